This is an optimization exercise on Yosys and OpenROAD, whose aim is small area, not a production implementation.
RTL that was checked went through simulation tests only; none was proved equivalent to the original.
Order is by start time. A run may have started before the one above it ended, and the first run may already hold edits.
Some runs may be left out. An edit can pass the tests and still lose a function that they never use.
Only the layout flow was run in runs 8 and 9; the RTL was not checked for function there.
The clock cells of runs 7 to 13 come from the design's own scripts or RTL, not from TritonCTS.
No driver is modelled on the clock port, so clock power and skew are understated where the tree is cut down; a real chip needs a root buffer or a tree.

--- run.sh ---
#!/bin/bash
# synth_recipe.tcl (not shown) runs the flow's synth.tcl, then flattens the netlist and writes it again
# the make line also repeats each setting of config.mk as NAME=value (left out here)
make -C /OpenROAD-flow-scripts/flow DESIGN_CONFIG=/design/flow/config.mk WORK_HOME=/design/flow/orfs CLKGATE_MAP_FILE= SYNTH_SCRIPT=/design/flow/synth_recipe.tcl finish
--- config.mk ---
export PLATFORM = sky130hd
export DESIGN_NAME = CRYPTO_PROCESSOR
export DESIGN_NICKNAME = CRYPTO_PROCESSOR
export VERILOG_FILES = /design/flow/design.v
export SDC_FILE = /design/flow/constraint.sdc
export NUM_CORES = 4
export LEC_CHECK = 0
export CAP_MARGIN = 20
export CORE_MARGIN = 2
export CORE_UTILIZATION = 40
export SLEW_MARGIN = 20
--- constraint.sdc ---
create_clock -name core_clock -period 4.0 [get_ports {clk}]
set_input_delay 0.8000 -clock core_clock [delete_from_list [all_inputs] [get_ports {clk}]]
set_output_delay 0.8000 -clock core_clock [all_outputs]
set_load 0.01 [all_outputs]
--- design.v ---
module debounce (
	input wire clk, rst, btn,
	output reg db_level, db_tick
);
localparam [1:0]
				zero = 2'b00,
				wait0 = 2'b01,
				one = 2'b10,
				wait1 = 2'b11;
localparam N = 12;   
reg [N-1:0] q_reg, q_next;
reg [1:0] state, next_state;
always @(posedge clk, negedge rst) begin
	if(!rst) begin
		state <= zero;
		q_reg <= 0;
	end else begin
		state <= next_state;
		q_reg <= q_next;
	end
end
always @* begin
	next_state = state;  
	q_next = q_reg;  
	db_tick = 1'b0;  
	db_level = 1'b0;
	case (state)
	zero : begin
		db_level = 1'b0;
		if (!btn) begin
			next_state = wait1;
			q_next = {N{1'b1}};  
		end
	end
	wait1 : begin
	db_level = 1'b0;
		if (!btn) begin
			q_next = q_reg - 1;
			if (q_next == 0) begin
				next_state = one;
				db_tick = 1'b1;
			end
		end else  
			next_state = zero;
	end
	one : begin
	db_level = 1'b1;
	if (btn) begin
		next_state = wait0;
		q_next = {N{1'b1}};  
		end
	end
	wait0 : begin   
	db_level = 1'b1;
	if (btn) begin
		q_next = q_reg - 1;
		if (q_next == 0)
		next_state = zero;
		end
	else  
		next_state = one;
	end
	default : next_state = zero;
	endcase
end
endmodule
`timescale 1ns / 1ps
module Tausworthe #(parameter N = 8)(
    input wire clk_in,
	 input wire reset_in,
    input wire en_in,
	 output wire send,
    output wire [N-1:0] urng_out
);
localparam IDLE = 1'b0, GENERATE = 1'b1;
reg [31:0] s0, s1, s2;
reg [31:0] next_s0, next_s1, next_s2;
reg [31:0] urng_out_r, next_urng_out;
reg state, next_state;
reg done, next_done;
reg [31:0] c0, c1, c2;
	always@(posedge clk_in or negedge reset_in) begin
		if(!reset_in) begin
			state <= 0;
			s0 <= 32'h00FFFFFF;
			s1 <= 32'h00CCCCCC;
			s2 <= 32'h00FF00FF;
			c0 <= 32'hFFFFFFFE;
			c1 <= 32'hFFFFFFF8;
			c2 <= 32'hFFFFFFF0;
			urng_out_r <= 0;
			done <= 0;
		end else begin
			state <= next_state;
			s0 <= next_s0;
			s1 <= next_s1;
			s2 <= next_s2;
			urng_out_r <= next_urng_out;
			done <= next_done;
		end
	end
	always @* begin
		next_state = state;
		next_urng_out = urng_out_r;
		next_done = 0;
		next_s0 = s0;
		next_s1 = s1;
		next_s2 = s2;
		case(state) 
			IDLE: begin
				if(!en_in) begin
					next_state = GENERATE;
				end 
			end
			GENERATE: begin
				next_s0 = ((s0 & c0) << 12) ^ (((s0 << 13) ^ s0) >> 19);
            next_s1 = ((s1 & c1) << 4) ^ (((s1 << 2) ^ s1) >> 25);
            next_s2 = ((s2 & c2) << 17) ^ (((s2 << 3) ^ s2) >> 11);
            next_urng_out = next_s0 ^ next_s1 ^ next_s2;
				next_done = 1'b1;
				next_state = IDLE;
			end
		endcase
	end
	assign urng_out = urng_out_r[N-1:0];
	assign send = done;
endmodule
module scrambler
#(parameter N = 8)(
	input wire clk, rst, en,
	input wire [N-1:0] seed, data_in,
	output wire send_to_uart,
	output wire [N-1:0] data_out,
	output wire [N-1:0] data_in_reg
);
localparam IDLE = 1'b0, SCRAM = 1'b1;
reg state, next_state;
reg send_to_uart_reg, next_send_to_uart_reg;
reg [N-1:0] seed_reg, next_seed_reg;
reg [N-1:0] data_scram, next_data_scram;
reg [3:0] counter, counter_reg;
reg [N-1:0] data_in_hold;
always @(posedge clk) begin
	if(state == IDLE)
		data_in_hold <= data_in;
end
assign data_in_reg = (state == IDLE) ? data_in : data_in_hold;
always @(posedge clk or negedge rst) begin
	if(!rst) begin
		state <= 0;
		send_to_uart_reg <= 0;
		seed_reg <= {N{1'b0}};
		data_scram <= {N{1'b0}};
		counter <= 0;
	end else begin
		state <= next_state;
		data_scram <= next_data_scram;
		seed_reg <= next_seed_reg;
		send_to_uart_reg <= next_send_to_uart_reg;
		counter <= counter_reg;
	end
end
always @* begin
	next_state = state;
	next_data_scram = data_scram;
	next_seed_reg = seed_reg;
	next_send_to_uart_reg = send_to_uart_reg;
	counter_reg = counter;
	case(state)
		IDLE: begin
			next_send_to_uart_reg = 0;
			counter_reg = 0;
			if(en) begin
				next_state = SCRAM;
				next_seed_reg = seed;
				next_data_scram = data_scram;
			end
		end
		SCRAM: begin
			if(counter == 4'b0111) begin
				next_state = IDLE;
				next_data_scram = next_seed_reg;
				next_send_to_uart_reg = 1'b1;
			end else begin
				counter_reg = counter_reg + 1;
				next_seed_reg = {seed_reg[N-2:0], seed_reg[N-1] ^ seed_reg[N-2] ^ seed_reg[2]};
			end
		end
	endcase
end
assign data_out = data_in ^ data_scram;
assign send_to_uart = send_to_uart_reg;
endmodule
module Crypto_Module #(parameter N = 8) (
	input wire clk, rst, en,
	input wire [N-1:0] plain_text,
	output wire [N-1:0] cipher_text,
	output wire [N-1:0] plain_text_reg,
	output wire send_to_uart
);
	wire [N-1:0] seed;
	wire send;
	scrambler #(.N(N)) scram(
		.clk(clk),
		.rst(rst),
		.en(send),
		.data_in(plain_text),
		.seed(seed),
		.data_out(cipher_text),
		.send_to_uart(send_to_uart),
		.data_in_reg(plain_text_reg)
	);
	Tausworthe #(.N(N)) taus(
		.clk_in(clk),
		.reset_in(rst),
		.en_in(en),
		.send(send),
		.urng_out(seed)
	);
endmodule
module uart_tx
	#(parameter DBIT = 8,		 
					SB_TICK = 16	 
	)
	(
	 input wire clk, reset, tx_start, s_tick,
	 input wire [7:0] din,
	 output reg tx_done_tick,
	 output wire tx
	);
	localparam [1:0]
		idle = 2'b00,
		start = 2'b01,
		data = 2'b10,
		stop = 2'b11;
	reg [1:0] state, next_state;
	reg [3:0] s_reg, s_next;
	reg [2:0] n_reg, n_next;
	reg [7:0] din_reg, din_next;
	reg tx_reg, tx_next;
	always @(posedge clk, negedge reset)
		if(!reset) begin
			state <= 0;
			s_reg <= 0;
			n_reg <= 0;
			din_reg <= 0;
			tx_reg <= 1'b1;
		end else begin
			state <= next_state;
			s_reg <= s_next;
			n_reg <= n_next;
			din_reg <= din_next;
			tx_reg <= tx_next;
		end
	always @*
	begin
		next_state = state;
		tx_done_tick = 1'b0;
		s_next = s_reg;
		n_next = n_reg;
		din_next = din_reg;
		tx_next = tx_reg;
		case(state)
			idle:
				begin
					tx_next = 1'b1;
					if(tx_start)
						begin
							next_state = start;
							s_next = 0;
							din_next = din;
						end
				end
			start:
				begin
					tx_next = 1'b0;
					if(s_tick)
						if(s_reg ==15)
							begin
								next_state = data;
								s_next = 0;
								n_next = 0;
							end
						else
							s_next = s_reg + 1'b1;
				end
			data:
				begin
					tx_next = din_reg[0];
					if(s_tick)
						if(s_reg==15)
							begin
								s_next = 0;
								din_next = din_reg >> 1;
								if(n_reg == (DBIT-1))
									next_state = stop;
								else
									n_next = n_reg + 1'b1;
							end
						else
							s_next = s_reg +1'b1;
				end
			stop:
				begin
					tx_next = 1'b1;
					if(s_tick)
						if(s_reg == (SB_TICK-1))
							begin
								next_state = idle;
								tx_done_tick = 1'b1;
							end
						else
							s_next = s_reg + 1'b1;
				end
		endcase
	end
	assign tx = tx_reg;
endmodule
module mux #(parameter N = 8)(
	input wire select,
	input wire [N-1:0] in_1, in_2,
	output wire [N-1:0] out
);
	assign out = (select ? in_2 : in_1);
endmodule
module mod_m_counter
	#(
		parameter N=9,  
					 M=325	 
	)
	(
		input wire clk, rst,
		output wire max_tick,
		output wire [N-1:0] q
	);
	reg [N-1:0] r_reg;
	wire [N-1:0] r_next;
	always @(posedge clk or negedge rst) begin
		if(~rst)
			r_reg <= 0;
		else
			r_reg <= r_next;
	end
	assign r_next = (r_reg == (M - 1)) ? 0 : r_reg + 1;
	assign q = r_reg;
	assign max_tick = (r_reg == (M - 1)) ? 1'b1 : 1'b0;
endmodule
module CRYPTO_PROCESSOR #(parameter DBITS = 8)(
	input wire clk, rst, en, select,
	input wire [DBITS-1:0] plain_text,
	output wire [DBITS-1:0] led_out,
	output wire tx
);
	wire [DBITS-1:0] cipher_text, plain_text_reg;
	wire send_to_uart, send_to_crypto;
	parameter N = 9, M = 325;
	wire tx_done_tick;
	wire s_tick;
	wire [N-1:0] q;
	debounce btn_debounce(
		.clk(clk),
		.rst(rst),
		.btn(en),
		.db_level(),
		.db_tick(send_to_crypto)
	);
	Crypto_Module #(.N(DBITS)) crypto_mod(
		.clk(clk),
		.rst(rst),
		.en(!send_to_crypto),
		.plain_text(plain_text),
		.send_to_uart(send_to_uart),
		.cipher_text(cipher_text),
		.plain_text_reg(plain_text_reg)
	);
	uart_tx uart_tx_mod(
		.clk(clk),
		.reset(rst),
		.tx_start(send_to_uart),
		.s_tick(s_tick),
		.din(cipher_text),
		.tx_done_tick(tx_done_tick),
		.tx(tx)
	);
	mux #(.N(DBITS)) mux1 (
		.select(select),
		.in_1(cipher_text),
		.in_2(plain_text_reg),
		.out(led_out)
	);
	mod_m_counter #(.N(N),.M(M)) counter(
		.clk(clk),
		.rst(rst),
		.max_tick(s_tick),
		.q(q)
	);
endmodule
==> reports/metrics.cfg, run 1 <==
[outcome]
status=finished clean

[yosys]
seq_area_frac_synth=0.5389
synth_edf_count=0
synth.avg_cell_area_um2=11.51
ys.flop_type=dfrtp_1
syn-num-nets=710
ys_seq_elements=169
netlist_instances=685
synth_top_area_frac=0.3619
synth_area_leaders=dfrtp_1 36%, dfstp_2 16%, mux2_2 12%
ys_types=52
asyncSetResetFlopFracSynth=0.9527
synth_area_leader_cell=dfrtp_1
synth_area_um2=7883
yosysWarnings=5

[layout]
areaGrowthSynthToFinish_pct=14.29
antenna_cells=0
nets=720
largest_register=crypto_mod.taus.s0
top_regs=crypto_mod.taus.s0 x31, crypto_mod.taus.s1 x29, crypto_mod.taus.s2 x28
drive_above_1_share=0.2458
instances_no_fill=973
largest_reg_flops=31

[sta]
slew_headroom=0.3590
fin_skew_ns=0.008289
fin_setup_tns_ns=0
rsz0062_at_grt=no
fin_crit_ns=3.391
hold_viol_final=0
fmax_ghz=0.2949
tightest_slew_ns=0.9615
setup_violations=0
drv_slew=0
fin_crit_sh=0.8478

[global_route]
gr-total-overflow=0
grt_pass1_vias=4897
antenna_found_initial=0
grtUsageTotal=0.1442
grt_max_degree=89
grt_pass1_wl_um=23730

[cts]
cts_tree=yes
cts_buffers=17
post-cts-setup-buffers=0
cts_resized=0
clkLatencyLatePin_ns=0.42
cts-root-buf=clkbuf_16
clock-sinks=169
cts_buffer_depth=2
cts_hold_buffers=0
clk_pin_slew_worst_paths_ns=0.07
htreeDepth=4

[setup_path]
cp.required_ns=3.20
cp-end-kind=primary output
criticalPathCategory=reg2out
arrival_ns=2.59
crit_fanout=23
worst_setup_path_start_kind=flop
reg2regPathDepth=3

[routing]
drtIter0Drc=220
drt_pass1_iterations=5
post-route-drc-count=0
vias=4869
wl_um=13900
wl_per_cell_um=14.28
ant_nets=0
vias_per_cell=5.004

[flow_run]
cap_viol_max_count=0

[placement]
placedCellCount=941
dp_hpwl_um=9319
globalplace.congestion=0.7524
numPortBuffers=20

[floorplan]
die-area_um2=20850
die_w_um=144.4
ioPinCount=21
initial_core_util=0.4063
fp.dieH_um=144.4
row_count=51
core_um2=19400

[hold_path]
hold_class=in2async

metal layers:
layer	routed length (um)	share of wire	vias to the layer above	GRT usage
li1	-	-	2399	-
met1	6381	0.46	2387	0.1791
met2	6933	0.50	63	0.2432
met3	356	0.026	20	0.03377
met4	227	0.016	0	0.05723
met5	0	0	-	0
kinds of logic after synthesis:
| kind of cell | share of synthesized area |
|---|---|
| xor gates and xnor gates | 0.08556 |
| buffers and inverters | 0.02603 |
| adders and majority gates | 0.02064 |
| AOI/OAI and AO/OA | 0.08555 |
| muxes | 0.1492 |
| DFF | 0.5389 |
| and+or+nand+nor | 0.09413 |
final timing paths:
path                                                           from                                  endpoint  slack, ns
setup reg to reg                   crypto_mod.scram.state$_DFF_PN0_  crypto_mod.scram.seed_reg[0]$_DFFE_PN0P_       1.53
hold reg to reg            crypto_mod.scram.data_in_hold[2]$_DFF_P_  crypto_mod.scram.data_in_hold[2]$_DFF_P_       0.47
max in group asynchronous                                       rst        crypto_mod.taus.s1[19]$_DFFE_PN1P_       2.65
setup / recovery                   crypto_mod.scram.state$_DFF_PN0_                                led_out[5]       0.61
min in group core_clock    crypto_mod.scram.data_in_hold[2]$_DFF_P_  crypto_mod.scram.data_in_hold[2]$_DFF_P_       0.47
hold / removal                                                  rst                counter.r_reg[3]$_DFF_PN0_       0.43
synth_stat cells, types with 3 or more instances:
cell type  count
dfrtp_1      114
mux2_2        84
xnor2_1       62
nor2_1        58
a21oi_1       55
dfstp_2       47
o21ai_0       32
nand2_1       30
clkbuf_1      28
mux2i_1       23
nand3_1       19
inv_1         18
xor2_1        15
ha_1          13
a211oi_1       9
dfxtp_1        8
and3_1         6
nor3_1         6
or3_1          5
a22o_1         4
nand2b_1       4
nor2b_1        4
buf_1          3
through the flow:
| stage | cell area, um^2 | hold WS [ns] | setup WS, ns | utilization |
|---|---|---|---|---|
| detailed placement | 8332 | 0.4612 | 0.7799 | 0.4295 |
| finish | 9009 | 0.4289 | 0.6087 | 0.4644 |
| floorplan | 7883 | 0.3519 | 1.684 | - |
| CTS | 9009 | 0.4616 | 0.5634 | 0.4644 |
| global placement | 8332 | 0.4523 | 0.7854 | 0.4295 |
| global route | 9009 | 0.4836 | 0.4912 | 0.4644 |
worst max-delay path, cell delays in order (launching register included):
cell             delay, ns
dfrtp_1               0.98
mux2_2                0.43
mux2_2                0.28
clkdlybuf4s50_1       0.48
layout make-up:
class	count	area, um^2
fill	1825	10390
sequential	169	4252
multi-input combinational	464	3430
clock buffer	20	456.7
tap	265	331.6
timing repair buffer	25	251.5
clock inverter	12	220.2
inverter	18	67.56
layout by cell type, fill, tap and decap left out, types with 6 or more instances in the layout:
cell and n:
clkbuf_16 17, xor2_1 15, mux2_2 84, o21ai_0 32, nor2_1 58, a211oi_1 9, nor3_1 6, and3_1 6
nand3_1 19, xnor2_1 62, nand2_1 30, mux2i_1 23, dfrtp_1 113, dfstp_2 47, dfxtp_1 8, ha_1 13
clkdlybuf4s50_1 19, bufinv_16 6, a21oi_1 55, inv_1 18
Power of run 1 is not shown: the default activity estimate is doubtful for this run.
==> run 2: changes to the inputs <==
==> design.v (replaced) <==
module debounce (
	input wire clk, rst, btn,
	output wire db_tick
);
reg level;        
reg waiting;      
reg [11:0] q;     
wire change = (~btn) ^ level;
wire last = waiting & (&q);
always @(posedge clk, negedge rst) begin
	if(!rst) begin
		level <= 1'b0;
		waiting <= 1'b0;
	end else begin
		level <= level ^ (change & last);
		waiting <= change & ~last;
	end
end
always @(posedge clk)
	q <= waiting ? {q[10:0], q[11] ^ q[10] ^ q[9] ^ q[3]} : 12'hFFE;
assign db_tick = change & last & ~level;
endmodule
module Tausworthe (
	input wire clk_in,
	input wire reset_in,
	input wire step,
	output wire [7:0] key
);
reg [31:1] s0;
reg [31:3] s1;
reg [31:4] s2;
wire [12:1] x0;
wire [6:3]  x1;
wire [20:4] x2;
genvar i;
generate
	for (i = 1; i <= 12; i = i + 1) begin : g0
		assign x0[i] = s0[i+6] ^ s0[i+19];
	end
	for (i = 3; i <= 6; i = i + 1) begin : g1
		assign x1[i] = s1[i+23] ^ s1[i+25];
	end
	for (i = 4; i <= 20; i = i + 1) begin : g2
		assign x2[i] = s2[i+8] ^ s2[i+11];
	end
endgenerate
always @(posedge clk_in or negedge reset_in) begin
	if(!reset_in) begin
		s0 <= 31'h007FFFFF;    
		s1 <= 29'h00199999;    
		s2 <= 28'h000FF00F;    
	end else if(step) begin
		s0 <= {s0[19:1], x0};
		s1 <= {s1[27:3], x1};
		s2 <= {s2[14:4], x2};
	end
end
wire [31:0] w0 = {s0, x0[12]};
wire [31:0] w1 = {s1, x1[6:4]};
wire [31:0] w2 = {s2, x2[20:17]};
wire [7:0] y = w0[7:0] ^ w1[7:0] ^ w2[7:0];
function [7:0] lfsr7(input [7:0] b);
	integer k;
	begin
		lfsr7 = b;
		for (k = 0; k < 7; k = k + 1)
			lfsr7 = {lfsr7[6:0], lfsr7[7] ^ lfsr7[6] ^ lfsr7[2]};
	end
endfunction
assign key = lfsr7(y);
endmodule
module scrambler (
	input wire clk, rst, press,
	input wire [7:0] data_in,
	output wire step,
	output wire hold,
	output wire send_to_uart,
	output wire [7:0] data_in_reg
);
reg [3:0] c;
wire rest = (c == 4'd1);
always @(posedge clk or negedge rst) begin
	if(!rst)
		c <= 4'd1;
	else if(!rest)
		c <= c + 4'd1;
	else if(press)
		c <= 4'd6;
end
assign hold = c[3];
assign step = (c == 4'd15);
assign send_to_uart = (c == 4'd0);
reg [7:0] data_in_hold;
assign data_in_reg = hold ? data_in_hold : data_in;
always @(posedge clk)
	data_in_hold <= data_in_reg;
endmodule
module Crypto_Module (
	input wire clk, rst, press,
	input wire [7:0] plain_text,
	output wire [7:0] cipher_text,
	output wire [7:0] plain_text_reg,
	output wire send_to_uart
);
	wire step, hold;
	wire [7:0] key;
	scrambler scram(
		.clk(clk),
		.rst(rst),
		.press(press),
		.data_in(plain_text),
		.step(step),
		.hold(hold),
		.send_to_uart(send_to_uart),
		.data_in_reg(plain_text_reg)
	);
	Tausworthe taus(
		.clk_in(clk),
		.reset_in(rst),
		.step(step),
		.key(key)
	);
	reg valid;
	always @(posedge clk or negedge rst)
		if(!rst) valid <= 1'b0;
		else if(step) valid <= 1'b1;
	assign cipher_text = plain_text ^ (key & {8{valid}});
endmodule
module uart_tx (
	input wire clk, reset, tx_start, s_tick,
	input wire [7:0] din,
	output wire tx
);
	reg [3:0] p;
	reg [3:0] s;
	reg [7:0] data;
	reg tx_reg;
	wire idle = (p == 4'b1001);
	wire bit_end = s_tick & (&s);
	always @(posedge clk, negedge reset)
		if(!reset) begin
			p <= 4'b1001;
			tx_reg <= 1'b1;
		end else begin
			if(idle) begin
				if(tx_start) p <= 4'b1111;
			end else if(bit_end)
				p <= p + 4'd1;
			tx_reg <= p[3] ? ~p[2] : data[p[2:0]];
		end
	always @(posedge clk) begin
		s <= idle ? 4'd0 : s + {3'd0, s_tick};
		if(idle) data <= din;
	end
	assign tx = tx_reg;
endmodule
module mux #(parameter N = 8)(
	input wire select,
	input wire [N-1:0] in_1, in_2,
	output wire [N-1:0] out
);
	assign out = (select ? in_2 : in_1);
endmodule
module mod_m_counter (
	input wire clk, rst,
	output wire max_tick
);
	reg [8:0] r;
	assign max_tick = ~r[8] & r[6] & ~r[4] & ~r[3] & r[2] & ~r[1] & ~r[0];
	always @(posedge clk or negedge rst) begin
		if(~rst)
			r <= 9'b011001001;
		else
			r <= {r[7:0], r[8] ^ r[4] ^ max_tick};
	end
endmodule
module CRYPTO_PROCESSOR #(parameter DBITS = 8)(
	input wire clk, rst, en, select,
	input wire [DBITS-1:0] plain_text,
	output wire [DBITS-1:0] led_out,
	output wire tx
);
	wire press;                  
	wire [7:0] cipher_text, plain_text_reg;
	wire send_to_uart, s_tick;
	debounce btn_debounce(
		.clk(clk),
		.rst(rst),
		.btn(en),
		.db_tick(press)
	);
	Crypto_Module crypto_mod(
		.clk(clk),
		.rst(rst),
		.press(press),
		.plain_text(plain_text),
		.send_to_uart(send_to_uart),
		.cipher_text(cipher_text),
		.plain_text_reg(plain_text_reg)
	);
	uart_tx uart_tx_mod(
		.clk(clk),
		.reset(rst),
		.tx_start(send_to_uart),
		.s_tick(s_tick),
		.din(cipher_text),
		.tx(tx)
	);
	mux #(.N(DBITS)) mux1 (
		.select(select),
		.in_1(cipher_text),
		.in_2(plain_text_reg),
		.out(led_out)
	);
	mod_m_counter counter(
		.clk(clk),
		.rst(rst),
		.max_tick(s_tick)
	);
endmodule
==> run 2 against run 1 <==
Still clean. Count of clock-buffer cells in the layout is 3 higher. Synthesized cell count is 32% lower. Global-route usage is 0.22 points lower. Critical endpoint is now led_out[0].
==> reports/metrics.cfg, run 2 <==
[sta]
fin_skew_ns=0.004873  ; was 0.008289 ns
setup_violations=0  ; unchanged
fmax_ghz=0.2559  ; was 0.2949 GHz
slew_headroom=0.4455  ; was 0.3590
hold_viol_final=0  ; unchanged
drv_slew=0  ; unchanged
rsz0062_at_grt=no  ; unchanged
fin_crit_ns=3.908  ; was 3.391 ns
fin_crit_sh=0.9769  ; was 0.8478
fin_setup_tns_ns=0  ; unchanged
fin_hold_ws_ns=0.3619  ; was 0.4289 ns
tightest_slew_ns=0.8318  ; was 0.9615 ns

[floorplan]
fp.dieH_um=126.8  ; was 144.4 um
initial_core_util=0.4120  ; was 0.4063
core_um2=14640  ; was 19400 um^2
row_count=44  ; was 51
die-area_um2=16080  ; was 20850 um^2
die_w_um=126.8  ; was 144.4 um
ioPinCount=21  ; unchanged

[routing]
ant_nets=0  ; unchanged
drtIter0Drc=135  ; was 220
drt_pass1_iterations=4  ; was 5
vias_per_cell=4.854  ; was 5.004
wl_per_cell_um=14.37  ; was 14.28 um
wl_um=9943  ; was 13900 um
post-route-drc-count=0  ; unchanged
drt-met1-wl_um=4656  ; was 6381 um
vias=3359  ; was 4869
met2_length_um=4810  ; was 6933 um
met3_length_um=275  ; was 356 um
maxUsedRoutingLayer=met4  ; unchanged

[setup_path]
r2r_setup_slack_ns=1.54  ; was 1.53 ns
cp-end-kind=primary output  ; unchanged
path_cells=xnor3_4, xnor2_2, xnor3_2, xnor3_1, or3_1, a31oi_1, clkdlybuf4s15_2  ; was mux2_2, mux2_2, clkdlybuf4s50_1
criticalPathCategory=reg2out  ; unchanged
cp.required_ns=3.20  ; about the same
crit_fanout=3  ; was 23
arrival_ns=3.11  ; was 2.59 ns
cp_slowest_cell=dfstp_2  ; was dfrtp_1
critPathMaxStageDelay_ns=0.54  ; was 0.98 ns
worst_setup_path_start_kind=flop  ; unchanged

[yosys]
synth_top_area_frac=0.2352  ; was 0.3619
synth_area_leaders=dfstp_2 24%, dfrtp_1 23%, mux2_2 13%  ; was dfrtp_1 36%, dfstp_2 16%, mux2_2 12%
synth_commonest_cells=67 x mux2_2, 56 x xnor2_1, 55 x dfrtp_1  ; was 114 x dfrtp_1, 84 x mux2_2, 62 x xnor2_1
seq_area_frac_synth=0.5827  ; was 0.5389
syn-num-nets=488  ; was 710
ys_seq_elements=141  ; was 169
yosysWarnings=6  ; was 5
synth_edf_count=8  ; was 0
synth_area_um2=6033  ; was 7883 um^2
post-synth-top-count-cell=mux2_2  ; was dfrtp_1
ys_types=34  ; was 52
asyncSetResetFlopFracSynth=0.7730  ; was 0.9527
synth.avg_cell_area_um2=12.92  ; was 11.51 um^2
netlist_instances=467  ; was 685
synth_area_leader_cell=dfstp_2  ; was dfrtp_1
ys.flop_type=dfrtp_1  ; unchanged

[layout]
final_common_cell=mux2_2  ; was dfrtp_1
fill_cells=1279  ; was 1825
drive_above_1_share=0.3366  ; was 0.2458
multi_input_area_um2=2440  ; was 3430 um^2
final_core_util=0.4857  ; was 0.4644
largest_register=crypto_mod.taus.s0  ; unchanged
top_regs=crypto_mod.taus.s0 x31, crypto_mod.taus.s1 x29, crypto_mod.taus.s2 x28  ; unchanged
regArea_um2=3516  ; was 4252 um^2
antenna_cells=0  ; unchanged
largest_reg_flops=31  ; unchanged
nets=516  ; was 720
areaGrowthSynthToFinish_pct=17.90  ; was 14.29%
layout_common_cells=67 x mux2_2, 55 x dfrtp_1, 54 x xnor2_1, 54 x dfstp_2, 50 x nand2_1  ; was 113 x dfrtp_1, 84 x mux2_2, 62 x xnor2_1

[global_route]
grt_pass1_vias=3546  ; was 4897
grt_max_degree=86  ; was 89
grt_pass1_wl_um=17560  ; was 23730 um
grtUsageTotal=0.1420  ; was 0.1442
gr-total-overflow=0  ; unchanged
antenna_found_initial=0  ; unchanged

[cts]
cts_buffer_depth=2  ; unchanged
clk_pin_slew_worst_paths_ns=0.06  ; was 0.07 ns
cts_buffers=17  ; unchanged
clkLatencyLatePin_ns=0.41  ; was 0.42 ns
clock-sinks=141  ; was 169
post-cts-setup-buffers=0  ; unchanged
cts_tree=yes  ; unchanged
cts_hold_buffers=0  ; unchanged
cts-root-buf=clkbuf_16  ; unchanged
htreeDepth=4  ; unchanged

[outcome]
status=finished clean  ; unchanged

[hold_path]
hold_class=reg2reg  ; was in2async

[placement]
numPortBuffers=20  ; unchanged
globalplace.congestion=0.7712  ; was 0.7524
dp_hpwl_um=6704  ; was 9319 um

[flow_run]
cap_viol_max_count=0  ; unchanged

[run 2: cell type report]
cell class,count,share of cell area
sequential,141,0.4943
tap,184,0.03237
timing repair buffer,26,0.03465
inverter,11,0.005805
clock buffer,23,0.07177
multi-input combinational,298,0.3430
clock inverter,9,0.01812
[run 2: timing repair]
action	in CTS	in global routing
pin swaps	0	3
setup endpoints to repair	1	4
resized for setup	4	2
[run 2: worst max-delay path: cells and delay by family (launching register included)]
family	cells	cell delay, ns
compound gates	1	0.20
xor+xnor	4	1.36
buf+inv	1	0.26
flops	1	0.54
simple gates	1	0.34
[run 2: through the flow]
stage          cells  instance area [um^2]  setup WS, ns
6_report         692                  7113       0.09232
5_1_grt          692                  7113      0.004924
4_1_cts          692                  7103       0.01522
3_5_place_dp     660                  6455        0.1087
3_3_place_gp     660                  6455        0.1506
2_1_floorplan    467                  6033        0.7063
[run 2: path summary, 6_finish.rpt]
kind	start	end	depth (start not counted)
max	crypto_mod.taus.s2[6]$_DFFE_PN1N_	led_out[0]	7
min	counter.r[5]$_DFF_PN0_	counter.r[6]$_DFF_PN1_	0
max reg2reg	crypto_mod.taus.s2[6]$_DFFE_PN1N_	uart_tx_mod.data[0]$_DFFE_PP_	6
min reg2reg	counter.r[5]$_DFF_PN0_	counter.r[6]$_DFF_PN1_	0
max in group asynchronous	rst	counter.r[7]$_DFF_PN1_	2
min in group asynchronous	rst	crypto_mod.taus.s1[12]$_DFFE_PN0N_	1
[run 2: logic make-up after synthesis]
| family | count (synthesis) | share of synthesized area |
|---|---|---|
| AO/OA/AOI/OAI | 47 | 0.04148 |
| multiplexers | 69 | 0.1325 |
| buffers and inverters | 28 | 0.01742 |
| AND/OR/NAND/NOR | 103 | 0.08005 |
| flip-flops | 141 | 0.5827 |
| adder cells (fa/ha/maj) | 9 | 0.01866 |
| XOR/XNOR | 70 | 0.1271 |
[run 2: routing by layer]
| layer | up-vias | global-route usage |
|---|---|---|
| li1 | 1640 | - |
| met1 | 1677 | 0.1840 |
| met2 | 26 | 0.2201 |
| met3 | 16 | 0.04175 |
| met4 | 0 | 0.06658 |
| met5 | - | 0 |
Power of run 2 is not shown: the default activity estimate is doubtful for this run.
==> run 3: changes to the inputs <==
--- a/config.mk
+++ b/config.mk
@@ -8,4 +8,5 @@
 export CAP_MARGIN = 20
 export CORE_MARGIN = 2
-export CORE_UTILIZATION = 40
+export CORE_UTILIZATION = 70
+export CTS_BUF_LIST = sky130_fd_sc_hd__clkbuf_8
 export SLEW_MARGIN = 20
==> run 3 against run 2 <==
Still clean. Worst hold slack hardly changed. Count of clock-buffer cells in the layout fell by 5. Via count increased by 1.3%. Area after synthesis unchanged. Utilization is 33 points higher. Sequential share of layout area rose by 2.5 points. Critical path depth is the same. Critical path type unchanged.
==> reports/metrics.cfg, run 3 <==
[outcome]
status=finished clean  ; unchanged

[yosys]
ys.flop_type=dfrtp_1  ; unchanged
synth_commonest_cells=67 x mux2_2, 56 x xnor2_1, 55 x dfrtp_1  ; unchanged
ys_types=34  ; unchanged
synth_top_area_frac=0.2352  ; unchanged
syn-num-nets=488  ; unchanged
seq_area_frac_synth=0.5827  ; unchanged
yosysWarnings=6  ; unchanged
synth_area_um2=6033  ; unchanged
post-synth-top-count-cell=mux2_2  ; unchanged
synth_edf_count=8  ; unchanged
ys_seq_elements=141  ; unchanged
synth_area_leaders=dfstp_2 24%, dfrtp_1 23%, mux2_2 13%  ; unchanged
netlist_instances=467  ; unchanged
synth_area_leader_cell=dfstp_2  ; unchanged
synth.avg_cell_area_um2=12.92  ; unchanged
asyncSetResetFlopFracSynth=0.7730  ; unchanged

[setup_path]
crit_fanout=3  ; unchanged
r2r_end=uart_tx_mod.data[0]$_DFFE_PP_  ; unchanged
cpMostUsedCell=xnor2_1
arrival_ns=3.11  ; about the same
cp-startpoint=crypto_mod.taus.s2[6]$_DFFE_PN1N_  ; unchanged
reg2regPathDepth=6  ; unchanged
criticalPathCategory=reg2out  ; unchanged
path_cells=xnor3_4, xnor2_1, xnor2_1, xnor2_1, a211o_1, nand3_1, clkdlybuf4s50_1  ; was xnor3_4, xnor2_2, xnor3_2, xnor3_1, or3_1, a31oi_1, clkdlybuf4s15_2
cp_slowest_cell=dfstp_2  ; unchanged
cp.required_ns=3.20  ; about the same
cp-end-kind=primary output  ; unchanged
cp_num_buf_inv=1  ; unchanged
worst_setup_path_start_kind=flop  ; unchanged
critPathMaxStageDelay_ns=0.55  ; was 0.54 ns
r2r_setup_slack_ns=1.43  ; was 1.54 ns
cp.depth=7  ; unchanged
crit_end=led_out[2]  ; was led_out[0]
worstReg2RegStart=crypto_mod.taus.s2[6]$_DFFE_PN1N_  ; unchanged
path_delay_family=XOR/XNOR gates  ; unchanged

[floorplan]
die-area_um2=9378  ; was 16080 um^2
core_um2=8299  ; was 14640 um^2
ioPinCount=21  ; unchanged
fp.dieH_um=96.84  ; was 126.8 um
row_count=33  ; was 44
die_w_um=96.84  ; was 126.8 um
initial_core_util=0.7270  ; was 0.4120

[global_route]
grt_use_met2=0.3622  ; was 0.2201
grtUsageTotal=0.2329  ; was 0.1420
grt_pass1_wl_um=17220  ; was 17560 um
grt_pass1_vias=3563  ; was 3546
grt_max_degree=85  ; was 86
antenna_found_initial=0  ; unchanged
gr-max-usage-layer=met2  ; unchanged
use_met3=0.05564  ; was 0.04175
gr-total-overflow=0  ; unchanged
use_met1=0.3248  ; was 0.1840

[cts]
clk_pin_slew_worst_paths_ns=0.08  ; was 0.06 ns
htreeDepth=4  ; unchanged
post-cts-setup-buffers=0  ; unchanged
cts_hold_buffers=0  ; unchanged
clock-sinks=141  ; unchanged
cts_tree=yes  ; unchanged
cts_buffers=17  ; unchanged
clkLatencyLatePin_ns=0.43  ; was 0.41 ns
cts_buffer_depth=2  ; unchanged
cts-root-buf=clkbuf_8  ; was clkbuf_16

[layout]
layout_common_cells=67 x mux2_2, 55 x dfrtp_1, 54 x dfstp_2  ; was 67 x mux2_2, 55 x dfrtp_1, 54 x xnor2_1, 54 x dfstp_2, 50 x nand2_1
antenna_cells=0  ; unchanged
top_regs=crypto_mod.taus.s0 x31, crypto_mod.taus.s1 x29, crypto_mod.taus.s2 x28  ; unchanged
largest_register=crypto_mod.taus.s0  ; unchanged
drive_above_1_share=0.3393  ; was 0.3366
instances_no_fill=612  ; was 692
largest_reg_flops=31  ; unchanged
areaGrowthSynthToFinish_pct=12.26  ; was 17.90%
nets=515  ; was 516
final_common_cell=mux2_2  ; unchanged

[placement]
placedCellCount=580  ; was 660
globalplace.congestion=0.8061  ; was 0.7712
dp_hpwl_um=6638  ; was 6704 um
numPortBuffers=20  ; unchanged

[routing]
wl_per_cell_um=16.43  ; was 14.37 um
drtIter0Drc=197  ; was 135
ant_nets=0  ; unchanged
drt_pass1_iterations=4  ; unchanged
vias=3401  ; was 3359
wl_um=10060  ; was 9943 um
post-route-drc-count=0  ; unchanged
vias_per_cell=5.557  ; was 4.854

[sta]
fin_skew_ns=0.01492  ; was 0.004873 ns
slew_headroom=0.3563  ; was 0.4455
hold_viol_final=0  ; unchanged
tightest_slew_ns=0.9655  ; was 0.8318 ns
fin_crit_ns=3.910  ; was 3.908 ns
fmax_ghz=0.2557  ; was 0.2559 GHz
setup_violations=0  ; unchanged
fin_crit_sh=0.9776  ; was 0.9769
drv_slew=0  ; unchanged

[hold_path]
hold_class=reg2reg  ; unchanged
hold_path_depth=0  ; unchanged

[flow_run]
cap_viol_max_count=0  ; unchanged

==> run 3: cell counts after synthesis <==
No cell type changed its count.
==> run 3: cell type report <==
| cell class | count | area (um^2) |
|---|---|---|
| Clock inverter | 14 | 145.1 |
| Clock buffer | 18 | 247.7 |
| Tap cell | 105 | 131.4 |
| Sequential cell | 141 | 3516 |
| Inverter | 11 | 41.29 |
| Fill cell | 472 | 1526 |
| Timing Repair Buffer | 25 | 232.7 |
| Multi-Input combinational cell | 298 | 2459 |
==> run 3: worst min path at each step <==
stage                           startpoint                      to  slack, ns
finish              counter.r[5]$_DFF_PN0_  counter.r[6]$_DFF_PN1_       0.36
global route        counter.r[5]$_DFF_PN0_  counter.r[6]$_DFF_PN1_       0.37
CTS                 counter.r[5]$_DFF_PN0_  counter.r[6]$_DFF_PN1_       0.36
detailed placement  counter.r[5]$_DFF_PN0_  counter.r[6]$_DFF_PN1_       0.34
global placement    counter.r[5]$_DFF_PN0_  counter.r[6]$_DFF_PN1_       0.34
floorplan           counter.r[5]$_DFF_PN0_  counter.r[6]$_DFF_PN1_       0.33
==> run 3: through the flow <==
step	util	TNS, ns	area (um^2)	hold WS, ns	setup WS, ns
3_3_place_gp	0.7650	0	6349	0.3399	0.1558
6_report	0.8161	0	6773	0.3618	0.08955
2_1_floorplan	-	0	6033	0.3330	0.7063
4_1_cts	0.8132	0	6749	0.3625	0.01079
3_5_place_dp	0.7650	0	6349	0.3392	0.1368
5_1_grt	0.8161	-0.03811	6773	0.3670	-0.03811
==> run 3: cell families after synthesis <==
family / after synthesis / synth area share
buffers and inverters: 28 / 0.01742
xor gates and xnor gates: 70 / 0.1271
muxes: 69 / 0.1325
and+or+nand+nor: 103 / 0.08005
adders and majority gates: 9 / 0.01866
AOI/OAI and AO/OA: 47 / 0.04148
DFF: 141 / 0.5827
==> run 3: timing repair <==
action                                  in CTS  in global routing
resized for setup                            3                  6
endpoints found under the setup margin       2                  4
hold endpoints to repair                     0                  0
pin swaps                                    0                  1
==> run 3: layer usage <==
metal | share of wire | routed length [um] | vias up
li1 | - | - | 1643
met1 | 0.47 | 4729 | 1706
met2 | 0.49 | 4925 | 34
met3 | 0.025 | 252 | 18
met4 | 0.015 | 149 | 0
met5 | 0 | 0 | -
Power of run 3 is not shown: the default activity estimate is doubtful for this run.
==> run 4: changes to the inputs <==
==> flow/run.sh (new file) <==
#!/bin/bash
export CTS_ARGS="-sink_clustering_enable -repair_clock_nets -buf_list sky130_fd_sc_hd__clkbuf_8 -dont_use_dummy_load"
export BUFFER_PORTS_ARGS="-buffer_cell sky130_fd_sc_hd__buf_1"
export RECOVER_POWER=100
bash standard.sh > standard.log 2>&1
==> standard.sh (new file) <==
#!/bin/bash
# synth_recipe.tcl (not shown) runs the flow's synth.tcl, then flattens the netlist and writes it again
# the make line also repeats each setting of config.mk as NAME=value (left out here)
make -C /OpenROAD-flow-scripts/flow DESIGN_CONFIG=/design/flow/config.mk WORK_HOME=/design/flow/orfs CLKGATE_MAP_FILE= SYNTH_SCRIPT=/design/flow/synth_recipe.tcl "${@:-finish}"
removed: run.sh
==> run 4 against run 3 <==
Sequential cell count did not move. Final area shrank 4.6%. Sequential share of layout area is 2.5 points higher. Critical path type unchanged. Area after synthesis unchanged. Setup slack better by 0.037 ns. Die area stayed put. First-iteration DRC count shrank 36%. Global-route usage shrank 1.3 points. Non-clock buffer count fell by 1. The layout now fails its checks (capacitance limit, slew limit). Final cell count is 2.6% lower. Critical endpoint is now led_out[0].
==> reports/metrics.cfg, run 4 <==
[global_route]
gr-total-overflow=0  ; unchanged
antenna_found_initial=0  ; unchanged
grt_pass1_vias=3478  ; was 3563
use_met3=0.05419  ; was 0.05564
use_met1=0.2953  ; was 0.3248
grtUsageTotal=0.2199  ; was 0.2329
grt_max_degree=121  ; was 85
grt_pass1_wl_um=16290  ; was 17220 um
gr-max-usage-layer=met2  ; unchanged
grt_use_met2=0.3488  ; was 0.3622

[sta]
fmax_ghz=0.2582  ; was 0.2557 GHz
fin_crit_sh=0.9684  ; was 0.9776
hold_viol_final=0  ; unchanged
fin_crit_ns=3.874  ; was 3.910 ns
fin_setup_tns_ns=0  ; unchanged
fin_hold_ws_ns=0.3591  ; was 0.3618 ns
fin_skew_ns=0.02003  ; was 0.01492 ns
tightest_slew_ns=2.731  ; was 0.9655 ns
rsz0062_at_grt=no
slew_headroom=-0.8204  ; was 0.3563
drv_slew=177  ; was 0
setup_violations=0  ; unchanged

[cts]
cts_tree=yes  ; unchanged
clk_pin_slew_worst_paths_ns=0.06  ; was 0.08 ns
cts_buffer_depth=2  ; unchanged
clock-sinks=141  ; unchanged
cts-root-buf=clkbuf_8  ; unchanged
clkLatencyLatePin_ns=0.41  ; was 0.43 ns
cts_buffers=17  ; unchanged
cts_hold_buffers=0  ; unchanged
post-cts-setup-buffers=0  ; unchanged
cts_resized=0  ; was 3
htreeDepth=4  ; unchanged

[placement]
numPortBuffers=20  ; unchanged
globalplace.congestion=0.8073  ; was 0.8061
dp_hpwl_um=6422  ; was 6638 um

[layout]
top_regs=crypto_mod.taus.s0 x31, crypto_mod.taus.s1 x29, crypto_mod.taus.s2 x28  ; unchanged
drive_above_1_share=0.3055  ; was 0.3393
nets=514  ; was 515
final_common_cell=mux2_2  ; unchanged
antenna_cells=0  ; unchanged
layout_common_cells=66 x mux2_2, 55 x xnor2_1, 55 x dfrtp_1  ; was 67 x mux2_2, 55 x dfrtp_1, 54 x dfstp_2
areaGrowthSynthToFinish_pct=7.072  ; was 12.26%
fill_cells=549  ; was 472
largest_register=crypto_mod.taus.s0  ; unchanged
largest_reg_flops=31  ; unchanged

[setup_path]
r2r_end=crypto_mod.taus.s0[25]$_DFFE_PN0N_  ; was uart_tx_mod.data[0]$_DFFE_PP_
worst_setup_path_start_kind=flop  ; unchanged
path_cells=xnor3_4, xnor2_4, xnor3_2, xnor3_1, or3_1, a31oi_1, buf_1  ; was xnor3_4, xnor2_1, xnor2_1, xnor2_1, a211o_1, nand3_1, clkdlybuf4s50_1
arrival_ns=3.07  ; was 3.11 ns
cp-end-kind=primary output  ; unchanged
crit_fanout=3  ; unchanged
critPathMaxStageDelay_ns=0.54  ; was 0.55 ns
r2r_setup_slack_ns=0.95  ; was 1.43 ns
cp_num_buf_inv=1  ; unchanged
path_delay_family=XOR/XNOR gates  ; unchanged
criticalPathCategory=reg2out  ; unchanged
worstReg2RegStart=crypto_mod.scram.c[1]$_DFFE_PN0P_  ; was crypto_mod.taus.s2[6]$_DFFE_PN1N_
cp_slowest_cell=dfstp_2  ; unchanged
cp.required_ns=3.20  ; about the same
reg2regPathDepth=4  ; was 6

[routing]
wl_per_cell_um=15.75  ; was 16.43 um
vias=3319  ; was 3401
drt_pass1_iterations=4  ; unchanged
post-route-drc-count=0  ; unchanged
ant_nets=0  ; unchanged
vias_per_cell=5.569  ; was 5.557
drtIter0Drc=126  ; was 197
wl_um=9388  ; was 10060 um

[yosys]
synth_area_um2=6033  ; unchanged
synth_edf_count=8  ; unchanged
asyncSetResetFlopFracSynth=0.7730  ; unchanged
synth_commonest_cells=67 x mux2_2, 56 x xnor2_1, 55 x dfrtp_1  ; unchanged
netlist_instances=467  ; unchanged
syn-num-nets=488  ; unchanged
ys.flop_type=dfrtp_1  ; unchanged
yosysWarnings=6  ; unchanged
synth_top_area_frac=0.2352  ; unchanged
synth_area_leader_cell=dfstp_2  ; unchanged
ys_seq_elements=141  ; unchanged
post-synth-top-count-cell=mux2_2  ; unchanged
ys_types=34  ; unchanged
synth_area_leaders=dfstp_2 24%, dfrtp_1 23%, mux2_2 13%  ; unchanged
synth.avg_cell_area_um2=12.92  ; unchanged
seq_area_frac_synth=0.5827  ; unchanged

[floorplan]
die_w_um=96.84  ; unchanged
die-area_um2=9378  ; unchanged
fp.dieH_um=96.84  ; unchanged
ioPinCount=21  ; unchanged
core_um2=8299  ; unchanged
initial_core_util=0.7270  ; unchanged
row_count=33  ; unchanged

[hold_path]
hold_path_depth=0  ; unchanged
hold_class=reg2reg  ; unchanged
worstHoldEndpoint=counter.r[6]$_DFF_PN1_  ; unchanged
min_from=counter.r[5]$_DFF_PN0_  ; unchanged

[outcome]
so.violations=capacitance limit, slew limit
status=failed layout checks  ; was finished clean

[flow_run]
cap_viol_max_count=2  ; was 0

==> run 4: cell counts after synthesis <==
No cell type changed its count.
==> run 4: cells by family after synthesis <==
| group | synth area share |
|---|---|
| and+or+nand+nor | 0.08005 |
| AOI/OAI and AO/OA | 0.04148 |
| adders and majority gates | 0.01866 |
| buffers and inverters | 0.01742 |
| xor gates and xnor gates | 0.1271 |
| DFF | 0.5827 |
| muxes | 0.1325 |
==> run 4: per-layer routing <==
layer  wire length [um]  share of wire
met1               4433           0.47
met2               4631           0.49
met4                114          0.012
met3                209          0.022
met5                  0              0
==> run 4: worst max path at each step <==
stage / start / end / slack (ns) / cells after the start
after CTS: crypto_mod.taus.s1[6]$_DFFE_PN1N_ / led_out[0] / 0.002 / 7
after global routing: crypto_mod.taus.s1[6]$_DFFE_PN1N_ / led_out[0] / 0.01 / 7
after floorplan: crypto_mod.taus.s1[6]$_DFFE_PN1N_ / led_out[0] / 0.71 / 6
after detailed placement: crypto_mod.taus.s1[6]$_DFFE_PN1N_ / led_out[0] / 0.46 / 7
final: crypto_mod.taus.s1[6]$_DFFE_PN1N_ / led_out[0] / 0.13 / 7
after global placement: crypto_mod.taus.s1[6]$_DFFE_PN1N_ / led_out[0] / 0.54 / 7
==> run 4: final cells by class <==
class / instances / area (um^2) / share of cell area
multi-input cells: 298 / 2444 / 0.3783
repair buffers: 24 / 93.84 / 0.01453
flip-flops and latches: 141 / 3516 / 0.5443
well taps: 105 / 131.4 / 0.02034
clock buffers: 17 / 234.0 / 0.03622
inverters: 11 / 41.29 / 0.006392
==> run 4: worst register-to-register path, cell delays in order (launching register included) <==
cell and delay [ns]:
dfrtp_1 0.41, ha_1 0.25, nand3_4 0.09, clkbuf_2 1.61, mux2_2 0.56
==> run 4: per-stage QoR <==
stage	instances	cell area, um^2	worst slack (ns)	util
global placement	579	6222	0.5353	0.7497
global route	596	6460	0.01426	0.7784
finish	596	6460	0.1263	0.7784
floorplan	467	6033	0.7063	-
detailed placement	579	6222	0.4647	0.7497
CTS	596	6456	0.001612	0.7779
Power of run 4 is not shown: the default activity estimate is doubtful for this run.
==> run 5: changes to the inputs <==
--- a/design.v
+++ b/design.v
@@ -27,7 +27,12 @@
 	output wire [7:0] key
 );
-reg [31:1] s0;
-reg [31:3] s1;
-reg [31:4] s2;
+localparam [31:0] SEED0 = 32'h00FFFFFF, SEED1 = 32'h00CCCCCC, SEED2 = 32'h00FF00FF;
+localparam [31:0] POL0 = 32'hFEFFEFFE, POL1 = 32'hCCCCCCC8, POL2 = 32'h00FF0070;
+reg [31:1] r0;
+reg [31:3] r1;
+reg [31:4] r2;
+wire [31:1] s0 = r0 ^ POL0[31:1];
+wire [31:3] s1 = r1 ^ POL1[31:3];
+wire [31:4] s2 = r2 ^ POL2[31:4];
 wire [12:1] x0;
 wire [6:3]  x1;
@@ -45,14 +50,14 @@
 	end
 endgenerate
-always @(posedge clk_in or negedge reset_in) begin
-	if(!reset_in) begin
-		s0 <= 31'h007FFFFF;    
-		s1 <= 29'h00199999;    
-		s2 <= 28'h000FF00F;    
-	end else if(step) begin
-		s0 <= {s0[19:1], x0};
-		s1 <= {s1[27:3], x1};
-		s2 <= {s2[14:4], x2};
-	end
+wire [31:1] n0 = {s0[19:1], x0} ^ POL0[31:1];
+wire [31:3] n1 = {s1[27:3], x1} ^ POL1[31:3];
+wire [31:4] n2 = {s2[14:4], x2} ^ POL2[31:4];
+wire st = step & reset_in;
+wire hd = ~step & reset_in;
+wire rs = ~reset_in;
+always @(posedge clk_in) begin
+	r0 <= (n0 & {31{st}}) | (r0 & {31{hd}}) | ((SEED0[31:1] ^ POL0[31:1]) & {31{rs}});
+	r1 <= (n1 & {29{st}}) | (r1 & {29{hd}}) | ((SEED1[31:3] ^ POL1[31:3]) & {29{rs}});
+	r2 <= (n2 & {28{st}}) | (r2 & {28{hd}}) | ((SEED2[31:4] ^ POL2[31:4]) & {28{rs}});
 end
 wire [31:0] w0 = {s0, x0[12]};
==> flow/run.sh (replaced) <==
#!/bin/bash
# The standard layout (standard.sh) with these changes:
#  - synthesis maps logic with ABC's area mapper (flow/abc_area.script,
#    used through a copy of the ORFS scripts folder); registers are mapped
#    before ABC runs, so they are the standard synthesis's registers;
#  - the clock tree gets no dummy loads;
#  - ports are buffered with sky130_fd_sc_hd__buf_2.
# Each tool's output goes to the ORFS logs; standard.sh's to standard.log.
set -euo pipefail
HERE=$(pwd)
rm -rf "$HERE/scripts_local"
cp -r "$FLOW_HOME/scripts" "$HERE/scripts_local"
cp "$HERE/flow/abc_area.script" "$HERE/scripts_local/abc_area.script"
export SCRIPTS_DIR="$HERE/scripts_local"
export CTS_ARGS="-sink_clustering_enable -repair_clock_nets -buf_list sky130_fd_sc_hd__clkbuf_8 -dont_use_dummy_load"
export BUFFER_PORTS_ARGS="-buffer_cell sky130_fd_sc_hd__buf_2"
bash standard.sh > standard.log 2>&1
==> flow/abc_area.script (new file) <==
strash
dch
amap
topo
stime -c
buffer -c
upsize -c
dnsize -c
--- a/config.mk
+++ b/config.mk
@@ -6,4 +6,5 @@
 export NUM_CORES = 4
 export LEC_CHECK = 0
+export ABC_AREA = 1
 export CAP_MARGIN = 20
 export CORE_MARGIN = 2
==> run 5 against run 4 <==
Clock skew grew 0.0091 ns. Worst hold slack lost 0.034 ns. Final cell count grew 15%. Count of clock-buffer cells in the layout is the same. Sequential cell count is the same. Synthesized cell count grew 22%. The run now finishes clean. Maximum frequency grew 7.0%. Highest routed layer unchanged. Global-route usage grew 4.3 points.
==> reports/metrics.cfg, run 5 <==
[outcome]
status=finished clean  ; was failed layout checks

[flow_run]
cap_viol_max_count=0  ; was 2

[cts]
post-cts-setup-buffers=0  ; unchanged
cts-root-buf=clkbuf_8  ; unchanged
htreeDepth=4  ; unchanged
clkLatencyLatePin_ns=0.43  ; was 0.41 ns
cts_buffer_depth=2  ; unchanged
cts_hold_buffers=0  ; unchanged
cts_tree=yes  ; unchanged
clock-sinks=141  ; unchanged
clk_pin_slew_worst_paths_ns=0.08  ; was 0.06 ns
cts_resized=0  ; unchanged
cts_buffers=17  ; unchanged

[floorplan]
ioPinCount=21  ; unchanged
die-area_um2=8332  ; was 9378 um^2
initial_core_util=0.7274  ; was 0.7270
core_um2=7331  ; was 8299 um^2
row_count=31  ; was 33
fp.dieH_um=91.28  ; was 96.84 um
die_w_um=91.28  ; was 96.84 um

[global_route]
antenna_found_initial=0  ; unchanged
gr-total-overflow=0  ; unchanged
grt_pass1_wl_um=17480  ; was 16290 um
grt_pass1_vias=3924  ; was 3478
grt_max_degree=89  ; was 121
grtUsageTotal=0.2632  ; was 0.2199

[setup_path]
worst_setup_path_start_kind=flop  ; unchanged
cp_slowest_cell=dfxtp_1  ; was dfstp_2
path_cells=nor2_1, a21oi_1, a21oi_1, o21ai_0, inv_1, o22ai_1, nor2_1, a211oi_2, nor2_1, a21oi_1, o22a_1, buf_2  ; was xnor3_4, xnor2_4, xnor3_2, xnor3_1, or3_1, a31oi_1, buf_1
critPathMaxStageDelay_ns=0.40  ; was 0.54 ns
arrival_ns=2.82  ; was 3.07 ns
cp-end-kind=primary output  ; unchanged
criticalPathCategory=reg2out  ; unchanged
crit_fanout=5  ; was 3
cp.required_ns=3.20  ; about the same

[yosys]
yosysWarnings=6  ; unchanged
seq_area_frac_synth=0.5659  ; was 0.5827
asyncSetResetFlopFracSynth=0.1489  ; was 0.7730
synth_area_leader_cell=dfxtp_1  ; was dfstp_2
synth_edf_count=8  ; unchanged
synth_area_um2=5333  ; was 6033 um^2
synth_commonest_cells=112 x dfxtp_1, 106 x o22ai_1, 104 x inv_1  ; was 67 x mux2_2, 56 x xnor2_1, 55 x dfrtp_1
ys_seq_elements=141  ; unchanged
post-synth-top-count-cell=dfxtp_1  ; was mux2_2
netlist_instances=568  ; was 467
synth_area_leaders=dfxtp_1 42%, o22ai_1 12%, inv_1 7.3%  ; was dfstp_2 24%, dfrtp_1 23%, mux2_2 13%
syn-num-nets=589  ; was 488
ys.flop_type=dfxtp_1  ; was dfrtp_1
ys_types=37  ; was 34
synth_top_area_frac=0.4205  ; was 0.2352
synth.avg_cell_area_um2=9.388  ; was 12.92 um^2

[layout]
multi_input_area_um2=1843  ; was 2444 um^2
largest_register=crypto_mod.taus.r0  ; was crypto_mod.taus.s0
top_regs=crypto_mod.taus.r0 x31, crypto_mod.taus.r1 x29, crypto_mod.taus.r2 x28  ; was crypto_mod.taus.s0 x31, crypto_mod.taus.s1 x29, crypto_mod.taus.s2 x28
layout_common_cells=112 x dfxtp_1, 106 x o22ai_1, 104 x inv_1  ; was 66 x mux2_2, 55 x xnor2_1, 55 x dfrtp_1
antenna_cells=0  ; unchanged
areaGrowthSynthToFinish_pct=7.790  ; was 7.072%
largest_reg_flops=31  ; unchanged
regArea_um2=3018  ; was 3516 um^2
nets=610  ; was 514
fill_cells=482  ; was 549
final_common_cell=dfxtp_1  ; was mux2_2
drive_above_1_share=0.1175  ; was 0.3055

[sta]
drv_slew=0  ; was 177
fmax_ghz=0.2761  ; was 0.2582 GHz
rsz0062_at_grt=no  ; unchanged
fin_setup_tns_ns=0  ; unchanged
tightest_slew_ns=0.8598  ; was 2.731 ns
slew_headroom=0.4268  ; was -0.8204
fin_skew_ns=0.02915  ; was 0.02003 ns
hold_viol_final=0  ; unchanged
fin_crit_sh=0.9053  ; was 0.9684
setup_violations=0  ; unchanged
fin_crit_ns=3.621  ; was 3.874 ns

[routing]
ant_nets=0  ; unchanged
drt_pass1_iterations=5  ; was 4
vias_per_cell=5.794  ; was 5.569
wl_um=10170  ; was 9388 um
vias=3975  ; was 3319
drtIter0Drc=248  ; was 126
wl_per_cell_um=14.83  ; was 15.75 um
post-route-drc-count=0  ; unchanged

[hold_path]
hold_class=in2async  ; was reg2reg

[placement]
numPortBuffers=20  ; unchanged
dp_hpwl_um=6929  ; was 6422 um
globalplace.congestion=0.9044  ; was 0.8073

==> run 5: cells by family (layout without fill, tap and decap cells) <==
group	count (synthesis)	after routing	share of synthesized area
buf+inv	127	146	0.08939
simple gates	90	90	0.07508
fa+ha+maj	9	9	0.02112
flops	141	141	0.5659
compound gates	201	201	0.2485
==> run 5: metal layers <==
| layer | track usage | share of wire | routed length [um] |
|---|---|---|---|
| met5 | 0 | 0 | 0 |
| met4 | 0.1136 | 0.022 | 220 |
| met2 | 0.4432 | 0.50 | 5036 |
| met3 | 0.06888 | 0.037 | 373 |
| met1 | 0.3188 | 0.45 | 4543 |
==> run 5: final cells by class <==
| class | count | area share |
|---|---|---|
| clock buffers | 17 | 0.04071 |
| inverters | 107 | 0.06987 |
| flip-flops and latches | 141 | 0.5250 |
| repair buffers | 22 | 0.02220 |
| well taps | 99 | 0.02155 |
| multi-input cells | 300 | 0.3206 |
==> run 5: worst max-delay path: cells and delay by family (launching register included) <==
family          cells  cell delay [ns]
compound gates      7             1.50
buf+inv             2             0.27
flops               1             0.40
simple gates        3             0.21
==> run 5: through the flow <==
stage	setup slack (ns)	instances	instance area (um^2)	utilization	hold slack, ns
floorplan	1.215	568	5333	-	0.3330
global route	0.05445	686	5748	0.7841	0.3391
detailed placement	0.8364	669	5514	0.7522	0.3418
finish	0.3786	686	5748	0.7841	0.3251
CTS	0.3612	686	5748	0.7841	0.3147
global placement	0.8708	669	5514	0.7522	0.3446
==> run 5: path summary, 6_finish.rpt <==
check	cells past startpoint	slack [ns]	startpoint	end
min in group core_clock	0	0.36	counter.r[5]$_DFF_PN0_	counter.r[6]$_DFF_PN1_
max in group asynchronous	1	3.29	rst	uart_tx_mod.p[3]$_DFFE_PN1P_
hold / removal	1	0.33	rst	counter.r[8]$_DFF_PN0_
hold reg to reg	0	0.36	counter.r[5]$_DFF_PN0_	counter.r[6]$_DFF_PN1_
setup / recovery	12	0.38	crypto_mod.taus.r1[28]$_DFF_P_	led_out[1]
setup reg to reg	6	1.26	crypto_mod.scram.c[3]$_DFFE_PN0P_	crypto_mod.taus.r0[5]$_DFF_P_
Power of run 5 is not shown: the default activity estimate is doubtful for this run.
==> run 6: changes to the inputs <==
--- a/design.v
+++ b/design.v
@@ -3,20 +3,16 @@
 	output wire db_tick
 );
+localparam [11:0] P = 12'hAAA;
 reg level;        
 reg waiting;      
-reg [11:0] q;     
+reg [11:0] v;     
+wire [11:0] q = v ^ P;
 wire change = (~btn) ^ level;
-wire last = waiting & (&q);
-always @(posedge clk, negedge rst) begin
-	if(!rst) begin
-		level <= 1'b0;
-		waiting <= 1'b0;
-	end else begin
-		level <= level ^ (change & last);
-		waiting <= change & ~last;
-	end
+wire last = waiting & (q == 12'h800);
+always @(posedge clk) begin
+	level <= rst & (level ^ (change & last));
+	waiting <= rst & change & ~last;
+	v <= ({q[10:0], ~(q[11] ^ q[10] ^ q[9] ^ q[3])} & {12{waiting}}) ^ P;
 end
-always @(posedge clk)
-	q <= waiting ? {q[10:0], q[11] ^ q[10] ^ q[9] ^ q[3]} : 12'hFFE;
 assign db_tick = change & last & ~level;
 endmodule
@@ -137,24 +133,20 @@
 	output wire tx
 );
-	reg [3:0] p;
+	reg [9:0] sr;
 	reg [3:0] s;
-	reg [7:0] data;
 	reg tx_reg;
-	wire idle = (p == 4'b1001);
+	wire idle = ~|sr;
 	wire bit_end = s_tick & (&s);
+	wire ld = idle & tx_start & reset;
+	wire sh = bit_end & reset;
+	wire hd = ~(idle & tx_start) & ~bit_end & reset;
 	always @(posedge clk, negedge reset)
-		if(!reset) begin
-			p <= 4'b1001;
+		if(!reset)
 			tx_reg <= 1'b1;
-		end else begin
-			if(idle) begin
-				if(tx_start) p <= 4'b1111;
-			end else if(bit_end)
-				p <= p + 4'd1;
-			tx_reg <= p[3] ? ~p[2] : data[p[2:0]];
-		end
+		else
+			tx_reg <= sr[0] | idle;
 	always @(posedge clk) begin
 		s <= idle ? 4'd0 : s + {3'd0, s_tick};
-		if(idle) data <= din;
+		sr <= ({1'b1, din, 1'b0} & {10{ld}}) | ({1'b0, sr[9:1]} & {10{sh}}) | (sr & {10{hd}});
 	end
 	assign tx = tx_reg;
==> flow/abc_area.script (replaced) <==
strash
dc2
&get -n
&dch -f
&nf -R 1000
&put
topo
dnsize -c
==> run 6 against run 5 <==
Critical path type unchanged. Register-to-register slack better by 0.54 ns. Area after synthesis is 5.8% lower. Final cell count fell by 14%. First-iteration DRC count decreased by 41%. Via count shrank 16%. Critical path depth fell by 2. Still clean. Routed wire length fell by 14%. Final area fell by 3.9%. Die area down 5.5%. Worst hold slack worse by 0.0055 ns.
==> reports/metrics.cfg, run 6 <==
[outcome]
status=finished clean  ; unchanged

[setup_path]
cpMostUsedCell=xnor2_1
r2r_setup_slack_ns=1.80  ; was 1.26 ns
worstReg2RegStart=crypto_mod.scram.c[0]$_DFFE_PN1P_  ; was crypto_mod.scram.c[3]$_DFFE_PN0P_
path_cells=xor2_1, xnor2_1, xnor2_1, xnor2_1, xnor2_1, xnor2_1, nand2_1, xor2_1, o21ai_0, buf_2  ; was nor2_1, a21oi_1, a21oi_1, o21ai_0, inv_1, o22ai_1, nor2_1, a211oi_2, nor2_1, a21oi_1, o22a_1, buf_2
arrival_ns=2.58  ; was 2.82 ns
criticalPathCategory=reg2out  ; unchanged
cp_slowest_cell=dfxtp_1  ; unchanged
reg2regPathDepth=5  ; was 6
crit_fanout=3  ; was 5
r2r_end=crypto_mod.taus.r1[13]$_DFF_P_  ; was crypto_mod.taus.r0[5]$_DFF_P_
crit_end=led_out[0]  ; was led_out[1]
worst_setup_path_start_kind=flop  ; unchanged
critPathMaxStageDelay_ns=0.37  ; was 0.40 ns
cp-end-kind=primary output  ; unchanged
cp.required_ns=3.20  ; about the same
cp-startpoint=crypto_mod.taus.r1[29]$_DFF_P_  ; was crypto_mod.taus.r1[28]$_DFF_P_

[yosys]
synth_area_um2=5025  ; was 5333 um^2
post-synth-top-count-cell=dfxtp_1  ; unchanged
syn-num-nets=473  ; was 589
ys_types=26  ; was 37
seq_area_frac_synth=0.5702  ; was 0.5659
synth.avg_cell_area_um2=11.07  ; was 9.388 um^2
asyncSetResetFlopFracSynth=0.1079  ; was 0.1489
synth_commonest_cells=124 x dfxtp_1, 57 x nand2_1, 47 x a22o_1, 47 x o21ai_0, 42 x xnor2_1  ; was 112 x dfxtp_1, 106 x o22ai_1, 104 x inv_1
synth_area_leader_cell=dfxtp_1  ; unchanged
ys_seq_elements=139  ; was 141
synth_area_leaders=dfxtp_1 49%, a22o_1 8.2%, xnor2_1 7.3%  ; was dfxtp_1 42%, o22ai_1 12%, inv_1 7.3%
synth_top_area_frac=0.4940  ; was 0.4205
ys.flop_type=dfxtp_1  ; unchanged
synth_edf_count=0  ; was 8
netlist_instances=454  ; was 568
yosysWarnings=6  ; unchanged

[cts]
htreeDepth=4  ; unchanged
cts_buffers=17  ; unchanged
clkLatencyLatePin_ns=0.43  ; about the same
cts-root-buf=clkbuf_8  ; unchanged
cts_buffer_depth=2  ; unchanged
post-cts-setup-buffers=0  ; unchanged
clk_pin_slew_worst_paths_ns=0.06  ; was 0.08 ns
cts_tree=yes  ; unchanged
cts_resized=0  ; unchanged
cts_hold_buffers=0  ; unchanged
clock-sinks=139  ; was 141

[floorplan]
fp.dieH_um=88.73  ; was 91.28 um
core_um2=6869  ; was 7331 um^2
initial_core_util=0.7315  ; was 0.7274
ioPinCount=21  ; unchanged
die_w_um=88.73  ; was 91.28 um
row_count=30  ; was 31
die-area_um2=7872  ; was 8332 um^2

[sta]
fin_skew_ns=0.02579  ; was 0.02915 ns
fmax_ghz=0.2963  ; was 0.2761 GHz
fin_crit_ns=3.375  ; was 3.621 ns
tightest_slew_ns=0.9226  ; was 0.8598 ns
hold_viol_final=0  ; unchanged
slew_headroom=0.3802  ; was 0.4268
rsz0062_at_grt=no  ; unchanged
fin_setup_tns_ns=0  ; unchanged
drv_slew=0  ; unchanged
setup_violations=0  ; unchanged
fin_crit_sh=0.8438  ; was 0.9053
fin_ws_ns=0.6247  ; was 0.3786 ns

[placement]
place_ws_ns=1.028  ; was 0.8364 ns
numPortBuffers=20  ; unchanged
dp_hpwl_um=5934  ; was 6929 um
placedCellCount=575  ; was 669
globalplace.congestion=0.8413  ; was 0.9044

[routing]
post-route-drc-count=0  ; unchanged
drtIter0Drc=147  ; was 248
wl_per_cell_um=14.86  ; was 14.83 um
ant_nets=0  ; unchanged
drt_pass1_iterations=4  ; was 5
wl_um=8798  ; was 10170 um
vias_per_cell=5.645  ; was 5.794
vias=3342  ; was 3975

[layout]
nets=517  ; was 610
areaGrowthSynthToFinish_pct=9.960  ; was 7.790%
largest_reg_flops=31  ; unchanged
largest_register=crypto_mod.taus.r0  ; unchanged
layout_common_cells=124 x dfxtp_1, 57 x nand2_1, 47 x o21ai_0, 47 x a22o_1, 42 x xnor2_1  ; was 112 x dfxtp_1, 106 x o22ai_1, 104 x inv_1
antenna_cells=0  ; unchanged
top_regs=crypto_mod.taus.r0 x31, crypto_mod.taus.r1 x29, crypto_mod.taus.r2 x28  ; unchanged
drive_above_1_share=0.1008  ; was 0.1175
final_common_cell=dfxtp_1  ; unchanged
fill_cells=441  ; was 482
instances_no_fill=592  ; was 686

[global_route]
grt_max_degree=44  ; was 89
grtUsageTotal=0.2437  ; was 0.2632
antenna_found_initial=0  ; unchanged
gr-total-overflow=0  ; unchanged
grt_pass1_vias=3124  ; was 3924
grt_pass1_wl_um=14520  ; was 17480 um

[flow_run]
cap_viol_max_count=0  ; unchanged

[hold_path]
hold_class=in2async  ; unchanged

## run 6: cell types whose count changed after synthesis, moves of 10 or more
| cell | previous run | this run |
|---|---|---|
| a22o_1 | 7 | 47 |
| clkbuf_1 | 17 | 0 |
| o21ai_0 | 20 | 47 |
| o22ai_1 | 106 | 0 |
| a21oi_1 | 23 | 5 |
| dfxtp_1 | 112 | 124 |
| o22a_1 | 22 | 12 |
| xnor2_1 | 0 | 42 |
| nand2_1 | 28 | 57 |
| inv_1 | 104 | 0 |
| nor2_1 | 34 | 10 |
| xor2_1 | 0 | 35 |
## run 6: worst min path at each step
stage                                                    to  cells after the start                    from  slack (ns)
after floorplan                      counter.r[6]$_DFF_PN1_                      0  counter.r[5]$_DFF_PN0_        0.33
after global placement               counter.r[6]$_DFF_PN1_                      0  counter.r[5]$_DFF_PN0_        0.34
after detailed placement             counter.r[6]$_DFF_PN1_                      0  counter.r[5]$_DFF_PN0_        0.35
after CTS                            counter.r[8]$_DFF_PN0_                      1                     rst        0.31
after global routing      crypto_mod.scram.c[3]$_DFFE_PN0P_                      1                     rst        0.32
final                                counter.r[8]$_DFF_PN0_                      1                     rst        0.32
## run 6: cell families after synthesis
logic type               after synthesis  synth area share
adder cells (fa/ha/maj)                7           0.01743
XOR/XNOR                              77            0.1342
buffers and inverters                  7          0.005230
multiplexers                           9           0.02017
flip-flops                           139            0.5702
AO/OA/AOI/OAI                        120            0.1683
AND/OR/NAND/NOR                       95           0.08442
## run 6: final cells by class
class | instances | area [um^2] | area share
Multi-Input combinational cell | 308 | 2142 | 0.3877
Clock buffer | 17 | 234.0 | 0.04235
Timing Repair Buffer | 25 | 137.6 | 0.02491
Tap cell | 96 | 120.1 | 0.02174
Sequential cell | 139 | 2865 | 0.5186
Inverter | 7 | 26.28 | 0.004755
## run 6: critical path, delay by kind of cell (launching register included)
kind	cells	cell delay, ns
xor gates and xnor gates	7	1.46
buffers and inverters	1	0.15
AOI/OAI and AO/OA	1	0.13
DFF	1	0.37
and+or+nand+nor	1	0.08
## run 6: through the flow
stage	util	cell area (um^2)	hold slack (ns)
after detailed placement	0.7703	5291	0.3463
after CTS	0.8044	5525	0.3142
after floorplan	-	5025	0.3330
after global routing	0.8044	5525	0.3249
final	0.8044	5525	0.3196
after global placement	0.7703	5291	0.3366
## run 6: per-layer routing
metal,track usage,wire (um),share of wire,vias up
li1,-,-,-,1689
met1,0.3103,4144,0.47,1597
met2,0.3942,4259,0.48,41
met3,0.05784,251,0.029,15
met4,0.1116,143,0.016,0
met5,0,0,0,-
Power of run 6 is not shown: the default activity estimate is doubtful for this run.
==> run 7: changes to the inputs <==
==> flow/run.sh (replaced) <==
#!/bin/bash
# The standard layout (standard.sh) with these changes:
#  - synthesis maps logic with an area-oriented ABC script
#    (flow/abc_area.script, used through a copy of the ORFS scripts folder);
#    registers are mapped before ABC runs, so they are the standard
#    synthesis's registers;
#  - the clock tree is built by flow/manual_cts.tcl instead of TritonCTS:
#    the clock port drives one root buffer, which drives MCTS_N leaf buffers,
#    each at the centre of a balanced k-means cluster of flip-flops;
#  - ports are buffered with sky130_fd_sc_hd__buf_2.
# Each tool's output goes to the ORFS logs; standard.sh's to standard.log.
set -euo pipefail
HERE=$(pwd)
rm -rf "$HERE/scripts_local"
cp -r "$FLOW_HOME/scripts" "$HERE/scripts_local"
cp "$HERE/flow/abc_area.script" "$HERE/scripts_local/abc_area.script"
python3 - "$HERE" <<'PY'
import sys
here = sys.argv[1]
p = here + "/scripts_local/cts.tcl"
s = open(p).read()
old = "log_cmd clock_tree_synthesis {*}$cts_args"
assert old in s
s = s.replace(old, "source " + here + "/flow/manual_cts.tcl\n"
              "mcts_build 8 sky130_fd_sc_hd__clkbuf_8 sky130_fd_sc_hd__clkbuf_8\n"
              "set_propagated_clock [all_clocks]")
open(p, "w").write(s)
PY
export SCRIPTS_DIR="$HERE/scripts_local"
export BUFFER_PORTS_ARGS="-buffer_cell sky130_fd_sc_hd__buf_2"
bash standard.sh > standard.log 2>&1
==> flow/manual_cts.tcl (new file) <==
# Manual clock tree: the clock port drives NBUF leaf buffers (a balanced
# one-level tree), each placed at the centre of a k-means cluster of the
# flip-flops it drives.
proc mcts_build {nbuf bufcell {rootcell ""}} {
  set block [ord::get_db_block]
  set db [ord::get_db]
  set clk_net [$block findNet clk]
  set sinks {}
  foreach it [$clk_net getITerms] {
    if {[$it isInputSignal]} { lappend sinks $it }
  }
  set n [llength $sinks]
  set xs {}; set ys {}
  foreach it $sinks {
    set loc [[$it getInst] getLocation]
    lappend xs [lindex $loc 0]; lappend ys [lindex $loc 1]
  }
  # initial centres: spread along sorted x then y
  set cx {}; set cy {}
  set idx [lsort -integer -indices $xs]
  for {set k 0} {$k < $nbuf} {incr k} {
    set i [lindex $idx [expr {int(($k + 0.5) * $n / $nbuf)}]]
    lappend cx [lindex $xs $i]; lappend cy [lindex $ys $i]
  }
  # balanced k-means: assign by distance with a capacity limit
  set cap [expr {int(ceil(double($n) / $nbuf))}]
  for {set iter 0} {$iter < 30} {incr iter} {
    set pairs {}
    for {set i 0} {$i < $n} {incr i} {
      for {set k 0} {$k < $nbuf} {incr k} {
        set d [expr {abs([lindex $xs $i]-[lindex $cx $k]) + abs([lindex $ys $i]-[lindex $cy $k])}]
        lappend pairs [list $d $i $k]
      }
    }
    set pairs [lsort -integer -index 0 $pairs]
    set assign [lrepeat $n -1]
    set cnt [lrepeat $nbuf 0]
    foreach p $pairs {
      lassign $p d i k
      if {[lindex $assign $i] >= 0} continue
      if {[lindex $cnt $k] >= $cap} continue
      lset assign $i $k
      lset cnt $k [expr {[lindex $cnt $k] + 1}]
    }
    set sx [lrepeat $nbuf 0]; set sy [lrepeat $nbuf 0]
    for {set i 0} {$i < $n} {incr i} {
      set k [lindex $assign $i]
      lset sx $k [expr {[lindex $sx $k] + [lindex $xs $i]}]
      lset sy $k [expr {[lindex $sy $k] + [lindex $ys $i]}]
    }
    for {set k 0} {$k < $nbuf} {incr k} {
      set c [lindex $cnt $k]
      if {$c > 0} {
        lset cx $k [expr {[lindex $sx $k] / $c}]
        lset cy $k [expr {[lindex $sy $k] / $c}]
      }
    }
  }
  set master [$db findMaster $bufcell]
  set drv_net $clk_net
  if {$rootcell ne ""} {
    set rinst [odb::dbInst_create $block [$db findMaster $rootcell] "mcts_root"]
    set rnet [odb::dbNet_create $block "mcts_clk_root"]
    $rnet setSigType CLOCK
    [$rinst findITerm A] connect $clk_net
    [$rinst findITerm X] connect $rnet
    set mx 0; set my 0
    for {set k 0} {$k < $nbuf} {incr k} { set mx [expr {$mx + [lindex $cx $k]}]; set my [expr {$my + [lindex $cy $k]}] }
    $rinst setLocation [expr {int($mx / $nbuf)}] [expr {int($my / $nbuf)}]
    $rinst setPlacementStatus PLACED
    set drv_net $rnet
  }
  for {set k 0} {$k < $nbuf} {incr k} {
    set inst [odb::dbInst_create $block $master "mcts_buf_$k"]
    set net [odb::dbNet_create $block "mcts_clk_$k"]
    $net setSigType CLOCK
    [$inst findITerm A] connect $drv_net
    [$inst findITerm X] connect $net
    $inst setLocation [expr {int([lindex $cx $k])}] [expr {int([lindex $cy $k])}]
    $inst setPlacementStatus PLACED
    set b($k) $net
  }
  for {set i 0} {$i < $n} {incr i} {
    set it [lindex $sinks $i]
    $it disconnect
    $it connect $b([lindex $assign $i])
  }
  puts "mcts: $n sinks, $nbuf x $bufcell, cluster sizes $cnt"
}
==> run 7 against run 6 <==
Area after synthesis did not move. Final area fell by 2.0%. Die area did not move. First-iteration DRC count fell by 8.8%. Via count fell by 1.9%. Critical path depth did not move. Worst hold slack improved by 0.022 ns. Routed wire length fell by 1.8%. Maximum frequency rose by 0.21%. Global-route usage fell by 2.2 points. Largest cell class unchanged.
==> reports/metrics.cfg, run 7 <==
[outcome]
status=finished clean  ; unchanged

[layout]
largest_register=crypto_mod.taus.r0  ; unchanged
layout_common_cells=124 x dfxtp_1, 57 x nand2_1, 47 x o21ai_0, 47 x a22o_1, 42 x xnor2_1  ; unchanged
nets=509  ; was 517
final_common_cell=dfxtp_1  ; unchanged
top_regs=crypto_mod.taus.r0 x31, crypto_mod.taus.r1 x29, crypto_mod.taus.r2 x28  ; unchanged
drive_above_1_share=0.08607  ; was 0.1008
areaGrowthSynthToFinish_pct=7.769  ; was 9.960%
largest_reg_flops=31  ; unchanged
antenna_cells=0  ; unchanged

[yosys]
synth_edf_count=0  ; unchanged
synth_commonest_cells=124 x dfxtp_1, 57 x nand2_1, 47 x a22o_1, 47 x o21ai_0, 42 x xnor2_1  ; unchanged
post-synth-top-count-cell=dfxtp_1  ; unchanged
ys_types=26  ; unchanged
seq_area_frac_synth=0.5702  ; unchanged
synth_area_leader_cell=dfxtp_1  ; unchanged
synth_area_leaders=dfxtp_1 49%, a22o_1 8.2%, xnor2_1 7.3%  ; unchanged
syn-num-nets=473  ; unchanged
ys.flop_type=dfxtp_1  ; unchanged
synth.avg_cell_area_um2=11.07  ; unchanged
yosysWarnings=6  ; unchanged
synth_top_area_frac=0.4940  ; unchanged
netlist_instances=454  ; unchanged
asyncSetResetFlopFracSynth=0.1079  ; unchanged
ys_seq_elements=139  ; unchanged
synth_area_um2=5025  ; unchanged

[routing]
vias=3278  ; was 3342
ant_nets=0  ; unchanged
drt_pass1_iterations=4  ; unchanged
vias_per_cell=5.613  ; was 5.645
drtIter0Drc=134  ; was 147
post-route-drc-count=0  ; unchanged
wl_um=8637  ; was 8798 um
wl_per_cell_um=14.79  ; was 14.86 um

[floorplan]
die-area_um2=7872  ; unchanged
row_count=30  ; unchanged
core_um2=6869  ; unchanged
fp.dieH_um=88.73  ; unchanged
initial_core_util=0.7315  ; unchanged
die_w_um=88.73  ; unchanged
ioPinCount=21  ; unchanged

[cts]
clkLatencyLatePin_ns=0.38  ; was 0.43 ns
clk_pin_slew_worst_paths_ns=0.10  ; was 0.06 ns
post-cts-setup-buffers=0  ; unchanged
cts_resized=0  ; unchanged
cts_hold_buffers=0  ; unchanged

[global_route]
grt_max_degree=44  ; unchanged
antenna_found_initial=0  ; unchanged
gr-total-overflow=0  ; unchanged
grt_pass1_wl_um=14300  ; was 14520 um
grt_pass1_vias=3043  ; was 3124
grtUsageTotal=0.2215  ; was 0.2437

[sta]
drv_slew=0  ; unchanged
fin_setup_tns_ns=0  ; unchanged
fin_crit_sh=0.8421  ; was 0.8438
slew_headroom=0.3568  ; was 0.3802
fmax_ghz=0.2969  ; was 0.2963 GHz
fin_skew_ns=0.007949  ; was 0.02579 ns
fin_crit_ns=3.368  ; was 3.375 ns
rsz0062_at_grt=no  ; unchanged
hold_viol_final=0  ; unchanged
setup_violations=0  ; unchanged
fin_hold_ws_ns=0.3415  ; was 0.3196 ns
tightest_slew_ns=0.9574  ; was 0.9226 ns

[placement]
dp_hpwl_um=5934  ; unchanged
numPortBuffers=20  ; unchanged
globalplace.congestion=0.8413  ; unchanged

[setup_path]
cp.required_ns=3.20  ; about the same
worst_setup_path_start_kind=flop  ; unchanged
criticalPathCategory=reg2out  ; unchanged
crit_fanout=3  ; unchanged
arrival_ns=2.57  ; was 2.58 ns
cp-end-kind=primary output  ; unchanged

[hold_path]
hold_class=in2async  ; unchanged

[flow_run]
cap_viol_max_count=0  ; unchanged

## run 7: per-layer routing
metal  part of all wire  wire (um)  GRT usage  vias to the layer above
li1                   -          -          -                     1671
met1               0.48       4106     0.3111                     1563
met2               0.49       4217     0.3867                       33
met3              0.023        200    0.01679                       11
met4              0.013        111    0.03030                        0
met5                  0          0          0                        -
## run 7: metrics by stage
| stage | worst slack [ns] | util | cell area, um^2 | instances |
|---|---|---|---|---|
| 2_1_floorplan | 0.9756 | - | 5025 | 454 |
| 3_3_place_gp | 1.123 | 0.7703 | 5291 | 575 |
| 3_5_place_dp | 1.028 | 0.7703 | 5291 | 575 |
| 4_1_cts | 0.5920 | 0.7883 | 5415 | 584 |
| 5_1_grt | 0.3650 | 0.7883 | 5415 | 584 |
| 6_report | 0.6317 | 0.7883 | 5415 | 584 |
## run 7: cell type report
cell class	instances	area [um^2]
Multi-Input combinational cell	308	2142
Sequential cell	139	2865
Fill cell	468	1454
Timing Repair Buffer	25	137.6
Inverter	7	26.28
Buffer	9	123.9
Tap cell	96	120.1
## run 7: kinds of logic after synthesis
family / after synthesis / synth area share
AO/OA/AOI/OAI: 120 / 0.1683
XOR/XNOR: 77 / 0.1342
adder cells (fa/ha/maj): 7 / 0.01743
buffers and inverters: 7 / 0.005230
flip-flops: 139 / 0.5702
multiplexers: 9 / 0.02017
AND/OR/NAND/NOR: 95 / 0.08442
## run 7: worst paths after layout
check	slack [ns]	cells after the start	end	startpoint
min reg2reg	0.37	0	counter.r[6]$_DFF_PN1_	counter.r[5]$_DFF_PN0_
min	0.34	1	counter.r[5]$_DFF_PN0_	rst
max reg2reg	1.79	5	crypto_mod.taus.r2[27]$_DFF_P_	crypto_mod.scram.c[0]$_DFFE_PN1P_
min in group core_clock	0.37	0	counter.r[6]$_DFF_PN1_	counter.r[5]$_DFF_PN0_
max	0.63	10	led_out[0]	crypto_mod.taus.r1[29]$_DFF_P_
max in group asynchronous	3.32	1	counter.r[0]$_DFF_PN1_	rst
## run 7: worst max-delay path, cell delays in order, from the launching register on
cell and delay (ns):
dfxtp_1 0.39, xor2_1 0.23, xnor2_1 0.11, xnor2_1 0.36
xnor2_1 0.18, xnor2_1 0.25, xnor2_1 0.14, nand2_1 0.08
xor2_1 0.15, o21ai_0 0.13, buf_2 0.15
Power of run 7 is not shown: the default activity estimate is doubtful for this run.
==> run 8: changes to the inputs <==
--- a/design.v
+++ b/design.v
@@ -163,12 +163,11 @@
 	output wire max_tick
 );
-	reg [8:0] r;
+	localparam [8:0] P = 9'b010101010, A = 9'b011001001;
+	reg [8:0] v;
+	wire [8:0] r = v ^ P;
 	assign max_tick = ~r[8] & r[6] & ~r[4] & ~r[3] & r[2] & ~r[1] & ~r[0];
-	always @(posedge clk or negedge rst) begin
-		if(~rst)
-			r <= 9'b011001001;
-		else
-			r <= {r[7:0], r[8] ^ r[4] ^ max_tick};
-	end
+	wire [8:0] r_next = {r[7:0], r[8] ^ r[4] ^ max_tick};
+	always @(posedge clk)
+		v <= (rst ? r_next : A) ^ P;
 endmodule
 module CRYPTO_PROCESSOR #(parameter DBITS = 8)(
--- a/flow/run.sh
+++ b/flow/run.sh
@@ -8,5 +8,5 @@
 #    the clock port drives one root buffer, which drives MCTS_N leaf buffers,
 #    each at the centre of a balanced k-means cluster of flip-flops;
-#  - ports are buffered with sky130_fd_sc_hd__buf_2.
+#  - ports are buffered with sky130_fd_sc_hd__buf_1.
 # Each tool's output goes to the ORFS logs; standard.sh's to standard.log.
 set -euo pipefail
@@ -23,9 +23,9 @@
 assert old in s
 s = s.replace(old, "source " + here + "/flow/manual_cts.tcl\n"
-              "mcts_build 8 sky130_fd_sc_hd__clkbuf_8 sky130_fd_sc_hd__clkbuf_8\n"
+              "mcts_build 8 sky130_fd_sc_hd__clkbuf_8 sky130_fd_sc_hd__clkbuf_4\n"
               "set_propagated_clock [all_clocks]")
 open(p, "w").write(s)
 PY
 export SCRIPTS_DIR="$HERE/scripts_local"
-export BUFFER_PORTS_ARGS="-buffer_cell sky130_fd_sc_hd__buf_2"
+export BUFFER_PORTS_ARGS="-buffer_cell sky130_fd_sc_hd__buf_1"
 bash standard.sh > standard.log 2>&1
==> run 8 against run 7 <==
Maximum frequency is 3.3% lower. Via count up 0.27%. Clock skew up 0.00050 ns. Critical path depth is the same. Utilization fell by 0.71 points. Global-route usage is 0.12 points lower. Routed wire length shrank 2.2%. Sequential share of layout area shrank 0.45 points. Area after synthesis is 0.35% lower. Final area fell by 0.90%. Final cell count rose by 1.7%. Critical endpoint unchanged. First-iteration DRC count increased by 15%.
==> reports/metrics.cfg, run 8 <==
[outcome]
status=finished clean  ; unchanged

[yosys]
syn-num-nets=483  ; was 473
netlist_instances=464  ; was 454
synth_area_um2=5007  ; was 5025 um^2
synth_area_leaders=dfxtp_1 53%, a22o_1 8.0%, xnor2_1 7.3%  ; was dfxtp_1 49%, a22o_1 8.2%, xnor2_1 7.3%
post-synth-top-count-cell=dfxtp_1  ; unchanged
yosysWarnings=6  ; unchanged
ys_types=26  ; unchanged
synth_area_leader_cell=dfxtp_1  ; unchanged
seq_area_frac_synth=0.5622  ; was 0.5702
synth.avg_cell_area_um2=10.79  ; was 11.07 um^2
synth_commonest_cells=133 x dfxtp_1, 62 x nand2_1, 47 x o21ai_0  ; was 124 x dfxtp_1, 57 x nand2_1, 47 x a22o_1, 47 x o21ai_0, 42 x xnor2_1
synth_top_area_frac=0.5317  ; was 0.4940
ys_seq_elements=139  ; unchanged
synth_edf_count=0  ; unchanged
ys.flop_type=dfxtp_1  ; unchanged
asyncSetResetFlopFracSynth=0.04317  ; was 0.1079

[routing]
drt_pass1_iterations=4  ; unchanged
wl_um=8451  ; was 8637 um
ant_nets=0  ; unchanged
post-route-drc-count=0  ; unchanged
wl_per_cell_um=14.23  ; was 14.79 um
drtIter0Drc=154  ; was 134
vias_per_cell=5.534  ; was 5.613
vias=3287  ; was 3278

[floorplan]
die_w_um=88.58  ; was 88.73 um
core_um2=6869  ; unchanged
ioPinCount=21  ; unchanged
die-area_um2=7846  ; was 7872 um^2
fp.dieH_um=88.58  ; was 88.73 um
initial_core_util=0.7290  ; was 0.7315
row_count=30  ; unchanged

[setup_path]
worst_setup_path_start_kind=flop  ; unchanged
critPathMaxStageDelay_ns=0.35  ; was 0.39 ns
cp-end-kind=primary output  ; unchanged
criticalPathCategory=reg2out  ; unchanged
path_cells=xnor2_1, xnor2_1, xor2_1, xnor2_1, xnor2_1, xnor2_1, nand2_1, xor2_1, o21ai_0, buf_1  ; was xor2_1, xnor2_1, xnor2_1, xnor2_1, xnor2_1, xnor2_1, nand2_1, xor2_1, o21ai_0, buf_2
cp-startpoint=crypto_mod.taus.r1[29]$_DFF_P_  ; unchanged
worstReg2RegStart=crypto_mod.scram.c[0]$_DFFE_PN1P_  ; unchanged
arrival_ns=2.68  ; was 2.57 ns
cp_slowest_cell=dfxtp_1  ; unchanged
cpMostUsedCell=xnor2_1  ; unchanged
crit_fanout=3  ; unchanged
cp.required_ns=3.20  ; about the same
path_delay_family=XOR/XNOR gates  ; unchanged
cp_num_buf_inv=1  ; unchanged

[global_route]
gr-total-overflow=0  ; unchanged
grt_pass1_wl_um=14170  ; was 14300 um
grt_use_met2=0.3725  ; was 0.3867
gr-max-usage-layer=met2  ; unchanged
use_met3=0.02146  ; was 0.01679
antenna_found_initial=0  ; unchanged
grt_pass1_vias=3025  ; was 3043
grtUsageTotal=0.2203  ; was 0.2215
use_met1=0.3128  ; was 0.3111
grt_max_degree=53  ; was 44

[placement]
globalplace.congestion=0.8182  ; was 0.8413
numPortBuffers=20  ; unchanged
dp_hpwl_um=5782  ; was 5934 um

[sta]
fmax_ghz=0.2870  ; was 0.2969 GHz
drv_slew=0  ; unchanged
tightest_slew_ns=1.061  ; was 0.9574 ns
slew_headroom=0.2910  ; was 0.3568
hold_viol_final=0  ; unchanged
fin_crit_ns=3.485  ; was 3.368 ns
fin_skew_ns=0.008452  ; was 0.007949 ns
fin_crit_sh=0.8712  ; was 0.8421
fin_setup_tns_ns=0  ; unchanged
rsz0062_at_grt=no  ; unchanged
setup_violations=0  ; unchanged

[layout]
drive_above_1_share=0.03614  ; was 0.08607
final_common_cell=dfxtp_1  ; unchanged
largest_register=crypto_mod.taus.r0  ; unchanged
nets=519  ; was 509
largest_reg_flops=31  ; unchanged
antenna_cells=0  ; unchanged
areaGrowthSynthToFinish_pct=7.171  ; was 7.769%
layout_common_cells=133 x dfxtp_1, 62 x nand2_1, 47 x o21ai_0  ; was 124 x dfxtp_1, 57 x nand2_1, 47 x o21ai_0, 47 x a22o_1, 42 x xnor2_1
top_regs=crypto_mod.taus.r0 x31, crypto_mod.taus.r1 x29, crypto_mod.taus.r2 x28  ; unchanged

[flow_run]
cap_viol_max_count=0  ; unchanged

[cts]
cts_resized=0  ; unchanged
cts_hold_buffers=0  ; unchanged
clk_pin_slew_worst_paths_ns=0.10  ; about the same
post-cts-setup-buffers=0  ; unchanged
clkLatencyLatePin_ns=0.47  ; was 0.38 ns

[hold_path]
hold_class=in2async  ; unchanged

run 8: cell count changes in the layout (fill, tap and decap cells not counted), sizes merged:
cell,before,now
a22o,47,46
and2,2,1
dfrtp,9,4
dfstp,6,2
dfxtp,124,133
nand2,57,62
nand4,4,5
nor2,10,16
nor4b,2,1
xor2,35,36
run 8: final cells by class:
type | instances | area, um^2
well taps | 96 | 120.1
plain buffers | 9 | 117.6
fillers | 498 | 1503
repair buffers | 25 | 112.6
inverters | 7 | 26.28
multi-input cells | 318 | 2175
flip-flops and latches | 139 | 2815
run 8: worst paths after layout:
kind	endpoint	slack (ns)	depth (start not counted)
max	led_out[0]	0.52	10
max reg2reg	crypto_mod.taus.r2[31]$_DFF_P_	1.75	5
min in group core_clock	counter.v[6]$_SDFF_PN1_	0.38	1
max in group asynchronous	uart_tx_mod.tx_reg$_DFF_PN1_	3.15	2
min reg2reg	counter.v[6]$_SDFF_PN1_	0.38	1
min	crypto_mod.scram.c[2]$_DFFE_PN0P_	0.28	1
run 8: logic make-up (layout without fill, tap and decap cells):
logic type | after synthesis | after routing | synth area share
buffers and inverters | 7 | 41 | 0.005248
DFF | 139 | 139 | 0.5622
muxes | 9 | 9 | 0.02024
AOI/OAI and AO/OA | 119 | 119 | 0.1672
and+or+nand+nor | 105 | 105 | 0.09121
adders and majority gates | 7 | 7 | 0.01749
xor gates and xnor gates | 78 | 78 | 0.1364
run 8: worst reg2reg max path: stages, from the launching register on:
cell and delay (ns):
dfstp_2 0.58, ha_1 0.23, nand3_1 0.19, and2_2 0.57
buf_4 0.34, a22o_1 0.23
run 8: layer usage:
layer  share of wire  wire length, um
met5               0                0
met4           0.019              163
met3           0.026              222
met2            0.47             3945
met1            0.49             4120
run 8: stage by stage:
| stage | std cells | hold slack [ns] | cell area, um^2 | util | setup WS (ns) |
|---|---|---|---|---|---|
| final | 594 | 0.2799 | 5366 | 0.7812 | 0.5151 |
| after global routing | 594 | 0.2786 | 5366 | 0.7812 | 0.2374 |
| after CTS | 594 | 0.2465 | 5366 | 0.7812 | 0.4529 |
| after detailed placement | 585 | 0.3568 | 5249 | 0.7641 | 0.9982 |
| after global placement | 585 | 0.3544 | 5249 | 0.7641 | 1.087 |
| after floorplan | 464 | 0.3504 | 5007 | - | 0.9768 |
Power of run 8 is not shown: the default activity estimate is doubtful for this run.
==> run 9: changes to the inputs <==
--- a/config.mk
+++ b/config.mk
@@ -7,7 +7,6 @@
 export LEC_CHECK = 0
 export ABC_AREA = 1
-export CAP_MARGIN = 20
+export CAP_MARGIN = 0
 export CORE_MARGIN = 2
 export CORE_UTILIZATION = 70
-export CTS_BUF_LIST = sky130_fd_sc_hd__clkbuf_8
-export SLEW_MARGIN = 20
+export SLEW_MARGIN = 0
==> run 9 against run 8 <==
Register-to-register slack about the same. Routed wire length unchanged. Critical path depth unchanged. Sequential share of layout area did not move. Highest routed layer unchanged.
==> reports/metrics.cfg, run 9 <==
[yosys]
ys.flop_type=dfxtp_1  ; unchanged
seq_area_frac_synth=0.5622  ; unchanged
asyncSetResetFlopFracSynth=0.04317  ; unchanged
synth_commonest_cells=133 x dfxtp_1, 62 x nand2_1, 47 x o21ai_0  ; unchanged
synth_area_um2=5007  ; unchanged
netlist_instances=464  ; unchanged
post-synth-top-count-cell=dfxtp_1  ; unchanged
synth_area_leader_cell=dfxtp_1  ; unchanged
synth_top_area_frac=0.5317  ; unchanged
synth_area_leaders=dfxtp_1 53%, a22o_1 8.0%, xnor2_1 7.3%  ; unchanged
ys_seq_elements=139  ; unchanged
yosysWarnings=6  ; unchanged
synth.avg_cell_area_um2=10.79  ; unchanged
ys_types=26  ; unchanged
syn-num-nets=483  ; unchanged
synth_edf_count=0  ; unchanged

[sta]
fin_crit_ns=3.485  ; unchanged
hold_viol_final=0  ; unchanged
tightest_slew_ns=1.061  ; unchanged
fmax_ghz=0.2870  ; unchanged
drv_slew=0  ; unchanged
fin_setup_tns_ns=0  ; unchanged
fin_skew_ns=0.008452  ; unchanged
fin_crit_sh=0.8712  ; unchanged
slew_headroom=0.2910  ; unchanged
rsz0062_at_grt=no  ; unchanged
setup_violations=0  ; unchanged

[layout]
antenna_cells=0  ; unchanged
areaGrowthSynthToFinish_pct=7.171  ; unchanged
largest_register=crypto_mod.taus.r0  ; unchanged
final_common_cell=dfxtp_1  ; unchanged
top_regs=crypto_mod.taus.r0 x31, crypto_mod.taus.r1 x29, crypto_mod.taus.r2 x28  ; unchanged
drive_above_1_share=0.03614  ; unchanged
layout_common_cells=133 x dfxtp_1, 62 x nand2_1, 47 x o21ai_0  ; unchanged
nets=519  ; unchanged
largest_reg_flops=31  ; unchanged

[cts]
post-cts-setup-buffers=0  ; unchanged
clk_pin_slew_worst_paths_ns=0.10  ; about the same
cts_hold_buffers=0  ; unchanged
cts_resized=0  ; unchanged
clkLatencyLatePin_ns=0.47  ; about the same

[floorplan]
core_um2=6869  ; unchanged
die-area_um2=7846  ; unchanged
initial_core_util=0.7290  ; unchanged
die_w_um=88.58  ; unchanged
fp.dieH_um=88.58  ; unchanged
ioPinCount=21  ; unchanged
row_count=30  ; unchanged

[global_route]
antenna_found_initial=0  ; unchanged
grt_pass1_vias=3025  ; unchanged
use_met1=0.3128  ; unchanged
grtUsageTotal=0.2203  ; unchanged
gr-total-overflow=0  ; unchanged
grt_use_met2=0.3725  ; unchanged
use_met3=0.02146  ; unchanged
grt_max_degree=53  ; unchanged
grt_pass1_wl_um=14170  ; unchanged
gr-max-usage-layer=met2  ; unchanged

[setup_path]
cp-startpoint=crypto_mod.taus.r1[29]$_DFF_P_  ; unchanged
crit_end=led_out[0]  ; unchanged
reg2regPathDepth=5  ; unchanged
cp-end-kind=primary output  ; unchanged
cp.required_ns=3.20  ; about the same
cp_slowest_cell=dfxtp_1  ; unchanged
worst_setup_path_start_kind=flop  ; unchanged
r2r_setup_slack_ns=1.75  ; about the same
crit_fanout=3  ; unchanged
worstReg2RegStart=crypto_mod.scram.c[0]$_DFFE_PN1P_  ; unchanged
r2r_end=crypto_mod.taus.r2[31]$_DFF_P_  ; unchanged
criticalPathCategory=reg2out  ; unchanged
path_cells=xnor2_1, xnor2_1, xor2_1, xnor2_1, xnor2_1, xnor2_1, nand2_1, xor2_1, o21ai_0, buf_1  ; unchanged
critPathMaxStageDelay_ns=0.35  ; about the same
cpMostUsedCell=xnor2_1  ; unchanged
arrival_ns=2.68  ; about the same

[routing]
vias=3287  ; unchanged
vias_per_cell=5.534  ; unchanged
wl_per_cell_um=14.23  ; unchanged
wl_um=8451  ; unchanged
drt_pass1_iterations=4  ; unchanged
drtIter0Drc=154  ; unchanged
post-route-drc-count=0  ; unchanged
ant_nets=0  ; unchanged

[outcome]
status=finished clean  ; unchanged

[placement]
dp_hpwl_um=5782  ; unchanged
globalplace.congestion=0.8182  ; unchanged
numPortBuffers=20  ; unchanged

[flow_run]
cap_viol_max_count=0  ; unchanged

[hold_path]
hold_class=in2async  ; unchanged

## run 9: area by class of cell
cell class | instances | area (um^2)
plain buffers | 9 | 117.6
multi-input cells | 318 | 2175
flip-flops and latches | 139 | 2815
fillers | 498 | 1503
repair buffers | 25 | 112.6
well taps | 96 | 120.1
inverters | 7 | 26.28
## run 9: cell families (layout without fill, tap and decap cells)
| group | count (synthesis) | after routing | synth area share |
|---|---|---|---|
| muxes | 9 | 9 | 0.02024 |
| and+or+nand+nor | 105 | 105 | 0.09121 |
| adders and majority gates | 7 | 7 | 0.01749 |
| AOI/OAI and AO/OA | 119 | 119 | 0.1672 |
| xor gates and xnor gates | 78 | 78 | 0.1364 |
| buffers and inverters | 7 | 41 | 0.005248 |
| DFF | 139 | 139 | 0.5622 |
## run 9: how the worst min path moves through the flow
stage,depth (start not counted),to
after detailed placement,1,counter.v[6]$_SDFF_PN1_
after global routing,1,crypto_mod.scram.c[2]$_DFFE_PN0P_
after CTS,1,crypto_mod.scram.c[2]$_DFFE_PN0P_
after global placement,1,counter.v[6]$_SDFF_PN1_
final,1,crypto_mod.scram.c[2]$_DFFE_PN0P_
after floorplan,1,counter.v[6]$_SDFF_PN1_
## run 9: worst max-delay path, delay by kind of cell (launching register included)
kind,cells,cell delay (ns)
AOI/OAI and AO/OA,1,0.13
buffers and inverters,1,0.17
and+or+nand+nor,1,0.08
xor gates and xnor gates,7,1.48
DFF,1,0.35
## run 9: per-stage QoR
step	setup WS [ns]	hold slack, ns	area, um^2	std cells	utilization
floorplan	0.9768	0.3504	5007	464	-
global placement	1.087	0.3544	5249	585	0.7641
detailed placement	0.9982	0.3568	5249	585	0.7641
CTS	0.4529	0.2465	5366	594	0.7812
global route	0.2374	0.2786	5366	594	0.7812
finish	0.5151	0.2799	5366	594	0.7812
## run 9: per-layer routing
layer | vias to the layer above | share of wire
met4 | 0 | 0.019
met2 | 31 | 0.47
li1 | 1695 | -
met1 | 1544 | 0.49
met5 | - | 0
met3 | 17 | 0.026
Power of run 9 is not shown: the default activity estimate is doubtful for this run.
==> run 10: changes to the inputs <==
--- a/design.v
+++ b/design.v
@@ -80,16 +80,20 @@
 );
 reg [3:0] c;
-wire rest = (c == 4'd1);
-always @(posedge clk or negedge rst) begin
+reg f;
+always @* begin
+	case (c)
+		4'b0000: f = press;
+		4'b0010, 4'b0100, 4'b1001, 4'b0011, 4'b0110, 4'b1011: f = 1'b1;
+		default: f = 1'b0;
+	endcase
+end
+always @(posedge clk or negedge rst)
 	if(!rst)
-		c <= 4'd1;
-	else if(!rest)
-		c <= c + 4'd1;
-	else if(press)
-		c <= 4'd6;
-end
-assign hold = c[3];
-assign step = (c == 4'd15);
-assign send_to_uart = (c == 4'd0);
+		c <= 4'b0000;
+	else
+		c <= {c[2:0], f};
+assign hold = c[2] | (c[3] & c[1]) | (c[3] & c[0]) | (c[1] & c[0]);
+assign step = c[3] & c[2] & ~c[1];
+assign send_to_uart = c[3] & ~c[2] & ~c[1] & ~c[0];
 reg [7:0] data_in_hold;
 assign data_in_reg = hold ? data_in_hold : data_in;
--- a/config.mk
+++ b/config.mk
@@ -7,6 +7,7 @@
 export LEC_CHECK = 0
 export ABC_AREA = 1
-export CAP_MARGIN = 0
+export CAP_MARGIN = 20
 export CORE_MARGIN = 2
 export CORE_UTILIZATION = 70
-export SLEW_MARGIN = 0
+export CTS_BUF_LIST = sky130_fd_sc_hd__clkbuf_8
+export SLEW_MARGIN = 20
==> run 10 against run 9 <==
Still clean on timing, DRC and antenna. Die area shrank 1.1%. Routed wire length grew 2.0%. Sequential cell count did not move.
==> reports/metrics.cfg, run 10 <==
[cts]
post-cts-setup-buffers=0  ; unchanged
clkLatencyLatePin_ns=0.48  ; was 0.47 ns
clk_pin_slew_worst_paths_ns=0.10  ; about the same
cts_resized=0  ; unchanged
cts_hold_buffers=0  ; unchanged

[floorplan]
row_count=30  ; unchanged
die-area_um2=7758  ; was 7846 um^2
ioPinCount=21  ; unchanged
initial_core_util=0.7244  ; was 0.7290
die_w_um=88.08  ; was 88.58 um
fp.dieH_um=88.08  ; was 88.58 um
core_um2=6832  ; was 6869 um^2

[layout]
largest_reg_flops=31  ; unchanged
areaGrowthSynthToFinish_pct=7.257  ; was 7.171%
largest_register=crypto_mod.taus.r0  ; unchanged
final_common_cell=dfxtp_1  ; unchanged
top_regs=crypto_mod.taus.r0 x31, crypto_mod.taus.r1 x29, crypto_mod.taus.r2 x28  ; unchanged
antenna_cells=0  ; unchanged
nets=509  ; was 519
drive_above_1_share=0.03462  ; was 0.03614
layout_common_cells=133 x dfxtp_1, 57 x nand2_1, 49 x o21ai_0  ; was 133 x dfxtp_1, 62 x nand2_1, 47 x o21ai_0

[yosys]
synth_top_area_frac=0.5381  ; was 0.5317
netlist_instances=457  ; was 464
yosysWarnings=6  ; unchanged
asyncSetResetFlopFracSynth=0.04317  ; unchanged
synth_area_leader_cell=dfxtp_1  ; unchanged
seq_area_frac_synth=0.5686  ; was 0.5622
synth_commonest_cells=133 x dfxtp_1, 57 x nand2_1, 49 x o21ai_0  ; was 133 x dfxtp_1, 62 x nand2_1, 47 x o21ai_0
synth.avg_cell_area_um2=10.83  ; was 10.79 um^2
post-synth-top-count-cell=dfxtp_1  ; unchanged
syn-num-nets=473  ; was 483
synth_area_um2=4948  ; was 5007 um^2
synth_edf_count=0  ; unchanged
ys_seq_elements=139  ; unchanged
ys_types=33  ; was 26
ys.flop_type=dfxtp_1  ; unchanged
synth_area_leaders=dfxtp_1 54%, a22o_1 8.1%, xnor2_1 6.7%  ; was dfxtp_1 53%, a22o_1 8.0%, xnor2_1 7.3%

[setup_path]
cp-end-kind=primary output  ; unchanged
criticalPathCategory=reg2out  ; unchanged
cp.required_ns=3.20  ; about the same
worst_setup_path_start_kind=flop  ; unchanged
arrival_ns=2.86  ; was 2.68 ns
crit_fanout=3  ; unchanged

[sta]
setup_violations=0  ; unchanged
slew_headroom=0.4591  ; was 0.2910
hold_viol_final=0  ; unchanged
fin_skew_ns=0.01195  ; was 0.008452 ns
fin_crit_sh=0.9143  ; was 0.8712
tightest_slew_ns=0.8113  ; was 1.061 ns
fin_crit_ns=3.657  ; was 3.485 ns
fin_setup_tns_ns=0  ; unchanged
drv_slew=0  ; unchanged
fmax_ghz=0.2734  ; was 0.2870 GHz
rsz0062_at_grt=no  ; unchanged

[routing]
wl_um=8623  ; was 8451 um
wl_per_cell_um=14.69  ; was 14.23 um
post-route-drc-count=0  ; unchanged
drtIter0Drc=99  ; was 154
drt_pass1_iterations=4  ; unchanged
vias=3332  ; was 3287
vias_per_cell=5.676  ; was 5.534
ant_nets=0  ; unchanged

[global_route]
grt_max_degree=37  ; was 53
gr-total-overflow=0  ; unchanged
grt_pass1_wl_um=14340  ; was 14170 um
grt_pass1_vias=3271  ; was 3025
antenna_found_initial=0  ; unchanged
grtUsageTotal=0.2234  ; was 0.2203

[placement]
numPortBuffers=20  ; unchanged
dp_hpwl_um=6009  ; was 5782 um
globalplace.congestion=0.7502  ; was 0.8182

[outcome]
status=finished clean  ; unchanged

[hold_path]
hold_class=in2async  ; unchanged

[flow_run]
cap_viol_max_count=0  ; unchanged

## run 10: cell types whose count changed after synthesis, sizes merged, moves of 2 or more
| cell | before | now |
|---|---|---|
| nand2 | 62 | 57 |
| nor2 | 16 | 20 |
| xnor2 | 42 | 38 |
| ha | 7 | 4 |
| nand4 | 5 | 2 |
| a21oi | 5 | 3 |
| nand3 | 4 | 2 |
| o21ai | 47 | 49 |
## run 10: through the flow
stage | utilization | setup slack (ns) | std cells | hold slack (ns) | cell area (um^2)
floorplan | - | 0.9766 | 457 | 0.3504 | 4949
global route | 0.7769 | 0.05755 | 587 | 0.2229 | 5308
finish | 0.7769 | 0.3427 | 587 | 0.2234 | 5308
global placement | 0.7597 | 0.9545 | 578 | 0.3554 | 5190
CTS | 0.7769 | 0.3083 | 587 | 0.2013 | 5308
detailed placement | 0.7597 | 0.8365 | 578 | 0.3552 | 5190
## run 10: logic make-up (layout without fill, tap and decap cells)
kind of cell	count (synthesis)	count (layout)	synth area share
buffers and inverters	6	40	0.004551
adders and majority gates	5	5	0.01214
DFF	139	139	0.5686
AOI/OAI and AO/OA	120	120	0.1699
xor gates and xnor gates	75	75	0.1327
and+or+nand+nor	104	104	0.09381
muxes	8	8	0.01821
## run 10: path summary, 6_finish.rpt
kind / start / endpoint / slack [ns] / depth (start not counted)
setup / recovery: crypto_mod.taus.r1[29]$_DFF_P_ / led_out[0] / 0.34 / 10
hold / removal: rst / crypto_mod.scram.c[0]$_DFF_PN0_ / 0.22 / 2
setup reg to reg: crypto_mod.taus.r1[29]$_DFF_P_ / uart_tx_mod.sr[1]$_DFF_P_ / 1.74 / 9
hold reg to reg: counter.v[5]$_DFF_P_ / counter.v[6]$_SDFF_PN1_ / 0.38 / 1
max in group asynchronous: rst / uart_tx_mod.tx_reg$_DFF_PN1_ / 3.55 / 2
min in group core_clock: counter.v[5]$_DFF_P_ / counter.v[6]$_SDFF_PN1_ / 0.38 / 1
## run 10: worst max-delay path, stage by stage, from the launching register on
cell and delay, ns:
dfxtp_1 0.40, xor2_1 0.27, xnor2_1 0.17, xor2_1 0.32, xnor2_1 0.18, xnor2_1 0.25, o21ai_0 0.12, a21o_1 0.17
xor2_1 0.15, o21ai_0 0.17, buf_1 0.18
## run 10: per-layer routing
| layer | up-vias | part of all wire | global-route usage |
|---|---|---|---|
| met5 | - | 0 | 0 |
| met4 | 0 | 0.025 | 0.05234 |
| met3 | 21 | 0.023 | 0.01791 |
| met2 | 33 | 0.49 | 0.4029 |
| met1 | 1605 | 0.47 | 0.2935 |
| li1 | 1673 | - | - |
## run 10: area by class of cell
cell class,count,area [um^2]
buffer,9,117.6
fill,480,1524
inverter,6,22.52
multi-input combinational,312,2121
sequential,139,2814
tap,96,120.1
timing repair buffer,25,112.6
Power of run 10 is not shown: the default activity estimate is doubtful for this run.
==> run 11: changes to the inputs <==
--- a/config.mk
+++ b/config.mk
@@ -9,5 +9,4 @@
 export CAP_MARGIN = 20
 export CORE_MARGIN = 2
-export CORE_UTILIZATION = 70
-export CTS_BUF_LIST = sky130_fd_sc_hd__clkbuf_8
+export CORE_UTILIZATION = 85
 export SLEW_MARGIN = 20
==> run 11 against run 10 <==
Via count up 13%. First-iteration DRC count grew to 4.2 times the previous value. Register-to-register slack got worse by 0.20 ns. Area after synthesis stayed put. Worst hold slack gained 0.022 ns. Critical path depth stayed put.
==> reports/metrics.cfg, run 11 <==
[sta]
fin_setup_tns_ns=0  ; unchanged
drv_slew=0  ; unchanged
fin_crit_ns=3.907  ; was 3.657 ns
fin_crit_sh=0.9768  ; was 0.9143
fin_skew_ns=0.02958  ; was 0.01195 ns
hold_viol_final=0  ; unchanged
slew_headroom=0.2586  ; was 0.4591
setup_violations=0  ; unchanged
tightest_slew_ns=1.110  ; was 0.8113 ns
fmax_ghz=0.2559  ; was 0.2734 GHz
rsz0062_at_grt=no  ; unchanged

[floorplan]
ioPinCount=21  ; unchanged
initial_core_util=0.8878  ; was 0.7244
die-area_um2=6448  ; was 7758 um^2
core_um2=5574  ; was 6832 um^2
row_count=27  ; was 30
fp.dieH_um=80.30  ; was 88.08 um
die_w_um=80.30  ; was 88.08 um

[routing]
drt_pass1_iterations=5  ; was 4
ant_nets=0  ; unchanged
wl_per_cell_um=22.60  ; was 14.69 um
vias_per_cell=6.748  ; was 5.676
drtIter0Drc=411  ; was 99
wl_um=12660  ; was 8623 um
post-route-drc-count=0  ; unchanged
vias=3779  ; was 3332

[yosys]
ys_seq_elements=139  ; unchanged
synth_xor_xnor_area_share=0.1327  ; unchanged
synth_area_um2=4948  ; unchanged
seq_area_frac_synth=0.5686  ; unchanged
synth_commonest_cells=133 x dfxtp_1, 57 x nand2_1, 49 x o21ai_0  ; unchanged
yosys.area_share.simple=0.09381  ; unchanged
synth_compound_area_frac=0.1699  ; unchanged
synthAdderAreaFrac=0.01214  ; unchanged
synth_edf_count=0  ; unchanged
synth_area_leader_cell=dfxtp_1  ; unchanged
netlist_instances=457  ; unchanged
syn-num-nets=473  ; unchanged
post-synth-top-count-cell=dfxtp_1  ; unchanged
synth.mux.area_fraction=0.01820  ; unchanged
synth.avg_cell_area_um2=10.83  ; unchanged
synth_area_leaders=dfxtp_1 54%, a22o_1 8.1%, xnor2_1 6.7%  ; unchanged
ys_types=33  ; unchanged
synth_top_area_frac=0.5381  ; unchanged
yosysWarnings=6  ; unchanged
synth_top_family_by_area=compound AO/OA/AOI/OAI gates  ; unchanged
ys.flop_type=dfxtp_1  ; unchanged
asyncSetResetFlopFracSynth=0.04317  ; unchanged

[setup_path]
criticalPathCategory=reg2out  ; unchanged
worst_setup_path_start_kind=flop  ; unchanged
cp-end-kind=primary output  ; unchanged
arrival_ns=3.11  ; was 2.86 ns
cp.required_ns=3.20  ; about the same
crit_fanout=3  ; unchanged

[layout]
areaGrowthSynthToFinish_pct=6.346  ; was 7.257%
final_common_cell=dfxtp_1  ; unchanged
largest_register=crypto_mod.taus.r0  ; unchanged
largest_reg_flops=31  ; unchanged
nets=506  ; was 509
antenna_cells=0  ; unchanged
drive_above_1_share=0.03279  ; was 0.03462
layout_common_cells=133 x dfxtp_1, 57 x nand2_1, 49 x o21ai_0  ; unchanged
instances_no_fill=560  ; was 587
top_regs=crypto_mod.taus.r0 x31, crypto_mod.taus.r1 x29, crypto_mod.taus.r2 x28  ; unchanged

[placement]
placedCellCount=551  ; was 578
globalplace.congestion=0.8143  ; was 0.7502
numPortBuffers=20  ; unchanged
dp_hpwl_um=7317  ; was 6009 um

[global_route]
grt_max_degree=76  ; was 37
grtUsageTotal=0.3578  ; was 0.2234
gr-total-overflow=0  ; unchanged
grt_pass1_wl_um=18040  ; was 14340 um
grt_pass1_vias=3732  ; was 3271
antenna_found_initial=0  ; unchanged

[cts]
clkLatencyLatePin_ns=0.48  ; about the same
clk_pin_slew_worst_paths_ns=0.11  ; was 0.10 ns

[outcome]
status=finished clean  ; unchanged

[flow_run]
cap_viol_max_count=0  ; unchanged

[hold_path]
hold_class=in2async  ; unchanged

[run 11: layer usage]
layer | track usage | vias up | share of wire
met4 | 0.1525 | 0 | 0.049
met5 | 0 | - | 0
li1 | - | 1662 | -
met1 | 0.4286 | 1823 | 0.38
met3 | 0.04157 | 65 | 0.065
met2 | 0.6467 | 229 | 0.51
[run 11: what timing repair did]
item	CTS	global route
resized for setup	0	1
buffers inserted	0	0
endpoints found under the setup margin	0	1
hold buffers	0	0
[run 11: kinds of logic (layout without fill, tap and decap cells)]
kind of cell / Yosys count / in the layout
AOI/OAI and AO/OA: 120 / 120
xor gates and xnor gates: 75 / 75
adders and majority gates: 5 / 5
buffers and inverters: 6 / 37
DFF: 139 / 139
muxes: 8 / 8
and+or+nand+nor: 104 / 104
[run 11: worst paths after layout]
path / cells past startpoint / endpoint / start / slack, ns
min in group core_clock: 1 / counter.v[6]$_SDFF_PN1_ / counter.v[5]$_DFF_P_ / 0.39
max in group asynchronous: 2 / uart_tx_mod.tx_reg$_DFF_PN1_ / rst / 3.54
min: 2 / crypto_mod.scram.c[0]$_DFF_PN0_ / rst / 0.25
max reg2reg: 6 / uart_tx_mod.sr[8]$_DFF_P_ / uart_tx_mod.sr[7]$_DFF_P_ / 1.54
min reg2reg: 1 / counter.v[6]$_SDFF_PN1_ / counter.v[5]$_DFF_P_ / 0.39
max: 10 / led_out[0] / crypto_mod.taus.r1[6]$_DFF_P_ / 0.09
[run 11: final cells by class]
cell class | count | area, um^2
buffer | 9 | 117.6
fill | 162 | 311.5
inverter | 6 | 22.52
multi-input combinational | 312 | 2128
sequential | 139 | 2814
tap | 72 | 90.09
timing repair buffer | 22 | 90.09
[run 11: worst max-delay path, stage by stage, from the launching register on]
cell and delay [ns]:
dfxtp_1 0.37, xor2_1 0.19, xnor2_1 0.39, xnor2_1 0.21, xnor2_1 0.17, xnor2_1 0.31, o21ai_0 0.15, a21o_1 0.20
xor2_1 0.17, o21ai_0 0.23, buf_1 0.23
[run 11: stage by stage]
step           area [um^2]    util  worst slack [ns]  hold WS (ns)
2_1_floorplan         4949       -            0.9766        0.3504
3_3_place_gp          5137  0.9217            0.9915        0.3546
3_5_place_dp          5137  0.9217            0.7672        0.3615
4_1_cts               5255  0.9428            0.2185        0.2398
5_1_grt               5263  0.9441           0.02544        0.2358
6_report              5263  0.9441           0.09281        0.2450
Power of run 11 is not shown: the default activity estimate is doubtful for this run.
==> run 12: changes to the inputs <==
--- a/flow/run.sh
+++ b/flow/run.sh
@@ -6,5 +6,5 @@
 #    synthesis's registers;
 #  - the clock tree is built by flow/manual_cts.tcl instead of TritonCTS:
-#    the clock port drives one root buffer, which drives MCTS_N leaf buffers,
+#    the clock port drives one root inverter, which drives 8 leaf inverters (two inversions, so the flip-flops see the clock as it is),
 #    each at the centre of a balanced k-means cluster of flip-flops;
 #  - ports are buffered with sky130_fd_sc_hd__buf_1.
@@ -23,5 +23,5 @@
 assert old in s
 s = s.replace(old, "source " + here + "/flow/manual_cts.tcl\n"
-              "mcts_build 8 sky130_fd_sc_hd__clkbuf_8 sky130_fd_sc_hd__clkbuf_4\n"
+              "mcts_build 8 sky130_fd_sc_hd__inv_6 sky130_fd_sc_hd__inv_4\n"
               "set_propagated_clock [all_clocks]")
 open(p, "w").write(s)
--- a/flow/manual_cts.tcl
+++ b/flow/manual_cts.tcl
@@ -1,2 +1,7 @@
+proc mcts_out {inst} {
+  set it [$inst findITerm X]
+  if {$it eq "NULL" || $it eq ""} { set it [$inst findITerm Y] }
+  return $it
+}
 # Manual clock tree: the clock port drives NBUF leaf buffers (a balanced
 # one-level tree), each placed at the centre of a k-means cluster of the
@@ -64,5 +69,5 @@
     $rnet setSigType CLOCK
     [$rinst findITerm A] connect $clk_net
-    [$rinst findITerm X] connect $rnet
+    [mcts_out $rinst] connect $rnet
     set mx 0; set my 0
     for {set k 0} {$k < $nbuf} {incr k} { set mx [expr {$mx + [lindex $cx $k]}]; set my [expr {$my + [lindex $cy $k]}] }
@@ -76,5 +81,5 @@
     $net setSigType CLOCK
     [$inst findITerm A] connect $drv_net
-    [$inst findITerm X] connect $net
+    [mcts_out $inst] connect $net
     $inst setLocation [expr {int([lindex $cx $k])}] [expr {int([lindex $cy $k])}]
     $inst setPlacementStatus PLACED
--- a/config.mk
+++ b/config.mk
@@ -9,4 +9,5 @@
 export CAP_MARGIN = 20
 export CORE_MARGIN = 2
-export CORE_UTILIZATION = 85
+export CORE_UTILIZATION = 70
+export CTS_BUF_LIST = sky130_fd_sc_hd__clkbuf_8
 export SLEW_MARGIN = 20
==> run 12 against run 11 <==
Sequential share of layout area about the same. Critical endpoint unchanged. Via count fell by 13%. Final area barely moved. Setup slack better by 0.42 ns. Critical path type unchanged. Critical path depth stayed put. Utilization is 17 points lower. Register-to-register slack gained 0.18 ns.
==> reports/metrics.cfg, run 12 <==
[sta]
fin_skew_ns=0.01643  ; was 0.02958 ns
rsz0062_at_grt=no  ; unchanged
slew_headroom=0.4588  ; was 0.2586
tightest_slew_ns=0.8117  ; was 1.110 ns
drv_slew=0  ; unchanged
fin_crit_ns=3.487  ; was 3.907 ns
hold_viol_final=0  ; unchanged
fmax_ghz=0.2867  ; was 0.2559 GHz
setup_violations=0  ; unchanged
fin_crit_sh=0.8718  ; was 0.9768
fin_setup_tns_ns=0  ; unchanged

[outcome]
status=finished clean  ; unchanged

[layout]
drive_above_1_share=0.03462  ; was 0.03279
nets=509  ; was 506
antenna_cells=0  ; unchanged
largest_reg_flops=31  ; unchanged
multi_input_area_um2=2121  ; was 2128 um^2
regArea_um2=2814  ; unchanged
final_common_cell=dfxtp_1  ; unchanged
largest_register=crypto_mod.taus.r0  ; unchanged
fill_cells=485  ; was 162
areaGrowthSynthToFinish_pct=6.422  ; was 6.346%
layout_common_cells=133 x dfxtp_1, 57 x nand2_1, 49 x o21ai_0  ; unchanged
top_regs=crypto_mod.taus.r0 x31, crypto_mod.taus.r1 x29, crypto_mod.taus.r2 x28  ; unchanged

[global_route]
grtUsageTotal=0.2232  ; was 0.3578
grt_use_met2=0.4105  ; was 0.6467
grt_pass1_vias=3251  ; was 3732
use_met3=0.02639  ; was 0.04157
grt_pass1_wl_um=14310  ; was 18040 um
antenna_found_initial=0  ; unchanged
use_met1=0.2886  ; was 0.4286
gr-max-usage-layer=met2  ; unchanged
gr-total-overflow=0  ; unchanged
grt_max_degree=37  ; was 76

[setup_path]
critPathMaxStageDelay_ns=0.41  ; was 0.39 ns
cp-startpoint=crypto_mod.taus.r1[29]$_DFF_P_  ; was crypto_mod.taus.r1[6]$_DFF_P_
cp.depth=10  ; unchanged
path_delay_family=XOR/XNOR gates  ; unchanged
worst_setup_path_start_kind=flop  ; unchanged
crit_end=led_out[0]  ; unchanged
arrival_ns=2.69  ; was 3.11 ns
path_cells=xor2_1, xnor2_1, xor2_1, xnor2_1, xnor2_1, o21ai_0, a21o_1, xor2_1, o21ai_0, buf_1  ; was xor2_1, xnor2_1, xnor2_1, xnor2_1, xnor2_1, o21ai_0, a21o_1, xor2_1, o21ai_0, buf_1
r2r_setup_slack_ns=1.72  ; was 1.54 ns
cp.required_ns=3.20  ; about the same
worstReg2RegStart=crypto_mod.taus.r1[29]$_DFF_P_  ; was uart_tx_mod.sr[7]$_DFF_P_
reg2regPathDepth=9  ; was 6
crit_fanout=3  ; unchanged
r2r_end=uart_tx_mod.sr[1]$_DFF_P_  ; was uart_tx_mod.sr[8]$_DFF_P_
cp-end-kind=primary output  ; unchanged
cp_slowest_cell=dfxtp_1  ; was xnor2_1
criticalPathCategory=reg2out  ; unchanged
cp_num_buf_inv=1  ; unchanged

[cts]
cts_hold_buffers=0  ; unchanged
clk_pin_slew_worst_paths_ns=0.12  ; was 0.11 ns
clkLatencyLatePin_ns=0.29  ; was 0.48 ns
post-cts-setup-buffers=0  ; unchanged
cts_resized=0  ; unchanged

[yosys]
synth_edf_count=0  ; unchanged
synth.avg_cell_area_um2=10.83  ; unchanged
post-synth-top-count-cell=dfxtp_1  ; unchanged
netlist_instances=457  ; unchanged
syn-num-nets=473  ; unchanged
yosysWarnings=6  ; unchanged
ys.flop_type=dfxtp_1  ; unchanged
synth_area_leaders=dfxtp_1 54%, a22o_1 8.1%, xnor2_1 6.7%  ; unchanged
synth_area_um2=4948  ; unchanged
seq_area_frac_synth=0.5686  ; unchanged
asyncSetResetFlopFracSynth=0.04317  ; unchanged
synth_area_leader_cell=dfxtp_1  ; unchanged
ys_types=33  ; unchanged
ys_seq_elements=139  ; unchanged
synth_top_area_frac=0.5381  ; unchanged
synth_commonest_cells=133 x dfxtp_1, 57 x nand2_1, 49 x o21ai_0  ; unchanged

[floorplan]
ioPinCount=21  ; unchanged
die-area_um2=7758  ; was 6448 um^2
die_w_um=88.08  ; was 80.30 um
initial_core_util=0.7244  ; was 0.8878
fp.dieH_um=88.08  ; was 80.30 um
core_um2=6832  ; was 5574 um^2
row_count=30  ; was 27

[flow_run]
cap_viol_max_count=0  ; unchanged

[routing]
post-route-drc-count=0  ; unchanged
wl_per_cell_um=14.68  ; was 22.60 um
drtIter0Drc=108  ; was 411
ant_nets=0  ; unchanged
vias_per_cell=5.624  ; was 6.748
drt_pass1_iterations=5  ; unchanged
vias=3301  ; was 3779
wl_um=8615  ; was 12660 um

[placement]
dp_hpwl_um=6009  ; was 7317 um
numPortBuffers=20  ; unchanged
globalplace.congestion=0.7502  ; was 0.8143

[hold_path]
hold_class=reg2reg  ; was in2async

## run 12: how the worst min path moves through the flow
| stage | depth (start not counted) | slack [ns] | endpoint | start |
|---|---|---|---|---|
| detailed placement | 1 | 0.36 | counter.v[6]$_SDFF_PN1_ | counter.v[5]$_DFF_P_ |
| floorplan | 1 | 0.35 | counter.v[6]$_SDFF_PN1_ | counter.v[5]$_DFF_P_ |
| global placement | 1 | 0.36 | counter.v[6]$_SDFF_PN1_ | counter.v[5]$_DFF_P_ |
| CTS | 1 | 0.39 | counter.v[6]$_SDFF_PN1_ | counter.v[5]$_DFF_P_ |
| global route | 2 | 0.40 | crypto_mod.scram.c[1]$_DFF_PN0_ | rst |
| finish | 1 | 0.38 | counter.v[6]$_SDFF_PN1_ | counter.v[5]$_DFF_P_ |
## run 12: metal layers
| metal | up-vias | share of wire |
|---|---|---|
| li1 | 1672 | - |
| met1 | 1577 | 0.46 |
| met2 | 42 | 0.49 |
| met3 | 10 | 0.032 |
| met4 | 0 | 0.014 |
| met5 | - | 0 |
## run 12: cell families after synthesis
kind of cell,after synthesis,synth area share
buffers and inverters,6,0.004551
AND/OR/NAND/NOR,104,0.09381
multiplexers,8,0.01821
XOR/XNOR,75,0.1327
AO/OA/AOI/OAI,120,0.1699
flip-flops,139,0.5686
adder cells (fa/ha/maj),5,0.01214
## run 12: layout make-up
cell class | instances | area share
multi-input combinational | 312 | 0.4027
timing repair buffer | 25 | 0.02138
sequential | 139 | 0.5343
tap | 96 | 0.02281
inverter | 15 | 0.01877
## run 12: metrics by stage
| stage | cells | hold WS [ns] | util | cell area, um^2 | setup slack (ns) |
|---|---|---|---|---|---|
| 2_1_floorplan | 457 | 0.3504 | - | 4949 | 0.9766 |
| 3_3_place_gp | 578 | 0.3554 | 0.7597 | 5190 | 0.9545 |
| 3_5_place_dp | 578 | 0.3552 | 0.7597 | 5190 | 0.8365 |
| 4_1_cts | 587 | 0.3887 | 0.7709 | 5266 | 0.5070 |
| 5_1_grt | 587 | 0.3962 | 0.7709 | 5266 | 0.2362 |
| 6_report | 587 | 0.3842 | 0.7709 | 5266 | 0.5126 |
## run 12: worst reg2reg max path, cell delays in order, from the launching register on
cell	delay, ns
dfxtp_1	0.41
xor2_1	0.28
xnor2_1	0.17
xor2_1	0.32
xnor2_1	0.18
xnor2_1	0.25
o21ai_0	0.12
a21o_1	0.17
xor2_1	0.17
o21ai_0	0.11
Power of run 12 is not shown: the default activity estimate is doubtful for this run.
==> run 13: changes to the inputs <==
--- a/config.mk
+++ b/config.mk
@@ -9,5 +9,4 @@
 export CAP_MARGIN = 20
 export CORE_MARGIN = 2
-export CORE_UTILIZATION = 70
-export CTS_BUF_LIST = sky130_fd_sc_hd__clkbuf_8
+export CORE_UTILIZATION = 80
 export SLEW_MARGIN = 20
==> run 13 against run 12 <==
Register-to-register slack worse by 0.13 ns. Clock skew shrank 0.0064 ns. Still clean on timing, DRC and antenna. Critical path type unchanged. Utilization increased by 11 points. Final area is 0.48% lower.
==> reports/metrics.cfg, run 13 <==
[outcome]
status=finished clean  ; unchanged

[placement]
place_ws_ns=0.8184  ; was 0.8365 ns
numPortBuffers=20  ; unchanged
globalplace.congestion=0.8319  ; was 0.7502
dp_hpwl_um=6500  ; was 6009 um

[setup_path]
r2r_end=uart_tx_mod.sr[1]$_DFF_P_  ; unchanged
crit_fanout=3  ; unchanged
worstReg2RegStart=crypto_mod.taus.r1[29]$_DFF_P_  ; unchanged
path_cells=xor2_1, xnor2_1, xor2_1, xnor2_1, xnor2_1, o21ai_0, a21o_1, xor2_1, o21ai_0, buf_1  ; unchanged
cp-end-kind=primary output  ; unchanged
cp_slowest_cell=dfxtp_1  ; unchanged
worst_setup_path_start_kind=flop  ; unchanged
reg2regPathDepth=9  ; unchanged
criticalPathCategory=reg2out  ; unchanged
critPathMaxStageDelay_ns=0.41  ; about the same
arrival_ns=2.77  ; was 2.69 ns
r2r_setup_slack_ns=1.59  ; was 1.72 ns
cp-startpoint=crypto_mod.taus.r1[29]$_DFF_P_  ; unchanged
cp.required_ns=3.20  ; about the same

[yosys]
ys_types=33  ; unchanged
synth_area_leaders=dfxtp_1 54%, a22o_1 8.1%, xnor2_1 6.7%  ; unchanged
netlist_instances=457  ; unchanged
synth_area_leader_cell=dfxtp_1  ; unchanged
ys.flop_type=dfxtp_1  ; unchanged
post-synth-top-count-cell=dfxtp_1  ; unchanged
synth_edf_count=0  ; unchanged
synth_area_um2=4948  ; unchanged
synth.avg_cell_area_um2=10.83  ; unchanged
synth_commonest_cells=133 x dfxtp_1, 57 x nand2_1, 49 x o21ai_0  ; unchanged
ys_seq_elements=139  ; unchanged
synth_top_area_frac=0.5381  ; unchanged
syn-num-nets=473  ; unchanged
yosysWarnings=6  ; unchanged
asyncSetResetFlopFracSynth=0.04317  ; unchanged
seq_area_frac_synth=0.5686  ; unchanged

[sta]
fin_skew_ns=0.01001  ; was 0.01643 ns
fin_hold_ws_ns=0.3859  ; was 0.3842 ns
fmax_ghz=0.2801  ; was 0.2867 GHz
fin_crit_sh=0.8927  ; was 0.8718
fin_ws_ns=0.4293  ; was 0.5126 ns
rsz0062_at_grt=no  ; unchanged
fin_setup_tns_ns=0  ; unchanged
hold_viol_final=0  ; unchanged
setup_violations=0  ; unchanged
drv_slew=0  ; unchanged
slew_headroom=0.4596  ; was 0.4588
tightest_slew_ns=0.8069  ; was 0.8117 ns
fin_crit_ns=3.571  ; was 3.487 ns

[layout]
antenna_cells=0  ; unchanged
drive_above_1_share=0.03462  ; unchanged
largest_reg_flops=31  ; unchanged
areaGrowthSynthToFinish_pct=5.917  ; was 6.422%
layout_common_cells=133 x dfxtp_1, 57 x nand2_1, 49 x o21ai_0  ; unchanged
nets=509  ; unchanged
final_common_cell=dfxtp_1  ; unchanged
top_regs=crypto_mod.taus.r0 x31, crypto_mod.taus.r1 x29, crypto_mod.taus.r2 x28  ; unchanged
fill_cells=316  ; was 485
largest_register=crypto_mod.taus.r0  ; unchanged

[floorplan]
row_count=28  ; was 30
die_w_um=82.65  ; was 88.08 um
ioPinCount=21  ; unchanged
die-area_um2=6831  ; was 7758 um^2
core_um2=5956  ; was 6832 um^2
fp.dieH_um=82.65  ; was 88.08 um
initial_core_util=0.8309  ; was 0.7244

[cts]
clk_pin_slew_worst_paths_ns=0.12  ; about the same
cts_resized=0  ; unchanged
clkLatencyLatePin_ns=0.29  ; about the same
cts_hold_buffers=0  ; unchanged
post-cts-setup-buffers=0  ; unchanged

[global_route]
grt_max_degree=64  ; was 37
gr-total-overflow=0  ; unchanged
grt_pass1_wl_um=15010  ; was 14310 um
grtUsageTotal=0.2778  ; was 0.2232
antenna_found_initial=0  ; unchanged
grt_pass1_vias=3274  ; was 3251

[hold_path]
min_from=counter.v[7]$_DFF_P_  ; was counter.v[5]$_DFF_P_
worstHoldEndpoint=counter.v[8]$_SDFF_PN0_  ; was counter.v[6]$_SDFF_PN1_
hold_path_depth=1  ; unchanged
hold_class=reg2reg  ; unchanged

[routing]
wl_um=9191  ; was 8615 um
ant_nets=0  ; unchanged
vias_per_cell=5.956  ; was 5.624
drtIter0Drc=252  ; was 108
post-route-drc-count=0  ; unchanged
drt_pass1_iterations=4  ; was 5
vias=3371  ; was 3301
wl_per_cell_um=16.24  ; was 14.68 um

[flow_run]
cap_viol_max_count=0  ; unchanged

==> run 13: cell counts after synthesis <==
No cell type changed its count.
==> run 13: worst max-delay path: cells and delay by family (launching register included) <==
kind	cells	cell delay (ns)
flip-flops	1	0.41
XOR/XNOR	6	1.42
AO/OA/AOI/OAI	3	0.47
buffers and inverters	1	0.18
==> run 13: layer usage <==
layer | vias up | share of wire | global-route usage
li1 | 1679 | - | -
met1 | 1636 | 0.44 | 0.3529
met2 | 40 | 0.51 | 0.5105
met3 | 16 | 0.017 | 0.01957
met4 | 0 | 0.027 | 0.07541
met5 | - | 0 | 0
==> run 13: metrics by stage <==
step,cells,util,cell area [um^2]
after global routing,566,0.8800,5241
after CTS,566,0.8798,5240
final,566,0.8800,5241
after global placement,557,0.8670,5164
after detailed placement,557,0.8670,5164
after floorplan,457,-,4949
==> run 13: worst max path at each step <==
stage | end | cells after the start
floorplan | crypto_mod.taus.r0[13]$_DFF_P_ | 2
detailed placement | led_out[0] | 10
global placement | led_out[0] | 10
global route | led_out[0] | 10
CTS | led_out[0] | 10
finish | led_out[0] | 10
==> run 13: cell families (layout without fill, tap and decap cells) <==
group,after synthesis,in the layout,synth area share
adder cells (fa/ha/maj),5,5,0.01214
AO/OA/AOI/OAI,120,120,0.1699
AND/OR/NAND/NOR,104,104,0.09381
XOR/XNOR,75,75,0.1327
multiplexers,8,8,0.01821
buffers and inverters,6,40,0.004551
flip-flops,139,139,0.5686
==> run 13: cell type report <==
| class | count | area [um^2] | area share |
|---|---|---|---|
| Timing Repair Buffer | 25 | 112.6 | 0.02148 |
| Sequential cell | 139 | 2814 | 0.5369 |
| Tap cell | 75 | 93.84 | 0.01790 |
| Inverter | 15 | 98.84 | 0.01886 |
| Multi-Input combinational cell | 312 | 2122 | 0.4049 |
Power of run 13 is not shown: the default activity estimate is doubtful for this run.

-- static timing again, ports no longer ideal --
No port has a modelled driver above. Below, the same layouts with a new extraction and two added sets of constraints.
Step 1, drivers: a clkbuf_16 drives clk and a buf_2 each remaining input, both assumed.
Step 2 moves the port delays by t, midway between the first and last clock arrival at a register: inputs arrive t later, outputs are due t later. That takes back most of the time a late clock gives input paths.
Three values: ideal, step 1, step 2; two values: the first two.
| run | t, ns | setup WS [ns] | slew at the worst register clock pin (ns) | worst slew at a driven data input, ns | cell pins on the clock port's net |
|---|---|---|---|---|---|
| run 1 | 0.464 | 0.609 / 0.565 / 0.751 | 0.07 / 0.07 | 0.04 | 1 |
| run 2 | 0.451 | 0.092 / 0.051 / 0.502 | 0.06 / 0.06 | 0.04 | 1 |
| run 3 | 0.459 | 0.090 / 0.057 / 0.516 | 0.09 / 0.09 | 0.04 | 1 |
| run 4 | 0.438 | 0.126 / 0.092 / 0.496 | 0.07 / 0.07 | 0.05 | 1 |
| run 5 | 0.452 | 0.379 / 0.346 / 0.798 | 0.08 / 0.08 | 0.03 | 1 |
| run 6 | 0.444 | 0.625 / 0.592 / 1.036 | 0.08 / 0.08 | 0.04 | 1 |
| run 7 | 0.411 | 0.632 / 0.601 / 1.013 | 0.10 / 0.10 | 0.04 | 1 |
| run 8 | 0.491 | 0.515 / 0.487 / 0.979 | 0.10 / 0.10 | 0.03 | 1 |
| run 9 | 0.491 | 0.515 / 0.487 / 0.979 | 0.10 / 0.10 | 0.03 | 1 |
| run 10 | 0.499 | 0.343 / 0.316 / 0.815 | 0.10 / 0.10 | 0.04 | 1 |
| run 11 | 0.493 | 0.093 / 0.065 / 0.558 | 0.12 / 0.12 | 0.05 | 1 |
| run 12 | 0.319 | 0.513 / 0.479 / 0.798 | 0.12 / 0.12 | 0.04 | 1 |
| run 13 | 0.318 | 0.429 / 0.397 / 0.715 | 0.12 / 0.12 | 0.04 | 1 |
Setup slack includes reset recovery checks.
